This design comes from an exercise in tuning for small area on the open sky130 flow, not from production work. Function was checked by simulation only, so behaviour that the tests miss may differ from the original. Order is by start time. A run may have started before the one above it ended, and the first run may already hold edits. Some runs may be left out. An edit can pass the tests and still lose a function that they never use. Power and IR drop assume default switching activity.

===== flow/run.sh =====
#!/bin/bash
# synth_recipe.tcl (not shown) runs the flow's synth.tcl, then flattens the netlist and writes it again
# the make line also repeats each setting of config.mk as NAME=value (left out here)
make -C /OpenROAD-flow-scripts/flow DESIGN_CONFIG=/design/flow/config.mk WORK_HOME=/design/flow/orfs CLKGATE_MAP_FILE= SYNTH_SCRIPT=/design/flow/synth_recipe.tcl finish

===== flow/constraint.sdc =====
create_clock -name core_clock -period 10.0 [get_ports {clk_i}]
set_input_delay 2.0000 -clock core_clock [delete_from_list [all_inputs] [get_ports {clk_i}]]
set_output_delay 2.0000 -clock core_clock [all_outputs]
set_load 0.01 [all_outputs]

===== flow/config.mk =====
export PLATFORM = sky130hd
export DESIGN_NAME = CPS_v3
export DESIGN_NICKNAME = CPS_v3
export VERILOG_FILES = /design/flow/design.v
export SDC_FILE = /design/flow/constraint.sdc
export NUM_CORES = 4
export LEC_CHECK = 0
export CAP_MARGIN = 20
export CORE_MARGIN = 2
export CORE_UTILIZATION = 40
export PLACE_DENSITY = 0.6
export SLEW_MARGIN = 20

===== flow/design.v =====
module CPS_v3
(	 
	input wire  			rst_i, clk_i,
	output reg  			vld_mem_o,
	input wire [383:0] 	doutb_bram12_i,
	input wire 				vld_i,
	input wire 				en_read_i,
	output reg 				rdy_o,
	output reg [6:0] 		addrb_bram12_o,
	input 					empty_i,
	output reg 				full_o,
	output reg 				wea_bram3_o,
	output reg [6:0] 		addra_bram3_o,
	output wire [383:0] 	dina_bram3_o,
	input [26:0] 			element_struct,
	input 					video_ACK_i);
	reg [3:0] 				vld_counter;
	reg [3:0] 				full_counter;
	reg		  				start_counter,read;
	reg [389:0] 			row2PE [2:0];  
	reg  						write_counter;
	wire 						WRITE;
	wire [383:0] 			processed;
	assign WRITE			= write_counter;
	always @(negedge clk_i or posedge rst_i)
	begin
		if(rst_i)
		begin
			addrb_bram12_o	<= 0;
			vld_counter		<= 0;
			rdy_o				<= 1'b1;
			read				<= 0;
		end
		else
		begin
			if( video_ACK_i )
			begin
				if( en_read_i == 1'b1 )
				begin
					if( vld_i )
					begin
						if( vld_counter != 4'd4 )
						begin
							rdy_o				<= 0;
							addrb_bram12_o	<= 0;
							vld_counter		<= 0;
							read				<= 1'b1;
						end
						else vld_counter	<= vld_counter + 1'b1;
					end
					else
					begin
						rdy_o	<= 1'b1;
						if( addrb_bram12_o != 7'd127 )
						begin
							addrb_bram12_o	<= addrb_bram12_o + 1'b1;
						end	
						else
						begin
							read	<= 0;
						end
					end
				end
				else
				begin
					addrb_bram12_o	<= 0;
					vld_counter		<= 0;
					rdy_o				<= 1'b1;
					read				<= 1'b0;
				end
			end	
		end
	end
	always @(posedge clk_i or posedge rst_i)
	begin
		if(rst_i)
		begin
			row2PE[0]		<= 0;
			row2PE[1]		<= 0;
			row2PE[2]		<= 0;
			write_counter	<= 0;
		end
		else
		begin
			if( video_ACK_i )
			begin
				if( read  &&  addrb_bram12_o != 0  &&  addrb_bram12_o != 7'd127 )
				begin
					row2PE[0][386:3]	<= doutb_bram12_i;
					row2PE[1][386:3]	<= row2PE[0][386:3];
					row2PE[2][386:3]	<= row2PE[1][386:3];
					if( write_counter == 1 )
					begin
						write_counter	<= 2'd1;
					end
					else 
					begin
						write_counter	<= write_counter+1'b1;
					end
				end
				else
				begin
					write_counter	<= 0;
					row2PE[0]		<= 0;
					row2PE[1]		<= 0;
					row2PE[2]		<= 0;
				end
			end	
		end
	end
	assign	processed[383:381]	= (element_struct=={row2PE[0][389:381],row2PE[1][389:381],row2PE[2][389:381]})? row2PE[1][386:384] : 3'b111;
	assign	processed[380:378]	= (element_struct=={row2PE[0][386:378],row2PE[1][386:378],row2PE[2][386:378]})? row2PE[1][383:381] : 3'b111;
	assign	processed[377:375]	= (element_struct=={row2PE[0][383:375],row2PE[1][383:375],row2PE[2][383:375]})? row2PE[1][380:378] : 3'b111;
	assign	processed[374:372]	= (element_struct=={row2PE[0][380:372],row2PE[1][380:372],row2PE[2][380:372]})? row2PE[1][377:375] : 3'b111;
	assign	processed[371:369]	= (element_struct=={row2PE[0][377:369],row2PE[1][377:369],row2PE[2][377:369]})? row2PE[1][374:372] : 3'b111;
	assign	processed[368:366]	= (element_struct=={row2PE[0][374:366],row2PE[1][374:366],row2PE[2][374:366]})? row2PE[1][371:369] : 3'b111;
	assign	processed[365:363]	= (element_struct=={row2PE[0][371:363],row2PE[1][371:363],row2PE[2][371:363]})? row2PE[1][368:366] : 3'b111;
	assign	processed[362:360]	= (element_struct=={row2PE[0][368:360],row2PE[1][368:360],row2PE[2][368:360]})? row2PE[1][365:363] : 3'b111;
	assign	processed[359:357]	= (element_struct=={row2PE[0][365:357],row2PE[1][365:357],row2PE[2][365:357]})? row2PE[1][362:360] : 3'b111;
	assign	processed[356:354]	= (element_struct=={row2PE[0][362:354],row2PE[1][362:354],row2PE[2][362:354]})? row2PE[1][359:357] : 3'b111;
	assign	processed[353:351]	= (element_struct=={row2PE[0][359:351],row2PE[1][359:351],row2PE[2][359:351]})? row2PE[1][356:354] : 3'b111;
	assign	processed[350:348]	= (element_struct=={row2PE[0][356:348],row2PE[1][356:348],row2PE[2][356:348]})? row2PE[1][353:351] : 3'b111;
	assign	processed[347:345]	= (element_struct=={row2PE[0][353:345],row2PE[1][353:345],row2PE[2][353:345]})? row2PE[1][350:348] : 3'b111;
	assign	processed[344:342]	= (element_struct=={row2PE[0][350:342],row2PE[1][350:342],row2PE[2][350:342]})? row2PE[1][347:345] : 3'b111;
	assign	processed[341:339]	= (element_struct=={row2PE[0][347:339],row2PE[1][347:339],row2PE[2][347:339]})? row2PE[1][344:342] : 3'b111;
	assign	processed[338:336]	= (element_struct=={row2PE[0][344:336],row2PE[1][344:336],row2PE[2][344:336]})? row2PE[1][341:339] : 3'b111;
	assign	processed[335:333]	= (element_struct=={row2PE[0][341:333],row2PE[1][341:333],row2PE[2][341:333]})? row2PE[1][338:336] : 3'b111;
	assign	processed[332:330]	= (element_struct=={row2PE[0][338:330],row2PE[1][338:330],row2PE[2][338:330]})? row2PE[1][335:333] : 3'b111;
	assign	processed[329:327]	= (element_struct=={row2PE[0][335:327],row2PE[1][335:327],row2PE[2][335:327]})? row2PE[1][332:330] : 3'b111;
	assign	processed[326:324]	= (element_struct=={row2PE[0][332:324],row2PE[1][332:324],row2PE[2][332:324]})? row2PE[1][329:327] : 3'b111;
	assign	processed[323:321]	= (element_struct=={row2PE[0][329:321],row2PE[1][329:321],row2PE[2][329:321]})? row2PE[1][326:324] : 3'b111;
	assign	processed[320:318]	= (element_struct=={row2PE[0][326:318],row2PE[1][326:318],row2PE[2][326:318]})? row2PE[1][323:321] : 3'b111;
	assign	processed[317:315]	= (element_struct=={row2PE[0][323:315],row2PE[1][323:315],row2PE[2][323:315]})? row2PE[1][320:318] : 3'b111;
	assign	processed[314:312]	= (element_struct=={row2PE[0][320:312],row2PE[1][320:312],row2PE[2][320:312]})? row2PE[1][317:315] : 3'b111;
	assign	processed[311:309]	= (element_struct=={row2PE[0][317:309],row2PE[1][317:309],row2PE[2][317:309]})? row2PE[1][314:312] : 3'b111;
	assign	processed[308:306]	= (element_struct=={row2PE[0][314:306],row2PE[1][314:306],row2PE[2][314:306]})? row2PE[1][311:309] : 3'b111;
	assign	processed[305:303]	= (element_struct=={row2PE[0][311:303],row2PE[1][311:303],row2PE[2][311:303]})? row2PE[1][308:306] : 3'b111;
	assign	processed[302:300]	= (element_struct=={row2PE[0][308:300],row2PE[1][308:300],row2PE[2][308:300]})? row2PE[1][305:303] : 3'b111;
	assign	processed[299:297]	= (element_struct=={row2PE[0][305:297],row2PE[1][305:297],row2PE[2][305:297]})? row2PE[1][302:300] : 3'b111;
	assign	processed[296:294]	= (element_struct=={row2PE[0][302:294],row2PE[1][302:294],row2PE[2][302:294]})? row2PE[1][299:297] : 3'b111;
	assign	processed[293:291]	= (element_struct=={row2PE[0][299:291],row2PE[1][299:291],row2PE[2][299:291]})? row2PE[1][296:294] : 3'b111;
	assign	processed[290:288]	= (element_struct=={row2PE[0][296:288],row2PE[1][296:288],row2PE[2][296:288]})? row2PE[1][293:291] : 3'b111;
	assign	processed[287:285]	= (element_struct=={row2PE[0][293:285],row2PE[1][293:285],row2PE[2][293:285]})? row2PE[1][290:288] : 3'b111;
	assign	processed[284:282]	= (element_struct=={row2PE[0][290:282],row2PE[1][290:282],row2PE[2][290:282]})? row2PE[1][287:285] : 3'b111;
	assign	processed[281:279]	= (element_struct=={row2PE[0][287:279],row2PE[1][287:279],row2PE[2][287:279]})? row2PE[1][284:282] : 3'b111;
	assign	processed[278:276]	= (element_struct=={row2PE[0][284:276],row2PE[1][284:276],row2PE[2][284:276]})? row2PE[1][281:279] : 3'b111;
	assign	processed[275:273]	= (element_struct=={row2PE[0][281:273],row2PE[1][281:273],row2PE[2][281:273]})? row2PE[1][278:276] : 3'b111;
	assign	processed[272:270]	= (element_struct=={row2PE[0][278:270],row2PE[1][278:270],row2PE[2][278:270]})? row2PE[1][275:273] : 3'b111;
	assign	processed[269:267]	= (element_struct=={row2PE[0][275:267],row2PE[1][275:267],row2PE[2][275:267]})? row2PE[1][272:270] : 3'b111;
	assign	processed[266:264]	= (element_struct=={row2PE[0][272:264],row2PE[1][272:264],row2PE[2][272:264]})? row2PE[1][269:267] : 3'b111;
	assign	processed[263:261]	= (element_struct=={row2PE[0][269:261],row2PE[1][269:261],row2PE[2][269:261]})? row2PE[1][266:264] : 3'b111;
	assign	processed[260:258]	= (element_struct=={row2PE[0][266:258],row2PE[1][266:258],row2PE[2][266:258]})? row2PE[1][263:261] : 3'b111;
	assign	processed[257:255]	= (element_struct=={row2PE[0][263:255],row2PE[1][263:255],row2PE[2][263:255]})? row2PE[1][260:258] : 3'b111;
	assign	processed[254:252]	= (element_struct=={row2PE[0][260:252],row2PE[1][260:252],row2PE[2][260:252]})? row2PE[1][257:255] : 3'b111;
	assign	processed[251:249]	= (element_struct=={row2PE[0][257:249],row2PE[1][257:249],row2PE[2][257:249]})? row2PE[1][254:252] : 3'b111;
	assign	processed[248:246]	= (element_struct=={row2PE[0][254:246],row2PE[1][254:246],row2PE[2][254:246]})? row2PE[1][251:249] : 3'b111;
	assign	processed[245:243]	= (element_struct=={row2PE[0][251:243],row2PE[1][251:243],row2PE[2][251:243]})? row2PE[1][248:246] : 3'b111;
	assign	processed[242:240]	= (element_struct=={row2PE[0][248:240],row2PE[1][248:240],row2PE[2][248:240]})? row2PE[1][245:243] : 3'b111;
	assign	processed[239:237]	= (element_struct=={row2PE[0][245:237],row2PE[1][245:237],row2PE[2][245:237]})? row2PE[1][242:240] : 3'b111;
	assign	processed[236:234]	= (element_struct=={row2PE[0][242:234],row2PE[1][242:234],row2PE[2][242:234]})? row2PE[1][239:237] : 3'b111;
	assign	processed[233:231]	= (element_struct=={row2PE[0][239:231],row2PE[1][239:231],row2PE[2][239:231]})? row2PE[1][236:234] : 3'b111;
	assign	processed[230:228]	= (element_struct=={row2PE[0][236:228],row2PE[1][236:228],row2PE[2][236:228]})? row2PE[1][233:231] : 3'b111;
	assign	processed[227:225]	= (element_struct=={row2PE[0][233:225],row2PE[1][233:225],row2PE[2][233:225]})? row2PE[1][230:228] : 3'b111;
	assign	processed[224:222]	= (element_struct=={row2PE[0][230:222],row2PE[1][230:222],row2PE[2][230:222]})? row2PE[1][227:225] : 3'b111;
	assign	processed[221:219]	= (element_struct=={row2PE[0][227:219],row2PE[1][227:219],row2PE[2][227:219]})? row2PE[1][224:222] : 3'b111;
	assign	processed[218:216]	= (element_struct=={row2PE[0][224:216],row2PE[1][224:216],row2PE[2][224:216]})? row2PE[1][221:219] : 3'b111;
	assign	processed[215:213]	= (element_struct=={row2PE[0][221:213],row2PE[1][221:213],row2PE[2][221:213]})? row2PE[1][218:216] : 3'b111;
	assign	processed[212:210]	= (element_struct=={row2PE[0][218:210],row2PE[1][218:210],row2PE[2][218:210]})? row2PE[1][215:213] : 3'b111;
	assign	processed[209:207]	= (element_struct=={row2PE[0][215:207],row2PE[1][215:207],row2PE[2][215:207]})? row2PE[1][212:210] : 3'b111;
	assign	processed[206:204]	= (element_struct=={row2PE[0][212:204],row2PE[1][212:204],row2PE[2][212:204]})? row2PE[1][209:207] : 3'b111;
	assign	processed[203:201]	= (element_struct=={row2PE[0][209:201],row2PE[1][209:201],row2PE[2][209:201]})? row2PE[1][206:204] : 3'b111;
	assign	processed[200:198]	= (element_struct=={row2PE[0][206:198],row2PE[1][206:198],row2PE[2][206:198]})? row2PE[1][203:201] : 3'b111;
	assign	processed[197:195]	= (element_struct=={row2PE[0][203:195],row2PE[1][203:195],row2PE[2][203:195]})? row2PE[1][200:198] : 3'b111;
	assign	processed[194:192]	= (element_struct=={row2PE[0][200:192],row2PE[1][200:192],row2PE[2][200:192]})? row2PE[1][197:195] : 3'b111;
	assign	processed[191:189]	= (element_struct=={row2PE[0][197:189],row2PE[1][197:189],row2PE[2][197:189]})? row2PE[1][194:192] : 3'b111;
	assign	processed[188:186]	= (element_struct=={row2PE[0][194:186],row2PE[1][194:186],row2PE[2][194:186]})? row2PE[1][191:189] : 3'b111;
	assign	processed[185:183]	= (element_struct=={row2PE[0][191:183],row2PE[1][191:183],row2PE[2][191:183]})? row2PE[1][188:186] : 3'b111;
	assign	processed[182:180]	= (element_struct=={row2PE[0][188:180],row2PE[1][188:180],row2PE[2][188:180]})? row2PE[1][185:183] : 3'b111;
	assign	processed[179:177]	= (element_struct=={row2PE[0][185:177],row2PE[1][185:177],row2PE[2][185:177]})? row2PE[1][182:180] : 3'b111;
	assign	processed[176:174]	= (element_struct=={row2PE[0][182:174],row2PE[1][182:174],row2PE[2][182:174]})? row2PE[1][179:177] : 3'b111;
	assign	processed[173:171]	= (element_struct=={row2PE[0][179:171],row2PE[1][179:171],row2PE[2][179:171]})? row2PE[1][176:174] : 3'b111;
	assign	processed[170:168]	= (element_struct=={row2PE[0][176:168],row2PE[1][176:168],row2PE[2][176:168]})? row2PE[1][173:171] : 3'b111;
	assign	processed[167:165]	= (element_struct=={row2PE[0][173:165],row2PE[1][173:165],row2PE[2][173:165]})? row2PE[1][170:168] : 3'b111;
	assign	processed[164:162]	= (element_struct=={row2PE[0][170:162],row2PE[1][170:162],row2PE[2][170:162]})? row2PE[1][167:165] : 3'b111;
	assign	processed[161:159]	= (element_struct=={row2PE[0][167:159],row2PE[1][167:159],row2PE[2][167:159]})? row2PE[1][164:162] : 3'b111;
	assign	processed[158:156]	= (element_struct=={row2PE[0][164:156],row2PE[1][164:156],row2PE[2][164:156]})? row2PE[1][161:159] : 3'b111;
	assign	processed[155:153]	= (element_struct=={row2PE[0][161:153],row2PE[1][161:153],row2PE[2][161:153]})? row2PE[1][158:156] : 3'b111;
	assign	processed[152:150]	= (element_struct=={row2PE[0][158:150],row2PE[1][158:150],row2PE[2][158:150]})? row2PE[1][155:153] : 3'b111;
	assign	processed[149:147]	= (element_struct=={row2PE[0][155:147],row2PE[1][155:147],row2PE[2][155:147]})? row2PE[1][152:150] : 3'b111;
	assign	processed[146:144]	= (element_struct=={row2PE[0][152:144],row2PE[1][152:144],row2PE[2][152:144]})? row2PE[1][149:147] : 3'b111;
	assign	processed[143:141]	= (element_struct=={row2PE[0][149:141],row2PE[1][149:141],row2PE[2][149:141]})? row2PE[1][146:144] : 3'b111;
	assign	processed[140:138]	= (element_struct=={row2PE[0][146:138],row2PE[1][146:138],row2PE[2][146:138]})? row2PE[1][143:141] : 3'b111;
	assign	processed[137:135]	= (element_struct=={row2PE[0][143:135],row2PE[1][143:135],row2PE[2][143:135]})? row2PE[1][140:138] : 3'b111;
	assign	processed[134:132]	= (element_struct=={row2PE[0][140:132],row2PE[1][140:132],row2PE[2][140:132]})? row2PE[1][137:135] : 3'b111;
	assign	processed[131:129]	= (element_struct=={row2PE[0][137:129],row2PE[1][137:129],row2PE[2][137:129]})? row2PE[1][134:132] : 3'b111;
	assign	processed[128:126]	= (element_struct=={row2PE[0][134:126],row2PE[1][134:126],row2PE[2][134:126]})? row2PE[1][131:129] : 3'b111;
	assign	processed[125:123]	= (element_struct=={row2PE[0][131:123],row2PE[1][131:123],row2PE[2][131:123]})? row2PE[1][128:126] : 3'b111;
	assign	processed[122:120]	= (element_struct=={row2PE[0][128:120],row2PE[1][128:120],row2PE[2][128:120]})? row2PE[1][125:123] : 3'b111;
	assign	processed[119:117]	= (element_struct=={row2PE[0][125:117],row2PE[1][125:117],row2PE[2][125:117]})? row2PE[1][122:120] : 3'b111;
	assign	processed[116:114]	= (element_struct=={row2PE[0][122:114],row2PE[1][122:114],row2PE[2][122:114]})? row2PE[1][119:117] : 3'b111;
	assign	processed[113:111]	= (element_struct=={row2PE[0][119:111],row2PE[1][119:111],row2PE[2][119:111]})? row2PE[1][116:114] : 3'b111;
	assign	processed[110:108]	= (element_struct=={row2PE[0][116:108],row2PE[1][116:108],row2PE[2][116:108]})? row2PE[1][113:111] : 3'b111;
	assign	processed[107:105]	= (element_struct=={row2PE[0][113:105],row2PE[1][113:105],row2PE[2][113:105]})? row2PE[1][110:108] : 3'b111;
	assign	processed[104:102]	= (element_struct=={row2PE[0][110:102],row2PE[1][110:102],row2PE[2][110:102]})? row2PE[1][107:105] : 3'b111;
	assign	processed[101:99]		= (element_struct=={row2PE[0][107:99], row2PE[1][107:99], row2PE[2][107:99]}) ? row2PE[1][104:102] : 3'b111;
	assign	processed[98:96]		= (element_struct=={row2PE[0][104:96], row2PE[1][104:96], row2PE[2][104:96]}) ? row2PE[1][101:99]  : 3'b111;
	assign	processed[95:93]		= (element_struct=={row2PE[0][101:93], row2PE[1][101:93], row2PE[2][101:93]}) ? row2PE[1][98:96]   : 3'b111;
	assign	processed[92:90]		= (element_struct=={row2PE[0][98:90],  row2PE[1][98:90],  row2PE[2][98:90]})  ? row2PE[1][95:93]   : 3'b111;
	assign	processed[89:87]		= (element_struct=={row2PE[0][95:87],  row2PE[1][95:87],  row2PE[2][95:87]})  ? row2PE[1][92:90]   : 3'b111;
	assign	processed[86:84]		= (element_struct=={row2PE[0][92:84],  row2PE[1][92:84],  row2PE[2][92:84]})  ? row2PE[1][89:87]   : 3'b111;
	assign	processed[83:81]		= (element_struct=={row2PE[0][89:81],  row2PE[1][89:81],  row2PE[2][89:81]})  ? row2PE[1][86:84]   : 3'b111;
	assign	processed[80:78]		= (element_struct=={row2PE[0][86:78],  row2PE[1][86:78],  row2PE[2][86:78]})  ? row2PE[1][83:81]   : 3'b111;
	assign	processed[77:75]		= (element_struct=={row2PE[0][83:75],  row2PE[1][83:75],  row2PE[2][83:75]})  ? row2PE[1][80:78]   : 3'b111;
	assign	processed[74:72]		= (element_struct=={row2PE[0][80:72],  row2PE[1][80:72],  row2PE[2][80:72]})  ? row2PE[1][77:75]   : 3'b111;
	assign	processed[71:69]		= (element_struct=={row2PE[0][77:69],  row2PE[1][77:69],  row2PE[2][77:69]})  ? row2PE[1][74:72]   : 3'b111;
	assign	processed[68:66]		= (element_struct=={row2PE[0][74:66],  row2PE[1][74:66],  row2PE[2][74:66]})  ? row2PE[1][71:69]   : 3'b111;
	assign	processed[65:63]		= (element_struct=={row2PE[0][71:63],  row2PE[1][71:63],  row2PE[2][71:63]})  ? row2PE[1][68:66]   : 3'b111;
	assign	processed[62:60]		= (element_struct=={row2PE[0][68:60],  row2PE[1][68:60],  row2PE[2][68:60]})  ? row2PE[1][65:63]   : 3'b111;
	assign	processed[59:57]		= (element_struct=={row2PE[0][65:57],  row2PE[1][65:57],  row2PE[2][65:57]})  ? row2PE[1][62:60]   : 3'b111;
	assign	processed[56:54]		= (element_struct=={row2PE[0][62:54],  row2PE[1][62:54],  row2PE[2][62:54]})  ? row2PE[1][59:57]   : 3'b111;
	assign	processed[53:51]		= (element_struct=={row2PE[0][59:51],  row2PE[1][59:51],  row2PE[2][59:51]})  ? row2PE[1][56:54]   : 3'b111;
	assign	processed[50:48]		= (element_struct=={row2PE[0][56:48],  row2PE[1][56:48],  row2PE[2][56:48]})  ? row2PE[1][53:51]   : 3'b111;
	assign	processed[47:45]		= (element_struct=={row2PE[0][53:45],  row2PE[1][53:45],  row2PE[2][53:45]})  ? row2PE[1][50:48]   : 3'b111;
	assign	processed[44:42]		= (element_struct=={row2PE[0][50:42],  row2PE[1][50:42],  row2PE[2][50:42]})  ? row2PE[1][47:45]   : 3'b111;
	assign	processed[41:39]		= (element_struct=={row2PE[0][47:39],  row2PE[1][47:39],  row2PE[2][47:39]})  ? row2PE[1][44:42]   : 3'b111;
	assign	processed[38:36]		= (element_struct=={row2PE[0][44:36],  row2PE[1][44:36],  row2PE[2][44:36]})  ? row2PE[1][41:39]   : 3'b111;
	assign	processed[35:33]		= (element_struct=={row2PE[0][41:33],  row2PE[1][41:33],  row2PE[2][41:33]})  ? row2PE[1][38:36]   : 3'b111;
	assign	processed[32:30]		= (element_struct=={row2PE[0][38:30],  row2PE[1][38:30],  row2PE[2][38:30]})  ? row2PE[1][35:33]   : 3'b111;
	assign	processed[29:27]		= (element_struct=={row2PE[0][35:27],  row2PE[1][35:27],  row2PE[2][35:27]})  ? row2PE[1][32:30]   : 3'b111;
	assign	processed[26:24]		= (element_struct=={row2PE[0][32:24],  row2PE[1][32:24],  row2PE[2][32:24]})  ? row2PE[1][29:27]   : 3'b111;
	assign	processed[23:21]		= (element_struct=={row2PE[0][29:21],  row2PE[1][29:21],  row2PE[2][29:21]})  ? row2PE[1][26:24]   : 3'b111;
	assign	processed[20:18]		= (element_struct=={row2PE[0][26:18],  row2PE[1][26:18],  row2PE[2][26:18]})  ? row2PE[1][23:21]   : 3'b111;
	assign	processed[17:15]		= (element_struct=={row2PE[0][23:15],  row2PE[1][23:15],  row2PE[2][23:15]})  ? row2PE[1][20:18]   : 3'b111;
	assign	processed[14:12]		= (element_struct=={row2PE[0][20:12],  row2PE[1][20:12],  row2PE[2][20:12]})  ? row2PE[1][17:15]   : 3'b111;
	assign	processed[11:9]		= (element_struct=={row2PE[0][17:9],   row2PE[1][17:9],   row2PE[2][17:9]})   ? row2PE[1][14:12]   : 3'b111;
	assign	processed[8:6]			= (element_struct=={row2PE[0][14:6],   row2PE[1][14:6],   row2PE[2][14:6]})   ? row2PE[1][11:9]    : 3'b111;
	assign	processed[5:3]	 		= (element_struct=={row2PE[0][11:3],   row2PE[1][11:3],   row2PE[2][11:3]})   ? row2PE[1][8:6]     : 3'b111;
	assign	processed[2:0]	 		= (element_struct=={row2PE[0][8:0],    row2PE[1][8:0],    row2PE[2][8:0]})    ? row2PE[1][5:3]     : 3'b111;
	assign 	dina_bram3_o	= processed;
	always @(negedge clk_i or posedge rst_i)
	begin
		if(rst_i)
		begin
			addra_bram3_o	<= 0;
			wea_bram3_o		<= 0;
			full_o			<= 0;
			full_counter	<= 0;
			start_counter	<= 0;
			vld_mem_o		<= 0;
		end
		else
		begin
			if( video_ACK_i )
			begin
				if( ~empty_i )
				begin
					full_o			<= 0;
					addra_bram3_o	<= 0;
					start_counter	<= 0;
					full_counter	<= 0;
				end
				else
				begin
					if( addra_bram3_o == 7'd125 ) start_counter<=1'b1;
					if( start_counter )
					begin
						if( full_counter > 4'h0 )
						begin
							full_o		<= 1'b1;
							vld_mem_o	<= 1'b1;
							wea_bram3_o	<= 1'b0;
						end
						else
						begin
							full_counter	<= full_counter + 1'b1;
						end
					end
					else
					begin
						full_o			<= 1'b0;
						full_counter	<= 0;
					end
				end
				if(WRITE) 
				begin
					if( addra_bram3_o[6] != 7'd126 )
					begin
						addra_bram3_o	<= addra_bram3_o + 1'b1;
						wea_bram3_o		<= 1'b1;
					end
					else
					begin
						wea_bram3_o		<= 1'b0;
					end
				end
				else
				begin
					wea_bram3_o			<= 1'b0;
				end	
			end		
		end
	end
endmodule

==> results.sh, run 1 <==
export IMPL_synth_area_mux_share_pct=0.02476
export IMPL_power_frac_comb_pct=16.6
export IMPL_drive_gt1_share_pct=4.497
export IMPL_hp_start="vld_mem_o$_DFFE_NP0P_"
export IMPL_rsz0062_at_grt="no"
export IMPL_finalMaxSlewViolations=0
export IMPL_synth_area_leaders="xnor2_1 (35%), dfrtp_1 (34%), a22o_1 (12%)"
export IMPL_rows=170
export IMPL_layout_nets=9333
export IMPL_worst_setup_path_end_kind="output pin"
export IMPL_cp_start_kind="flop"
export IMPL_intPower_mw=9.548
export IMPL_synthSimpleGateAreaFrac_pct=12.07
export IMPL_netlist_area_leader_share_pct=35.06
export IMPL_slowest_delay_ps=600
export IMPL_worst_pin_slew_ps=1107
export IMPL_p_sw_share_pct=28.91
export IMPL_antenna_found_initial=44
export IMPL_cts_buffers=149
export IMPL_grtUsageTotal_pct=30.09
export IMPL_clk_pin_slew_worst_paths_ps=40
export IMPL_pin_count=819
export IMPL_maxSlewHeadroom_pct=26.22
export IMPL_synth_warnings=2
export IMPL_place_ws_ps=1212
export IMPL_clkLatencyLatePin_ps=830
export IMPL_startpoint="addrb_bram12_o[4]$_DFFE_NP0P_"
export IMPL_synth_xor_area_share_pct=35.06
export IMPL_antenna_left=0
export IMPL_dpl_hpwl_um=215100
export IMPL_synth_cell_type_count=49
export IMPL_critPathRequiredTime_ps=8000
export IMPL_gp_congestion=0.8997
export IMPL_crit_family="buffers and inverters"
export IMPL_synth_commonest_cells="xnor2_1 (3439), a22o_1 (1161), dfrtp_1 (1153)"
export IMPL_synth_fa_ha_area_share_pct=0.1165
export IMPL_critPathMaxFanout=8
export IMPL_initial_utilization_pct=40.15
export IMPL_avgViaCountPerCell=6.077
export IMPL_ys_seq_area_share_pct=34.40
export IMPL_route_detailed_drc=0
export IMPL_layout_cells_non_filler=11890
export IMPL_die_x_um=467.5
export IMPL_outcome="finished clean"
export IMPL_worst_slack_ps=1099
export IMPL_vdd_ir_drop_max_uv=169.0
export IMPL_die_h_um=467.5
export IMPL_hp_class="flop to flop"
export IMPL_htreeDepth=4
export IMPL_synth_edf_count=0
export IMPL_cts_root_buf="clkbuf_16"
export IMPL_clock_path_buffers=3
export IMPL_synth_area_um2=85920
export IMPL_switchingPower_mw=3.883
export IMPL_gr_total_overflow=0
export IMPL_cts_setup_buffers=0
export IMPL_powerDensity_nw_per_um2=135.3
export IMPL_power_leakage_nw=34.44
export IMPL_grt_pass1_wl_um=497500
export IMPL_seqPwrFrac_pct=38.6
export IMPL_setup_viol_count_final=0
export IMPL_r2r_start="addrb_bram12_o[0]$_DFFE_NP0P_"
export IMPL_grt_pass1_vias=72520
export IMPL_fin_util_pct=46.40
export IMPL_drtPass1Iterations=6
export IMPL_wire_per_inst_um=28.54
export IMPL_die_area_um2=218500
export IMPL_synth_avg_cell_area_um2=9.326
export IMPL_synth_main_ff_cell="dfrtp_1"
export IMPL_crit_buf_inv=1
export IMPL_cts_sinks=1181
export IMPL_drt_initial_drc_count=8043
export IMPL_grt_max_degree=195
export IMPL_routed_wl_um=339400
export IMPL_synth_most_common_cell="xnor2_1"
export IMPL_area_growth_syn_to_layout_pct=15.54
export IMPL_hold_violations=0
export IMPL_path_class="flop to output pin"
export IMPL_worstPathCellList="clkdlybuf4s50_1"
export IMPL_via_count=72270
export IMPL_clock_power_share_pct=44.7
export IMPL_cts_hold_buf=0
export IMPL_place_inst=11600
export IMPL_synth_compound_area_share_pct=12.12
export IMPL_arrival_ps=6900
export IMPL_cts_resized=0
export IMPL_cpMaxStageDelayCell="clkdlybuf4s50_1"
export IMPL_io_buffers=818
export IMPL_synth_top_family_by_area="XOR/XNOR gates"
export IMPL_ys_ff_latch=1181
export IMPL_finalClockSkew_ps=86.99
export IMPL_synth_largest_area_cell="xnor2_1"
export IMPL_max_cap_viol_count=0
export IMPL_core_um2=214000
export IMPL_tritoncts="done"
export IMPL_async_flop_share_pct=100.0
export IMPL_synthCells=9213
==> through the flow <==
step	area, µm²	setup TNS, ps	hold slack, ps	power, mW
finish	99280	0	413.2	13.43
global route	99250	0	434.4	13.86
CTS	99200	0	417.5	13.50
detailed placement	93780	0	417.7	7.473
global placement	93760	0	420.4	7.441
floorplan	85930	-9936600	416.7	6.757
==> final cells by class <==
cell class	instances	area, µm²
fillers	19920	114700
flip-flops and latches	1181	29550
multi-input cells	6621	51030
diodes	25	62.56
well taps	2838	3551
clock inverters	63	1005
clock buffers	210	4424
repair buffers	939	9580
inverters	15	67.56
==> registers in the layout (all words and copies together), names as in the netlist <==
register	flops
addra_bram3_o	7
addrb_bram12_o	7
full_counter	4
full_o	1
rdy_o	1
read	1
row2PE	1152
start_counter	1
vld_counter	4
vld_mem_o	1
wea_bram3_o	1
write_counter	1
==> worst paths after layout <==
kind / to / slack [ps] / cells after the start
worst max-delay path: addrb_bram12_o[4] / 1100 / 1
worst min register to register: vld_mem_o$_DFFE_NP0P_ / 410 / 1
min in group asynchronous: row2PE[2][51]$_DFFE_PP0P_ / 1560 / 2
worst min-delay path: vld_mem_o$_DFFE_NP0P_ / 410 / 1
worst max register to register: row2PE[1][78]$_DFFE_PP0P_ / 2000 / 8
max in group asynchronous: rdy_o$_DFFE_NP1P_ / 2620 / 3
==> cells in the final DEF, fill, tap and decap left out, drive strengths merged, types with 16 or more instances in the layout <==
cell / n
dfrtn: 27
xnor2: 3439
a22o: 1161
nor4: 131
nand4: 766
inv: 21
nand3: 514
clkdlybuf4s50: 791
dfrtp: 1153
clkbuf: 210
o21ai: 16
buf: 148
nor2: 515
diode: 25
nand2: 25
clkinv: 24
bufinv: 23
==> cell families (layout without fill, tap and decap cells) <==
logic type / Yosys count / after routing
buffers and inverters: 1411 / 1227
and+or+nand+nor: 1974 / 1974
AOI/OAI and AO/OA: 1198 / 1198
adders and majority gates: 8 / 8
xor gates and xnor gates: 3439 / 3439
muxes: 2 / 2
other: 0 / 25
DFF: 1181 / 1181
==> metal layers <==
metal  part of all wire, %  global-route usage, %  up-vias  wire, µm
met5                 0.053                      0        -       180
met4                   6.1                  17.19       28     20580
met3                   8.8                  6.318     1015     30020
met2                    45                  46.91     4071    153400
met1                    40                  38.61    36420    135200
li1                      -                      -    30740         -
==> power by group through the flow <==
| stage | combinational, mW | sequential (mW) | clock [mW] |
|---|---|---|---|
| 3_3_place_gp | 2.18 | 5.26 | 0.00125 |
| 2_1_floorplan | 1.73 | 5.02 | 0.00125 |
| 6_report | 2.24 | 5.19 | 6.01 |
| 4_1_cts | 2.22 | 5.18 | 6.10 |
| 3_5_place_dp | 2.21 | 5.26 | 0.00125 |
| 5_1_grt | 2.39 | 5.19 | 6.29 |
==> run 2, diff against run 1 <==
==> flow/design.v (replaced) <==
module CPS_v3
(	 
	input wire  			rst_i, clk_i,
	output reg  			vld_mem_o,
	input wire [383:0] 	doutb_bram12_i,
	input wire 				vld_i,
	input wire 				en_read_i,
	output reg 				rdy_o,
	output reg [6:0] 		addrb_bram12_o,
	input 					empty_i,
	output reg 				full_o,
	output reg 				wea_bram3_o,
	output reg [6:0] 		addra_bram3_o,
	output wire [383:0] 	dina_bram3_o,
	input [26:0] 			element_struct,
	input 					video_ACK_i);
	reg						read;
	reg						full_counter, start_counter;
	reg						write_counter;
	reg						clr_q;
	reg [127:0]				W, Y, Z;
	always @(negedge clk_i or posedge rst_i)
	begin
		if(rst_i)
		begin
			addrb_bram12_o	<= 0;
			rdy_o			<= 1'b1;
			read			<= 0;
		end
		else if( video_ACK_i )
		begin
			if( en_read_i )
			begin
				if( vld_i )
				begin
					rdy_o			<= 0;
					addrb_bram12_o	<= 0;
					read			<= 1'b1;
				end
				else
				begin
					rdy_o	<= 1'b1;
					if( addrb_bram12_o != 7'd127 )
						addrb_bram12_o	<= addrb_bram12_o + 1'b1;
					else
						read	<= 0;
				end
			end
			else
			begin
				addrb_bram12_o	<= 0;
				rdy_o			<= 1'b1;
				read			<= 1'b0;
			end
		end
	end
	wire [389:0] prow = {3'b000, doutb_bram12_i, 3'b000};
	wire [127:0] m0, m1, m2;
	genvar g;
	generate
		for (g = 0; g < 128; g = g + 1)
		begin : col
			assign m0[g] = (prow[3*g+8:3*g] == element_struct[26:18]);
			assign m1[g] = (prow[3*g+8:3*g] == element_struct[17:9]);
			assign m2[g] = (prow[3*g+8:3*g] == element_struct[8:0]);
		end
	endgenerate
	wire c2   = (element_struct[8:0]  == 9'd0);
	wire c12  = (element_struct[17:0] == 18'd0);
	wire c012 = (element_struct       == 27'd0);
	wire [127:0] W_eff = clr_q ? {128{c2}}   : W;
	wire [127:0] Y_eff = clr_q ? {128{c12}}  : Y;
	wire [127:0] Z_eff = clr_q ? {128{c012}} : Z;
	wire load = read && addrb_bram12_o != 7'd0 && addrb_bram12_o != 7'd127;
	always @(posedge clk_i or posedge rst_i)
	begin
		if(rst_i)
			write_counter	<= 0;
		else if( video_ACK_i )
			write_counter	<= load;
	end
	always @(posedge clk_i)
	begin
		if( video_ACK_i )
		begin
			clr_q	<= ~load;
			if( load )
			begin
				W	<= m2;
				Y	<= m1 & W_eff;
				Z	<= m0 & Y_eff;
			end
		end
	end
	generate
		for (g = 0; g < 128; g = g + 1)
		begin : outp
			assign dina_bram3_o[3*g+2:3*g] = Z_eff[g] ? element_struct[14:12] : 3'b111;
		end
	endgenerate
	always @(negedge clk_i or posedge rst_i)
	begin
		if(rst_i)
		begin
			addra_bram3_o	<= 0;
			wea_bram3_o		<= 0;
			full_o			<= 0;
			full_counter	<= 0;
			start_counter	<= 0;
			vld_mem_o		<= 0;
		end
		else if( video_ACK_i )
		begin
			if( ~empty_i )
			begin
				full_o			<= 0;
				addra_bram3_o	<= 0;
				start_counter	<= 0;
				full_counter	<= 0;
			end
			else
			begin
				if( addra_bram3_o == 7'd125 ) start_counter <= 1'b1;
				if( start_counter )
				begin
					if( full_counter )
					begin
						full_o		<= 1'b1;
						vld_mem_o	<= 1'b1;
					end
					else
						full_counter	<= 1'b1;
				end
				else
				begin
					full_o			<= 1'b0;
					full_counter	<= 0;
				end
			end
			wea_bram3_o	<= write_counter;
			if( write_counter )
				addra_bram3_o	<= addra_bram3_o + 1'b1;
		end
	end
endmodule
==> run 2 against run 1 <==
Worst hold slack better by 18 ps. Setup slack improved by 100 ps. Clock skew fell by 36 ps. First-iteration DRC count shrank 33%. Sequential share of layout area down 12 points. Utilization grew 1.0 points. Critical endpoint is now addrb_bram12_o[2]. Wire length is 29% lower. Still clean. Sequential power fell by 62%. Area after synthesis decreased by 34%. Final area down 33%.
==> results.sh, run 2 <==
export IMPL_critPathRequiredTime_ps=8000
export IMPL_rsz0062_at_grt="no"
export IMPL_fin_util_pct=47.44
export IMPL_r2r_setup_slack_ps=2010
export IMPL_cts_buffers=59
export IMPL_gp_congestion=0.8770
export IMPL_die_area_um2=145100
export IMPL_cts_resized=0
export IMPL_worstPathCellList="clkdlybuf4s50_1"
export IMPL_outcome="finished clean"
export IMPL_drive_gt1_share_pct=3.768
export IMPL_die_h_um=380.9
export IMPL_synth_main_ff_cell="edfxtp_1"
export IMPL_power_frac_comb_pct=39.0
export IMPL_final_common_cell="xnor2_1"
export IMPL_cpMaxStageDelayCell="clkdlybuf4s50_1"
export IMPL_arrival_ps=6800
export IMPL_core_um2=141200
export IMPL_io_buffers=818
export IMPL_route_detailed_drc=0
export IMPL_final_cell_mix="xnor2_1 (3107), clkdlybuf4s50_1 (791), nand4_1 (617)"
export IMPL_gr_total_overflow=0
export IMPL_synth_area_um2=56820
export IMPL_routed_wl_um=241900
export IMPL_place_inst=8548
export IMPL_worst_slack_ps=1203
export IMPL_antenna_found_initial=59
export IMPL_synth_largest_area_cell="xnor2_1"
export IMPL_vdd_ir_drop_max_uv=131.0
export IMPL_r2r_start="addrb_bram12_o[1]$_DFFE_NP0P_"
export IMPL_synth_area_leaders="xnor2_1 (48%), edfxtp_1 (20%), nand4_1 (6.8%)"
export IMPL_cts_sinks=407
export IMPL_synth_warnings=1
export IMPL_min_to="vld_mem_o$_DFFE_NP0P_"
export IMPL_critPathMaxFanout=9
export IMPL_regToRegEndpoint="Z[56]$_DFFE_PP_"
export IMPL_ys_seq_area_share_pct=21.32
export IMPL_tritoncts="done"
export IMPL_holdPathStages=1
export IMPL_grt_max_degree=129
export IMPL_synth_cell_type_count=46
export IMPL_wire_per_inst_um=27.85
export IMPL_antenna_left=0
export IMPL_via_count=52270
export IMPL_multi_input_area_um2=41180
export IMPL_synth_edf_count=385
export IMPL_synth_most_common_cell="xnor2_1"
export IMPL_setup_viol_count_final=0
export IMPL_htreeDepth=2
export IMPL_layout_cells_non_filler=8687
export IMPL_grt_pass1_wl_um=353700
export IMPL_layout_nets=7140
export IMPL_seqPwrFrac_pct=27.8
export IMPL_avgViaCountPerCell=6.017
export IMPL_netlist_area_leader_share_pct=47.89
export IMPL_async_flop_share_pct=5.405
export IMPL_area_growth_syn_to_layout_pct=17.92
export IMPL_reg_top3="W: 128 flops, Y: 128 flops, Z: 128 flops"
export IMPL_clkLatencyLatePin_ps=690
export IMPL_seqCellArea_um2=12110
export IMPL_cts_setup_buffers=0
export IMPL_rows=138
export IMPL_grtUsageTotal_pct=31.74
export IMPL_powerDensity_nw_per_um2=105.8
export IMPL_cp_start_kind="flop"
export IMPL_p_sw_share_pct=36.33
export IMPL_drtPass1Iterations=5
export IMPL_drt_initial_drc_count=5364
export IMPL_synth_commonest_cells="xnor2_1 (3107), nand4_1 (617), buf_1 (514)"
export IMPL_die_x_um=380.9
export IMPL_hp_start="vld_mem_o$_DFFE_NP0P_"
export IMPL_initial_utilization_pct=40.23
export IMPL_cts_hold_buf=0
export IMPL_clock_path_buffers=3
export IMPL_ys_ff_latch=407
export IMPL_intPower_mw=4.513
export IMPL_path_class="flop to output pin"
export IMPL_power_leakage_nw=17.88
export IMPL_crit_family="buffers and inverters"
export IMPL_pin_count=819
export IMPL_synth_avg_cell_area_um2=8.541
export IMPL_cts_root_buf="clkbuf_16"
export IMPL_clock_power_share_pct=33.2
export IMPL_finalClockSkew_ps=50.69
export IMPL_slowest_delay_ps=600
export IMPL_clk_pin_slew_worst_paths_ps=40
export IMPL_fin_tns_setup_ps=0
export IMPL_max_cap_viol_count=0
export IMPL_worst_pin_slew_ps=1189
export IMPL_p_total_mw=7.088
export IMPL_nFillCells=13480
export IMPL_dpl_hpwl_um=150200
export IMPL_worst_setup_path_end_kind="output pin"
export IMPL_hold_violations=0
export IMPL_finalMaxSlewViolations=0
export IMPL_switchingPower_mw=2.575
export IMPL_maxSlewHeadroom_pct=20.06
export IMPL_hp_class="flop to flop"
export IMPL_place_ws_ps=1278
export IMPL_crit_buf_inv=1
export IMPL_worstRegToRegCells=6
export IMPL_grt_pass1_vias=51780
export IMPL_synthCells=6652
[run 2: cell types whose count changed in the layout (fill, tap and decap cells not counted), sizes merged, moves of 331 or more]
| cell | delta |
|---|---|
| xor2 | +331 |
| a21oi | +384 |
| edfxtp | +385 |
| xnor2 | -332 |
| nor2 | -496 |
| nand3 | -377 |
| a22o | -1156 |
| dfrtp | -1152 |
[run 2: through the flow]
stage	hold WS (ps)	cell area, µm²
6_report	431.6	67000
5_1_grt	450.7	66980
4_1_cts	440.8	66910
3_5_place_dp	436.1	64860
3_3_place_gp	415.5	64860
2_1_floorplan	426.9	56820
[run 2: layer usage]
layer / vias up / track usage [%] / share of wire [%]
met3: 578 / 6.432 / 9.7
met2: 2967 / 50.10 / 45
li1: 22650 / - / -
met4: 52 / 12.28 / 3.3
met1: 26020 / 42.39 / 42
met5: - / 0 / 0.14
[run 2: cell families after synthesis]
logic type                 after synthesis  share of synthesized area, %
AOI/OAI and AO/OA                      672                         6.120
xor gates and xnor gates              3438                         53.00
adders and majority gates                4                       0.08809
buffers and inverters                  920                         6.329
DFF                                    407                         21.32
muxes                                    4                       0.07707
and+or+nand+nor                       1207                         13.07
[run 2: cell type report]
class | instances | share of cell area (%)
well taps | 1890 | 3.530
diodes | 29 | 0.1083
flip-flops and latches | 407 | 18.08
multi-input cells | 5325 | 61.46
clock buffers | 70 | 2.392
clock inverters | 41 | 0.6798
repair buffers | 916 | 13.70
inverters | 9 | 0.05042
[run 2: worst max path at each step]
stage,from,end,cells after the start
global route,addrb_bram12_o[2]$_DFFE_NP0P_,addrb_bram12_o[2],1
CTS,rdy_o$_DFFE_NP1P_,rdy_o,1
floorplan,addrb_bram12_o[0]$_DFFE_NP0P_,W[0]$_DFFE_PP_,5
detailed placement,vld_i,addrb_bram12_o[3]$_DFFE_NP0P_,5
finish,addrb_bram12_o[2]$_DFFE_NP0P_,addrb_bram12_o[2],1
global placement,vld_i,addrb_bram12_o[3]$_DFFE_NP0P_,5
[run 2: power by group through the flow]
stage	combinational (mW)	clock, mW	sequential, mW
3_3_place_gp	2.67	0.00125	2.00
6_report	2.77	2.35	1.97
4_1_cts	2.74	2.38	1.97
5_1_grt	2.95	2.43	1.98
3_5_place_dp	2.73	0.00125	2.00
2_1_floorplan	1.97	0.00125	1.99
==> run 3, diff against run 2 <==
--- a/flow/design.v
+++ b/flow/design.v
@@ -17,7 +17,6 @@
 	reg						read;
 	reg						full_counter, start_counter;
 	reg						write_counter;
-	reg						clr_q;
 	reg [127:0]				W, Y, Z;
 	always @(negedge clk_i or posedge rst_i)
 	begin
@@ -54,24 +53,34 @@
 			end
 		end
 	end
-	wire [389:0] prow = {3'b000, doutb_bram12_i, 3'b000};
-	wire [127:0] m0, m1, m2;
+	wire [389:0] prow  = {3'b000, doutb_bram12_i, 3'b000};
+	wire [389:0] prown = ~prow;
+	wire [26:0]  e_n   = ~element_struct;
+	wire c2   = (element_struct[8:0]  == 9'd0);
+	wire c12  = (element_struct[17:0] == 18'd0);
+	wire c012 = (element_struct       == 27'd0);
+	wire load = read && addrb_bram12_o != 7'd0 && addrb_bram12_o != 7'd127;
+	wire ld    = video_ACK_i & load;
+	wire hold  = ~video_ACK_i;
+	wire clr   = video_ACK_i & ~load;
+	wire w_clr = clr & c2;
+	wire y_clr = clr & c12;
+	wire z_clr = clr & c012;
+	wire [127:0] W_d, Y_d, Z_d;
 	genvar g;
 	generate
 		for (g = 0; g < 128; g = g + 1)
 		begin : col
-			assign m0[g] = (prow[3*g+8:3*g] == element_struct[26:18]);
-			assign m1[g] = (prow[3*g+8:3*g] == element_struct[17:9]);
-			assign m2[g] = (prow[3*g+8:3*g] == element_struct[8:0]);
+			CPS_v3_col u_col (
+				.p(prow[3*g+8:3*g]), .pn(prown[3*g+8:3*g]),
+				.e(element_struct), .en(e_n),
+				.ld(ld), .hold(hold),
+				.w(W[g]), .w_clr(w_clr),
+				.y(Y[g]), .y_clr(y_clr),
+				.z(Z[g]), .z_clr(z_clr),
+				.w_d(W_d[g]), .y_d(Y_d[g]), .z_d(Z_d[g]));
 		end
 	endgenerate
-	wire c2   = (element_struct[8:0]  == 9'd0);
-	wire c12  = (element_struct[17:0] == 18'd0);
-	wire c012 = (element_struct       == 27'd0);
-	wire [127:0] W_eff = clr_q ? {128{c2}}   : W;
-	wire [127:0] Y_eff = clr_q ? {128{c12}}  : Y;
-	wire [127:0] Z_eff = clr_q ? {128{c012}} : Z;
-	wire load = read && addrb_bram12_o != 7'd0 && addrb_bram12_o != 7'd127;
 	always @(posedge clk_i or posedge rst_i)
 	begin
 		if(rst_i)
@@ -81,21 +90,14 @@
 	end
 	always @(posedge clk_i)
 	begin
-		if( video_ACK_i )
-		begin
-			clr_q	<= ~load;
-			if( load )
-			begin
-				W	<= m2;
-				Y	<= m1 & W_eff;
-				Z	<= m0 & Y_eff;
-			end
-		end
+		W	<= W_d;
+		Y	<= Y_d;
+		Z	<= Z_d;
 	end
 	generate
 		for (g = 0; g < 128; g = g + 1)
 		begin : outp
-			assign dina_bram3_o[3*g+2:3*g] = Z_eff[g] ? element_struct[14:12] : 3'b111;
+			assign dina_bram3_o[3*g+2:3*g] = Z[g] ? element_struct[14:12] : 3'b111;
 		end
 	endgenerate
 	always @(negedge clk_i or posedge rst_i)
@@ -143,3 +145,22 @@
 		end
 	end
 endmodule
+module CPS_v3_col
+(
+	input  [8:0]  p, pn,
+	input  [26:0] e, en,
+	input        ld, hold,
+	input        w, w_clr,
+	input        y, y_clr,
+	input        z, z_clr,
+	output       w_d, y_d, z_d);
+	wire [26:0] pp  = {p, p, p};
+	wire [26:0] ppn = {pn, pn, pn};
+	wire [26:0] lit = (e | ppn) & (en | pp);
+	wire m0 = &lit[26:18];
+	wire m1 = &lit[17:9];
+	wire m2 = &lit[8:0];
+	assign w_d = (ld & m2)     | (hold & w) | w_clr;
+	assign y_d = (ld & m1 & w) | (hold & y) | y_clr;
+	assign z_d = (ld & m0 & y) | (hold & z) | z_clr;
+endmodule
==> flow/flow/run.sh (new file) <==
#!/bin/bash
# Standard ORFS layout, with the port buffers that global placement inserts on
# every input and output made of the smallest buffer cell (buf_1) instead of
# the cell buffer_ports picks by default.
set -euo pipefail
export BUFFER_PORTS_ARGS="-buffer_cell sky130_fd_sc_hd__buf_1"
bash standard.sh finish > standard_flow.log 2>&1
==> flow/standard.sh (new file) <==
#!/bin/bash
# synth_recipe.tcl (not shown) runs the flow's synth.tcl, then flattens the netlist and writes it again
# the make line also repeats each setting of config.mk as NAME=value (left out here)
make -C /OpenROAD-flow-scripts/flow DESIGN_CONFIG=/design/flow/config.mk WORK_HOME=/design/flow/orfs CLKGATE_MAP_FILE= SYNTH_SCRIPT=/design/flow/synth_recipe.tcl "${@:-finish}"
--- a/flow/config.mk
+++ b/flow/config.mk
@@ -7,6 +7,8 @@
 export LEC_CHECK = 0
 export CAP_MARGIN = 20
 export CORE_MARGIN = 2
-export CORE_UTILIZATION = 40
-export PLACE_DENSITY = 0.6
+export CORE_UTILIZATION = 20
+export PLACE_DENSITY = 0.3
 export SLEW_MARGIN = 20
+export SYNTH_HIERARCHICAL = 1
+export SYNTH_MINIMUM_KEEP_SIZE = 0
removed: flow/run.sh
==> run 3 against run 2 <==
Count of clock-buffer cells in the layout is 43 higher. Critical path type is now flop to flop. Still clean. Utilization down 23 points. Setup slack better by 260 ps. Die area is 69% higher. Clock power up about 20%. Highest routed layer unchanged. Sequential power fell by 17%.
==> results.sh, run 3 <==
export IMPL_core_um2=240300
export IMPL_netlist_area_leader_share_pct=38.17
export IMPL_wire_per_inst_um=40.58
export IMPL_outcome="finished clean"
export IMPL_synth_warnings=7
export IMPL_clock_power_share_pct=39.0
export IMPL_synth_commonest_cells="o22ai_1 (2944), nor2_1 (776), nand2_1 (528)"
export IMPL_critPathRequiredTime_ps=10650
export IMPL_power_frac_comb_pct=38.2
export IMPL_critPathMaxFanout=48
export IMPL_synth_area_mux_share_pct=0.1115
export IMPL_synthSimpleGateAreaFrac_pct=19.87
export IMPL_synth_area_leaders="o22ai_1 (38%), dfxtp_1 (16%), nor4_1 (6.7%)"
export IMPL_setup_viol_count_final=0
export IMPL_cp_start_kind="flop"
export IMPL_via_count=84390
export IMPL_synth_fa_ha_area_share_pct=0.1037
export IMPL_rows=180
export IMPL_routed_wl_um=470200
export IMPL_power_leakage_nw=17.69
export IMPL_antenna_left=0
export IMPL_async_flop_share_pct=5.419
export IMPL_synthCells=7244
export IMPL_max_cap_viol_count=0
export IMPL_cts_resized=0
export IMPL_worst_setup_path_end_kind="flop"
export IMPL_pin_count=819
export IMPL_finalMaxSlewViolations=0
export IMPL_avgViaCountPerCell=7.284
export IMPL_grt_pass1_wl_um=650000
export IMPL_fin_tns_setup_ps=0
export IMPL_gp_congestion=0.8706
export IMPL_initial_utilization_pct=20.08
export IMPL_cts_sinks=406
export IMPL_gr_total_overflow=0
export IMPL_grt_pass1_vias=81570
export IMPL_dpl_hpwl_um=261300
export IMPL_io_buffers=818
export IMPL_rsz0062_at_grt="no"
export IMPL_finalClockSkew_ps=83.58
export IMPL_clock_path_buffers=3
export IMPL_tritoncts="done"
export IMPL_place_ws_ps=1493
export IMPL_cts_buffers=72
export IMPL_hp_class="flop to flop"
export IMPL_area_growth_syn_to_layout_pct=23.74
export IMPL_place_area_um2=57120
export IMPL_p_total_mw=7.190
export IMPL_cts_setup_buffers=0
export IMPL_whs_ps=436.3
export IMPL_switchingPower_mw=3.304
export IMPL_path_class="flop to flop"
export IMPL_die_area_um2=245200
export IMPL_clkLatencyLatePin_ps=750
export IMPL_synth_most_common_cell="o22ai_1"
export IMPL_drtPass1Iterations=9
export IMPL_cts_hold_buf=0
export IMPL_synth_cell_type_count=44
export IMPL_reg_top3="W: 128 flops, Y: 128 flops, Z: 128 flops"
export IMPL_clk_pin_slew_worst_paths_ps=60
export IMPL_hold_violations=0
export IMPL_p_sw_share_pct=45.96
export IMPL_worst_slack_ps=1463
export IMPL_ys_seq_area_share_pct=17.07
export IMPL_synth_xor_area_share_pct=0
export IMPL_maxSlewHeadroom_pct=11.53
export IMPL_drive_gt1_share_pct=7.498
export IMPL_powerDensity_nw_per_um2=120.4
export IMPL_arrival_ps=9190
export IMPL_worst_pin_slew_ps=1327
export IMPL_intPower_mw=3.885
export IMPL_place_inst=11420
export IMPL_vdd_ir_drop_max_uv=118.5
export IMPL_synth_edf_count=0
export IMPL_synth_main_ff_cell="dfxtp_1"
export IMPL_grt_max_degree=131
export IMPL_die_x_um=495.2
export IMPL_route_detailed_drc=0
export IMPL_synth_largest_area_cell="o22ai_1"
export IMPL_layout_cells_non_filler=11590
export IMPL_htreeDepth=3
export IMPL_die_h_um=495.2
export IMPL_layout_nets=8728
export IMPL_grtUsageTotal_pct=35.97
export IMPL_seqPwrFrac_pct=22.7
export IMPL_drt_initial_drc_count=14260
export IMPL_cts_root_buf="clkbuf_16"
export IMPL_synth_area_um2=48250
export IMPL_final_cell_mix="o22ai_1 (2944), buf_1 (791), nor2_1 (775)"
export IMPL_fin_util_pct=24.85
export IMPL_design_area_um2=59710
export IMPL_synth_avg_cell_area_um2=6.661
export IMPL_synth_top_family_by_area="compound AO/OA/AOI/OAI gates"
export IMPL_ys_ff_latch=406
export IMPL_antenna_found_initial=78
export IMPL_synth_compound_area_share_pct=59.18
export IMPL_final_common_cell="o22ai_1"
run 3: worst paths after layout:
kind,from,end,slack (ps),cells after the start
min in group asynchronous,rst_i,write_counter$_DFFE_PP0P_,1430,2
max in group asynchronous,rst_i,addra_bram3_o[5]$_DFFE_NP0P_,3040,2
setup / recovery,addrb_bram12_o[0]$_DFFE_NP0P_,Z[98]$_DFF_P_,1460,10
hold reg to reg,vld_mem_o$_DFFE_NP0P_,vld_mem_o$_DFFE_NP0P_,440,1
hold / removal,vld_mem_o$_DFFE_NP0P_,vld_mem_o$_DFFE_NP0P_,440,1
setup reg to reg,addrb_bram12_o[0]$_DFFE_NP0P_,Z[98]$_DFF_P_,1460,10
run 3: modules after synthesis (local to each module, per instance):
module	flops+latches	area, µm²	copies in the design	cells inside
CPS_v3	406	12060	1	1356
CPS_v3_col	0	282.8	128	46
run 3: cell type report:
type | count | area [µm²]
diodes | 39 | 97.59
repair buffers | 1001 | 4768
inverters | 419 | 1732
clock buffers | 113 | 2270
well taps | 3185 | 3985
clock inverters | 17 | 170.2
flip-flops and latches | 406 | 8239
multi-input cells | 6406 | 38450
fillers | 27140 | 180600
run 3: critical path, cell delays in order (launching register included):
cell and delay (ps):
dfrtn_1 450, inv_1 80, ha_1 210, nand3b_1 150
nor2b_2 260, and2_4 690, buf_4 700, o211ai_1 180
nor4_1 360, nand3_1 130, o31ai_2 180
run 3: power groups by stage:
stage | Combinational [mW] | Sequential, mW | Clock (mW)
after floorplan | 1.18 | 1.67 | 0.00125
after global placement | 2.57 | 1.67 | 0.00125
after detailed placement | 2.57 | 1.67 | 0.00125
after CTS | 2.58 | 1.63 | 2.87
after global routing | 2.78 | 1.64 | 2.89
final | 2.75 | 1.64 | 2.81
run 3: logic make-up after synthesis:
logic type      Yosys count
flops                   406
compound gates         4256
fa+ha+maj                 4
mux                       5
buf+inv                 466
other cells               2
simple gates           2105
run 3: layer usage:
layer / wire [µm] / share of wire (%) / up-vias / track usage, %
met5: 386 / 0.082 / - / 0.05871
met4: 27860 / 5.9 / 60 / 20.30
met3: 58590 / 12 / 2125 / 11.52
met2: 196800 / 42 / 8047 / 52.73
met1: 186600 / 40 / 40930 / 46.12
li1: - / - / 33230 / -
==> run 4, diff against run 3 <==
--- a/flow/design.v
+++ b/flow/design.v
@@ -60,7 +60,7 @@
 	wire c12  = (element_struct[17:0] == 18'd0);
 	wire c012 = (element_struct       == 27'd0);
 	wire load = read && addrb_bram12_o != 7'd0 && addrb_bram12_o != 7'd127;
-	wire ld    = video_ACK_i & load;
+	wire ld_n  = ~(video_ACK_i & load);
 	wire hold  = ~video_ACK_i;
 	wire clr   = video_ACK_i & ~load;
 	wire w_clr = clr & c2;
@@ -74,7 +74,7 @@
 			CPS_v3_col u_col (
 				.p(prow[3*g+8:3*g]), .pn(prown[3*g+8:3*g]),
 				.e(element_struct), .en(e_n),
-				.ld(ld), .hold(hold),
+				.ld_n(ld_n), .hold(hold),
 				.w(W[g]), .w_clr(w_clr),
 				.y(Y[g]), .y_clr(y_clr),
 				.z(Z[g]), .z_clr(z_clr),
@@ -149,7 +149,7 @@
 (
 	input  [8:0]  p, pn,
 	input  [26:0] e, en,
-	input        ld, hold,
+	input        ld_n, hold,
 	input        w, w_clr,
 	input        y, y_clr,
 	input        z, z_clr,
@@ -160,6 +160,7 @@
 	wire m0 = &lit[26:18];
 	wire m1 = &lit[17:9];
 	wire m2 = &lit[8:0];
+	wire ld = ~ld_n;
 	assign w_d = (ld & m2)     | (hold & w) | w_clr;
 	assign y_d = (ld & m1 & w) | (hold & y) | y_clr;
 	assign z_d = (ld & m0 & y) | (hold & z) | z_clr;
==> flow/flow/run.sh (replaced) <==
#!/bin/bash
# Standard ORFS layout, except:
#  - the column matcher CPS_v3_col is read as a hand-mapped gate-level module
#    (flow/col_gates.v, same function as the RTL module) instead of being
#    mapped by ABC; all registers stay in the top module and go through the
#    standard synthesis unchanged;
#  - the port buffers that global placement puts on every input and output
#    use the smallest buffer cell (buf_1).
set -euo pipefail
python3 flow/swap_col.py design.v flow/col_gates.v design_mapped.v > swap_col.log 2>&1
export BUFFER_PORTS_ARGS="-buffer_cell sky130_fd_sc_hd__buf_1"
bash standard.sh VERILOG_FILES="$PWD/design_mapped.v" finish > standard_flow.log 2>&1
==> flow/flow/col_gates.v (new file) <==
// Gate-level CPS_v3_col for sky130hd: one o22ai per compared bit (its output
// is high on a mismatch), NOR4/NOR2 trees, and a NAND/AOI stage that merges
// the load, hold and clear terms. Same function as CPS_v3_col in the RTL.
module CPS_v3_col
(
	input  [8:0]  p, pn,
	input  [26:0] e, en,
	input        ld_n, hold,
	input        w, w_clr,
	input        y, y_clr,
	input        z, z_clr,
	output       w_d, y_d, z_d);

	wire [26:0] pp  = {p, p, p};
	wire [26:0] ppn = {pn, pn, pn};
	wire [26:0] x;
	genvar k;
	generate
		for (k = 0; k < 27; k = k + 1)
		begin : lit
			sky130_fd_sc_hd__o22ai_1 u_x (.A1(e[k]), .A2(ppn[k]), .B1(en[k]), .B2(pp[k]), .Y(x[k]));
		end
	endgenerate

	wire [2:0] a, b, c, g, h;
	wire [2:0] hq = {z, y, w};
	wire [2:0] hc = {z_clr, y_clr, w_clr};
	wire [2:0] o;
	generate
		for (k = 0; k < 3; k = k + 1)
		begin : row
			sky130_fd_sc_hd__nor4_1 u_a (.A(x[9*k+0]), .B(x[9*k+1]), .C(x[9*k+2]), .D(x[9*k+3]), .Y(a[k]));
			sky130_fd_sc_hd__nor4_1 u_b (.A(x[9*k+4]), .B(x[9*k+5]), .C(x[9*k+6]), .D(x[9*k+7]), .Y(b[k]));
			sky130_fd_sc_hd__nor2_1 u_c (.A(x[9*k+8]), .B(ld_n), .Y(c[k]));
			sky130_fd_sc_hd__a21oi_1 u_h (.A1(hold), .A2(hq[k]), .B1(hc[k]), .Y(h[k]));
			sky130_fd_sc_hd__nand2_1 u_o (.A(g[k]), .B(h[k]), .Y(o[k]));
		end
	endgenerate
	sky130_fd_sc_hd__nand3_1 u_g0 (.A(a[0]), .B(b[0]), .C(c[0]), .Y(g[0]));
	sky130_fd_sc_hd__nand4_1 u_g1 (.A(a[1]), .B(b[1]), .C(c[1]), .D(w), .Y(g[1]));
	sky130_fd_sc_hd__nand4_1 u_g2 (.A(a[2]), .B(b[2]), .C(c[2]), .D(y), .Y(g[2]));
	assign w_d = o[0];
	assign y_d = o[1];
	assign z_d = o[2];
endmodule
==> flow/flow/swap_col.py (new file) <==
# Writes design_mapped.v: design.v with the RTL module CPS_v3_col replaced by
# the gate-level CPS_v3_col in flow/col_gates.v.
import re, sys
src = open(sys.argv[1]).read()
gates = open(sys.argv[2]).read()
m = re.search(r'^module CPS_v3_col\b.*?^endmodule\b', src, re.S | re.M)
if not m:
    sys.exit('CPS_v3_col not found in ' + sys.argv[1])
open(sys.argv[3], 'w').write(src[:m.start()] + src[m.end():] + '\n' + gates)
--- a/flow/config.mk
+++ b/flow/config.mk
@@ -6,9 +6,12 @@
 export NUM_CORES = 4
 export LEC_CHECK = 0
 export CAP_MARGIN = 20
+export CELL_PAD_IN_SITES_DETAIL_PLACEMENT = 1
+export CELL_PAD_IN_SITES_GLOBAL_PLACEMENT = 1
 export CORE_MARGIN = 2
-export CORE_UTILIZATION = 20
-export PLACE_DENSITY = 0.3
+export CORE_UTILIZATION = 30
+export CTS_BUF_LIST = sky130_fd_sc_hd__clkbuf_4 sky130_fd_sc_hd__clkbuf_8
+export PLACE_DENSITY = 0.5
 export SLEW_MARGIN = 20
 export SYNTH_HIERARCHICAL = 1
 export SYNTH_MINIMUM_KEEP_SIZE = 0
==> run 4 against run 3 <==
Clock skew is 61 ps higher. Sequential share of layout area grew 1.1 points. Count of clock-buffer cells in the layout up 39. Via count shrank 1.4%. Non-clock buffer count shrank 26. Critical path type is now flop to output pin. Critical endpoint is now addrb_bram12_o[3]. Largest power group is now combinational logic. Highest routed layer unchanged.
==> results.sh, run 4 <==
export IMPL_worst_setup_path_end_kind="output pin"
export IMPL_clock_path_buffers=3
export IMPL_hold_violations=0
export IMPL_avgViaCountPerCell=8.047
export IMPL_core_um2=150300
export IMPL_clkLatencyLatePin_ps=890
export IMPL_cts_root_buf="clkbuf_8"
export IMPL_tritoncts="done"
export IMPL_r2r_setup_slack_ps=2020
export IMPL_finalClockSkew_ps=145.0
export IMPL_slowest_delay_ps=570
export IMPL_layout_nets=8598
export IMPL_cts_resized=0
export IMPL_cts_buffers=96
export IMPL_final_common_cell="o22ai_1"
export IMPL_power_leakage_nw=18.21
export IMPL_grt_max_degree=163
export IMPL_grt_pass1_wl_um=578100
export IMPL_gp_congestion=0.9091
export IMPL_cpMaxStageDelayCell="dfrtn_1"
export IMPL_hp_class="flop to flop"
export IMPL_place_area_um2=52800
export IMPL_path_class="flop to output pin"
export IMPL_netlist_area_leader_share_pct=47.49
export IMPL_clk_pin_slew_worst_paths_ps=40
export IMPL_reg_top3="W: 128 flops, Y: 128 flops, Z: 128 flops"
export IMPL_async_flop_share_pct=5.419
export IMPL_critPathMaxFanout=9
export IMPL_synth_avg_cell_area_um2=6.398
export IMPL_final_cell_mix="o22ai_1 (3456), buf_1 (791), nand2_1 (784)"
export IMPL_gr_total_overflow=0
export IMPL_synth_main_ff_cell="dfxtp_1"
export IMPL_antenna_left=0
export IMPL_routed_wl_um=402800
export IMPL_fin_tns_setup_ps=0
export IMPL_max_cap_viol_count=0
export IMPL_die_h_um=393.6
export IMPL_synth_edf_count=0
export IMPL_die_x_um=393.6
export IMPL_synth_most_common_cell="o22ai_1"
export IMPL_grtUsageTotal_pct=48.54
export IMPL_area_growth_syn_to_layout_pct=21.20
export IMPL_drtPass1Iterations=7
export IMPL_cts_setup_buffers=0
export IMPL_grt_pass1_vias=81950
export IMPL_setup_viol_count_final=0
export IMPL_dpl_hpwl_um=222600
export IMPL_crit_family="flip-flops"
export IMPL_rsz0062_at_grt="no"
export IMPL_vdd_ir_drop_max_uv=93.61
export IMPL_drt_initial_drc_count=15910
export IMPL_worstPathCellList="buf_1"
export IMPL_cts_hold_buf=0
export IMPL_rows=142
export IMPL_wire_per_inst_um=38.94
export IMPL_nFillCells=19900
export IMPL_powerDensity_nw_per_um2=121.6
export IMPL_synth_area_um2=45530
export IMPL_io_buffers=818
export IMPL_ys_seq_area_share_pct=18.10
export IMPL_synth_cell_type_count=41
export IMPL_cts_sinks=406
export IMPL_cp_start_kind="flop"
export IMPL_synth_area_leaders="o22ai_1 (47%), dfxtp_1 (17%), nor4_1 (11%)"
export IMPL_drive_gt1_share_pct=4.917
export IMPL_synth_warnings=7
export IMPL_route_detailed_drc=0
export IMPL_pin_count=819
export IMPL_synth_commonest_cells="o22ai_1 (3456), nand2_1 (785), nor4_1 (771)"
export IMPL_worst_pin_slew_ps=1291
export IMPL_maxSlewHeadroom_pct=13.95
export IMPL_antenna_found_initial=109
export IMPL_synth_largest_area_cell="o22ai_1"
export IMPL_die_area_um2=154900
export IMPL_worst_slack_ps=1456
export IMPL_arrival_ps=6540
export IMPL_synthCells=7116
export IMPL_finalMaxSlewViolations=0
export IMPL_initial_utilization_pct=30.29
export IMPL_design_area_um2=55180
export IMPL_place_ws_ps=1559
export IMPL_htreeDepth=3
export IMPL_ys_ff_latch=406
export IMPL_critPathRequiredTime_ps=8000
export IMPL_crit_buf_inv=1
export IMPL_outcome="finished clean"
export IMPL_via_count=83230
run 4: metrics by stage:
| step | util, % | std cells | total power [mW] | hold WS (ps) |
|---|---|---|---|---|
| 2_1_floorplan | - | 7150 | 2.916 | 435.4 |
| 3_3_place_gp | 35.12 | 10090 | 4.096 | 425.2 |
| 3_5_place_dp | 35.13 | 10100 | 4.122 | 421.7 |
| 4_1_cts | 36.59 | 10270 | 6.530 | 421.6 |
| 5_1_grt | 36.69 | 10330 | 6.815 | 428.8 |
| 6_report | 36.71 | 10340 | 6.710 | 418.6 |
run 4: layer usage:
metal	vias up	global-route usage, %	part of all wire (%)
met3	2246	18.24	15
met1	39720	60.36	37
met4	86	30.92	6.8
met2	8144	69.92	41
li1	33030	-	-
met5	-	0	0.13
run 4: logic make-up (layout without fill, tap and decap cells):
family	after synthesis	in the layout	share of synthesized area, %
buffers and inverters	466	1573	3.861
adder cells (fa/ha/maj)	4	4	0.1099
multiplexers	5	5	0.1182
AND/OR/NAND/NOR	2361	2361	25.62
AO/OA/AOI/OAI	3872	3872	52.17
flip-flops	406	406	18.10
other	2	106	0.01650
run 4: layout make-up:
class | count | area, µm² | area share, %
Tap cell | 2016 | 2522 | 4.571
Timing Repair Buffer | 975 | 4579 | 8.299
Sequential cell | 406 | 8239 | 14.93
Multi-Input combinational cell | 6278 | 35720 | 64.74
Clock buffer | 152 | 1954 | 3.542
Clock inverter | 27 | 254.0 | 0.4603
Antenna cell | 70 | 175.2 | 0.3174
Inverter | 419 | 1732 | 3.138
run 4: where the power goes:
part	total [mW]	switching, mW	internal [mW]
clock	2.42	1.08	1.34
sequential	1.63	0.00829	1.63
combinational	2.65	1.97	0.678
run 4: final timing paths:
check	start	to	depth (start not counted)
worst max register to register	addrb_bram12_o[1]$_DFFE_NP0P_	Z[10]$_DFF_P_	9
max in group asynchronous	rst_i	start_counter$_DFFE_NP0P_	2
min in group asynchronous	rst_i	write_counter$_DFFE_PP0P_	2
worst min-delay path	vld_mem_o$_DFFE_NP0P_	vld_mem_o$_DFFE_NP0P_	1
worst max-delay path	addrb_bram12_o[3]$_DFFE_NP0P_	addrb_bram12_o[3]	1
worst min register to register	vld_mem_o$_DFFE_NP0P_	vld_mem_o$_DFFE_NP0P_	1
run 4: modules after synthesis (local to each module, per instance):
module | flops+latches | cells inside
CPS_v3 | 406 | 1356
CPS_v3_col | 0 | 45
==> run 5, diff against run 4 <==
--- a/flow/design.v
+++ b/flow/design.v
@@ -71,7 +71,7 @@
 	generate
 		for (g = 0; g < 128; g = g + 1)
 		begin : col
-			CPS_v3_col u_col (
+			CPS_v3_col #(.EDGE(g == 0 ? 1 : g == 127 ? 2 : 0)) u_col (
 				.p(prow[3*g+8:3*g]), .pn(prown[3*g+8:3*g]),
 				.e(element_struct), .en(e_n),
 				.ld_n(ld_n), .hold(hold),
@@ -146,6 +146,9 @@
 	end
 endmodule
 module CPS_v3_col
+#(
+	parameter EDGE = 0
+)
 (
 	input  [8:0]  p, pn,
 	input  [26:0] e, en,
@@ -154,9 +157,10 @@
 	input        y, y_clr,
 	input        z, z_clr,
 	output       w_d, y_d, z_d);
+	localparam [26:0] OUT = EDGE == 1 ? {3{9'b000_000_111}} : EDGE == 2 ? {3{9'b111_000_000}} : 27'd0;
 	wire [26:0] pp  = {p, p, p};
 	wire [26:0] ppn = {pn, pn, pn};
-	wire [26:0] lit = (e | ppn) & (en | pp);
+	wire [26:0] lit = ((e | ppn) & (en | pp) & ~OUT) | (~e & OUT);
 	wire m0 = &lit[26:18];
 	wire m1 = &lit[17:9];
 	wire m2 = &lit[8:0];
--- a/flow/flow/col_gates.v
+++ b/flow/flow/col_gates.v
@@ -1,7 +1,11 @@
 // Gate-level CPS_v3_col for sky130hd: one o22ai per compared bit (its output
 // is high on a mismatch), NOR4/NOR2 trees, and a NAND/AOI stage that merges
-// the load, hold and clear terms. Same function as CPS_v3_col in the RTL.
+// the load, hold and clear terms. Same function as CPS_v3_col in the RTL,
+// including its EDGE parameter.
 module CPS_v3_col
+#(
+	parameter EDGE = 0
+)
 (
 	input  [8:0]  p, pn,
 	input  [26:0] e, en,
@@ -18,7 +22,15 @@
 	generate
 		for (k = 0; k < 27; k = k + 1)
 		begin : lit
-			sky130_fd_sc_hd__o22ai_1 u_x (.A1(e[k]), .A2(ppn[k]), .B1(en[k]), .B2(pp[k]), .Y(x[k]));
+			// a window pixel outside the row is 0: its bits mismatch where e is 1
+			if ((EDGE == 1 && k % 9 < 3) || (EDGE == 2 && k % 9 >= 6))
+			begin : out
+				assign x[k] = e[k];
+			end
+			else
+			begin : in
+				sky130_fd_sc_hd__o22ai_1 u_x (.A1(e[k]), .A2(ppn[k]), .B1(en[k]), .B2(pp[k]), .Y(x[k]));
+			end
 		end
 	endgenerate
 
--- a/flow/config.mk
+++ b/flow/config.mk
@@ -10,7 +10,9 @@
 export CELL_PAD_IN_SITES_GLOBAL_PLACEMENT = 1
 export CORE_MARGIN = 2
 export CORE_UTILIZATION = 30
-export CTS_BUF_LIST = sky130_fd_sc_hd__clkbuf_4 sky130_fd_sc_hd__clkbuf_8
+export CTS_BUF_LIST = sky130_fd_sc_hd__clkbuf_8
+export CTS_CLUSTER_DIAMETER = 80
+export CTS_CLUSTER_SIZE = 14
 export PLACE_DENSITY = 0.5
 export SLEW_MARGIN = 20
 export SYNTH_HIERARCHICAL = 1
==> run 5 against run 4 <==
Synthesized cell count decreased by 0.28%. Global-route usage increased by 1.5 points. Sequential share of layout area increased by 0.29 points. Flip-flop and latch count unchanged. Setup slack got worse by 26 ps. Non-clock buffer count decreased by 5. Count of clock-buffer cells in the layout decreased by 89. Clock power decreased by 22%. Via count increased by 0.57%. Critical path depth unchanged. Combinational power about the same. Critical path type unchanged. Largest cell class unchanged.
==> results.sh, run 5 <==
export IMPL_cts_root_buf="clkbuf_8"
export IMPL_cts_setup_buffers=0
export IMPL_cts_sinks=406
export IMPL_synth_warnings=7
export IMPL_initial_utilization_pct=30.25
export IMPL_cts_resized=0
export IMPL_synth_area_um2=45410
export IMPL_pin_count=819
export IMPL_nFillCells=19830
export IMPL_rsz0062_at_grt="no"
export IMPL_clk_pin_slew_worst_paths_ps=70
export IMPL_rows=142
export IMPL_hold_violations=0
export IMPL_die_x_um=393.1
export IMPL_setup_viol_count_final=0
export IMPL_io_buffers=818
export IMPL_layout_nets=8503
export IMPL_grt_max_degree=162
export IMPL_htreeDepth=2
export IMPL_finalClockSkew_ps=210.0
export IMPL_synth_avg_cell_area_um2=6.399
export IMPL_dpl_hpwl_um=225800
export IMPL_vdd_ir_drop_max_uv=122.4
export IMPL_finalMaxSlewViolations=0
export IMPL_cpMaxStageDelayCell="dfrtn_1"
export IMPL_wire_per_inst_um=40.25
export IMPL_slowest_delay_ps=600
export IMPL_fin_util_pct=36.05
export IMPL_clkLatencyLatePin_ps=960
export IMPL_drive_gt1_share_pct=4.046
export IMPL_cp_start_kind="flop"
export IMPL_worst_pin_slew_ps=1307
export IMPL_final_common_cell="o22ai_1"
export IMPL_drt_initial_drc_count=16190
export IMPL_grtUsageTotal_pct=50.02
export IMPL_p_total_mw=6.191
export IMPL_outcome="finished clean"
export IMPL_worst_setup_path_end_kind="output pin"
export IMPL_crit_buf_inv=1
export IMPL_grt_pass1_wl_um=582600
export IMPL_reg_top3="W: 128 flops, Y: 128 flops, Z: 128 flops"
export IMPL_area_growth_syn_to_layout_pct=19.18
export IMPL_cts_buffers=60
export IMPL_power_leakage_nw=17.62
export IMPL_via_count=83710
export IMPL_grt_pass1_vias=81310
export IMPL_arrival_ps=6570
export IMPL_gp_congestion=0.9425
export IMPL_powerDensity_nw_per_um2=114.4
export IMPL_cts_hold_buf=0
export IMPL_hp_class="flop to flop"
export IMPL_critPathRequiredTime_ps=8000
export IMPL_die_area_um2=154500
export IMPL_gr_total_overflow=0
export IMPL_avgViaCountPerCell=8.179
export IMPL_final_cell_mix="o22ai_1 (3438), buf_1 (791), nand2_1 (784)"
export IMPL_core_um2=150100
export IMPL_antenna_found_initial=121
export IMPL_antenna_left=0
export IMPL_die_h_um=393.1
export IMPL_route_detailed_drc=0
export IMPL_whs_ps=423.4
export IMPL_routed_wl_um=411900
export IMPL_drtPass1Iterations=7
export IMPL_crit_family="flip-flops"
export IMPL_clock_path_buffers=3
export IMPL_path_class="flop to output pin"
export IMPL_synthCells=7096
export IMPL_maxSlewHeadroom_pct=12.86
export IMPL_worstPathCellList="buf_1"
export IMPL_r2r_setup_slack_ps=2080
export IMPL_max_cap_viol_count=0
export IMPL_critPathMaxFanout=9
export IMPL_tritoncts="done"
-- run 5: power breakdown --
group          switching, mW  internal, mW  total (mW)
Sequential           0.00820          1.62        1.63
Clock                   1.06         0.829        1.89
Combinational           2.00         0.674        2.67
Total                   3.06          3.13        6.19
-- run 5: through the flow --
stage	setup slack [ps]	std cells	TNS, ps	area, µm²
after floorplan	-291.4	7096	-37300	45440
after global placement	1311	10040	0	52440
after detailed placement	1262	10040	0	52440
after CTS	1408	10150	0	53870
after global routing	1384	10210	0	54070
final	1430	10230	0	54120
-- run 5: per-layer routing --
metal / share of wire [%] / track usage (%) / vias to the layer above
li1: - / - / 32810
met1: 36 / 61.41 / 39800
met2: 41 / 71.37 / 8430
met3: 15 / 18.87 / 2573
met4: 7.8 / 35.07 / 88
met5: 0.15 / 0.6380 / -
-- run 5: path summary, 6_finish.rpt --
path	start	end	cells after the start
max	addrb_bram12_o[3]$_DFFE_NP0P_	addrb_bram12_o[3]	1
min	vld_mem_o$_DFFE_NP0P_	vld_mem_o$_DFFE_NP0P_	1
max reg2reg	addrb_bram12_o[1]$_DFFE_NP0P_	Z[60]$_DFF_P_	9
min reg2reg	vld_mem_o$_DFFE_NP0P_	vld_mem_o$_DFFE_NP0P_	1
max in group asynchronous	rst_i	addra_bram3_o[5]$_DFFE_NP0P_	2
min in group asynchronous	rst_i	write_counter$_DFFE_PP0P_	2
-- run 5: final cells by class --
type / count / area (µm²) / area share, %
Antenna cell: 86 / 215.2 / 0.3977
Clock buffer: 63 / 867.1 / 1.602
Clock inverter: 50 / 566.8 / 1.047
Inverter: 419 / 1734 / 3.204
Multi-Input combinational cell: 6224 / 35470 / 65.53
Sequential cell: 406 / 8239 / 15.22
Tap cell: 2016 / 2522 / 4.661
Timing Repair Buffer: 970 / 4508 / 8.330
==> run 6, diff against run 5 <==
==> flow/config.mk (replaced) <==
export PLATFORM = sky130hd
export DESIGN_NAME = CPS_v3
export DESIGN_NICKNAME = CPS_v3
export VERILOG_FILES = /design/flow/design.v
export SDC_FILE = /design/flow/constraint.sdc
export NUM_CORES = 4
export LEC_CHECK = 0
export CAP_MARGIN = 10
export CELL_PAD_IN_SITES_DETAIL_PLACEMENT = 1
export CELL_PAD_IN_SITES_GLOBAL_PLACEMENT = 1
export CORE_MARGIN = 2
export CORE_UTILIZATION = 35
export CTS_BUF_LIST = sky130_fd_sc_hd__clkbuf_8
export CTS_CLUSTER_DIAMETER = 70
export CTS_CLUSTER_SIZE = 12
export PLACE_DENSITY = 0.55
export SLEW_MARGIN = 10
export SYNTH_HIERARCHICAL = 1
export SYNTH_MINIMUM_KEEP_SIZE = 0
==> run 6 against run 5 <==
Sequential share of layout area hardly changed. Critical path type unchanged. Setup slack better by 70 ps. Clock skew down 51 ps. Largest cell class unchanged. Critical path depth did not move. Combinational power barely moved.
==> results.sh, run 6 <==
export IMPL_powerDensity_nw_per_um2=118.1
export IMPL_arrival_ps=6500
export IMPL_synth_avg_cell_area_um2=6.399
export IMPL_worst_setup_path_end_kind="output pin"
export IMPL_final_common_cell="o22ai_1"
export IMPL_clk_pin_slew_worst_paths_ps=60
export IMPL_route_detailed_drc=0
export IMPL_clock_path_buffers=3
export IMPL_die_h_um=364.2
export IMPL_io_buffers=818
export IMPL_cts_sinks=406
export IMPL_grt_max_degree=153
export IMPL_via_count=84960
export IMPL_cts_buffers=73
export IMPL_slowest_delay_ps=580
export IMPL_synthCells=7096
export IMPL_layout_nets=8513
export IMPL_core_um2=129200
export IMPL_cts_resized=0
export IMPL_clkLatencyLatePin_ps=870
export IMPL_hold_violations=0
export IMPL_vdd_ir_drop_max_uv=100.3
export IMPL_path_class="flop to output pin"
export IMPL_tritoncts="done"
export IMPL_area_growth_syn_to_layout_pct=18.94
export IMPL_drtPass1Iterations=14
export IMPL_crit_family="flip-flops"
export IMPL_antenna_found_initial=125
export IMPL_grt_pass1_wl_um=561300
export IMPL_cp_start_kind="flop"
export IMPL_finalClockSkew_ps=159.4
export IMPL_worst_pin_slew_ps=1323
export IMPL_hp_class="flop to flop"
export IMPL_whs_ps=434.3
export IMPL_worst_slack_ps=1500
export IMPL_cpMaxStageDelayCell="dfrtn_1"
export IMPL_grtUsageTotal_pct=55.60
export IMPL_cts_setup_buffers=0
export IMPL_fin_tns_setup_ps=0
export IMPL_setup_viol_count_final=0
export IMPL_finalMaxSlewViolations=0
export IMPL_cts_hold_buf=0
export IMPL_critPathMaxFanout=9
export IMPL_place_ws_ps=1523
export IMPL_place_inst=9759
export IMPL_routed_wl_um=392400
export IMPL_final_cell_mix="o22ai_1 (3438), buf_1 (791), nand2_1 (784)"
export IMPL_synth_warnings=7
export IMPL_outcome="finished clean"
export IMPL_grt_pass1_vias=81790
export IMPL_htreeDepth=3
export IMPL_die_x_um=364.2
export IMPL_drt_initial_drc_count=19950
export IMPL_maxSlewHeadroom_pct=11.81
export IMPL_initial_utilization_pct=35.16
export IMPL_wire_per_inst_um=39.35
export IMPL_cts_root_buf="clkbuf_8"
export IMPL_worstPathCellList="buf_1"
export IMPL_die_area_um2=132600
export IMPL_max_cap_viol_count=0
export IMPL_crit_buf_inv=1
export IMPL_pin_count=819
export IMPL_avgViaCountPerCell=8.520
export IMPL_power_leakage_nw=17.71
export IMPL_drive_gt1_share_pct=4.233
export IMPL_rsz0062_at_grt="no"
export IMPL_rows=132
export IMPL_gp_congestion=0.9465
export IMPL_reg_top3="W: 128 flops, Y: 128 flops, Z: 128 flops"
export IMPL_fin_util_pct=41.82
export IMPL_critPathRequiredTime_ps=8000
export IMPL_gr_total_overflow=0
export IMPL_layout_cells_non_filler=9972
export IMPL_antenna_left=0
export IMPL_synth_area_um2=45410
export IMPL_dpl_hpwl_um=210300
==> run 6: per-stage QoR <==
stage | power, mW | instance area, µm²
floorplan | 2.909 | 45440
global placement | 4.045 | 52090
detailed placement | 4.081 | 52090
CTS | 6.129 | 53800
global route | 6.433 | 53970
finish | 6.380 | 54010
==> run 6: layout make-up <==
type | instances | area (µm²)
Clock inverter | 52 | 589.3
Timing Repair Buffer | 967 | 4466
Multi-Input combinational cell | 6224 | 35470
Tap cell | 1742 | 2180
Antenna cell | 80 | 200.2
Clock buffer | 82 | 1129
Sequential cell | 406 | 8239
Inverter | 419 | 1732
Fill cell | 17480 | 75150
==> run 6: worst paths after layout <==
check | startpoint | to | slack (ps) | depth (start not counted)
max in group asynchronous | rst_i | addrb_bram12_o[5]$_DFFE_NP0P_ | 3100 | 2
hold / removal | vld_mem_o$_DFFE_NP0P_ | vld_mem_o$_DFFE_NP0P_ | 430 | 1
hold reg to reg | vld_mem_o$_DFFE_NP0P_ | vld_mem_o$_DFFE_NP0P_ | 430 | 1
setup / recovery | addrb_bram12_o[3]$_DFFE_NP0P_ | addrb_bram12_o[3] | 1500 | 1
setup reg to reg | addrb_bram12_o[1]$_DFFE_NP0P_ | Z[72]$_DFF_P_ | 1870 | 8
min in group asynchronous | rst_i | write_counter$_DFFE_PP0P_ | 1330 | 2
==> run 6: metal layers <==
layer,up-vias,GRT usage (%),wire length [µm]
li1,32800,-,-
met1,39440,66.66,135200
met3,3139,26.54,69770
met4,98,42.12,33990
met2,9487,75.77,152800
met5,-,0.6173,646
==> run 6: power breakdown <==
group	switching (mW)	internal [mW]	total (mW)
clock	1.06	1.03	2.09
combinational	1.98	0.673	2.65
sequential	0.00824	1.62	1.63
==> run 7, diff against run 6 <==
--- a/flow/flow/run.sh
+++ b/flow/flow/run.sh
@@ -5,8 +5,9 @@
 #    mapped by ABC; all registers stay in the top module and go through the
 #    standard synthesis unchanged;
 #  - the port buffers that global placement puts on every input and output
-#    use the smallest buffer cell (buf_1).
+#    use the smallest buffer cell (buf_1);
 set -euo pipefail
 python3 flow/swap_col.py design.v flow/col_gates.v design_mapped.v > swap_col.log 2>&1
 export BUFFER_PORTS_ARGS="-buffer_cell sky130_fd_sc_hd__buf_1"
+export CTS_ARGS="-sink_clustering_enable -repair_clock_nets -buf_list sky130_fd_sc_hd__clkbuf_8 -sink_clustering_size 14 -sink_clustering_max_diameter 80 -dont_use_dummy_load"
 bash standard.sh VERILOG_FILES="$PWD/design_mapped.v" finish > standard_flow.log 2>&1
==> flow/config.mk (replaced) <==
export PLATFORM = sky130hd
export DESIGN_NAME = CPS_v3
export DESIGN_NICKNAME = CPS_v3
export VERILOG_FILES = /design/flow/design.v
export SDC_FILE = /design/flow/constraint.sdc
export NUM_CORES = 4
export LEC_CHECK = 0
export CAP_MARGIN = 20
export CELL_PAD_IN_SITES_DETAIL_PLACEMENT = 1
export CELL_PAD_IN_SITES_GLOBAL_PLACEMENT = 1
export CORE_MARGIN = 2
export CORE_UTILIZATION = 30
export CTS_BUF_LIST = sky130_fd_sc_hd__clkbuf_8
export CTS_CLUSTER_DIAMETER = 80
export CTS_CLUSTER_SIZE = 14
export PLACE_DENSITY = 0.5
export SLEW_MARGIN = 20
export SYNTH_HIERARCHICAL = 1
export SYNTH_MINIMUM_KEEP_SIZE = 0
==> run 7 against run 6 <==
Clock power shrank 33%. Via count is 1.6% lower. Final area shrank 0.94%. Non-clock buffer count rose by 3. Worst hold slack worse by 15 ps. Combinational power barely moved. Total power is 10% lower. Critical path depth stayed put. Sequential share of layout area up 0.15 points. Area after synthesis is the same. Clock skew increased by 47 ps. Count of clock-buffer cells in the layout is 22 lower. Critical path type unchanged. Largest cell class unchanged.
==> results.sh, run 7 <==
export IMPL_synth_avg_cell_area_um2=6.399
export IMPL_cts_hold_buf=0
export IMPL_routed_wl_um=412000
export IMPL_drive_gt1_share_pct=3.478
export IMPL_core_um2=150100
export IMPL_drtPass1Iterations=7
export IMPL_crit_buf_inv=1
export IMPL_worstPathCellList="buf_1"
export IMPL_final_common_cell="o22ai_1"
export IMPL_finalClockSkew_ps=206.8
export IMPL_grt_pass1_vias=81130
export IMPL_grtUsageTotal_pct=50.04
export IMPL_path_class="flop to output pin"
export IMPL_place_inst=10040
export IMPL_outcome="finished clean"
export IMPL_via_count=83610
export IMPL_grt_max_degree=162
export IMPL_die_x_um=393.1
export IMPL_setup_viol_count_final=0
export IMPL_final_cell_mix="o22ai_1 (3438), buf_1 (791), nand2_1 (784)"
export IMPL_die_area_um2=154500
export IMPL_crit_family="flip-flops"
export IMPL_drt_initial_drc_count=16300
export IMPL_dpl_hpwl_um=225800
export IMPL_crit_path_end="addrb_bram12_o[3]"
export IMPL_layout_cells_non_filler=10180
export IMPL_initial_utilization_pct=30.25
export IMPL_powerDensity_nw_per_um2=106.8
export IMPL_io_buffers=818
export IMPL_cts_resized=0
export IMPL_reg_top3="W: 128 flops, Y: 128 flops, Z: 128 flops"
export IMPL_hold_violations=0
export IMPL_path_depth=1
export IMPL_cp_start_kind="flop"
export IMPL_r2r_start="addrb_bram12_o[1]$_DFFE_NP0P_"
export IMPL_max_cap_viol_count=0
export IMPL_place_ws_ps=1262
export IMPL_critPathRequiredTime_ps=8000
export IMPL_regToRegEndpoint="Z[60]$_DFF_P_"
export IMPL_fin_tns_setup_ps=0
export IMPL_layout_nets=8503
export IMPL_rsz0062_at_grt="no"
export IMPL_maxSlewHeadroom_pct=13.33
export IMPL_vdd_ir_drop_max_uv=119.4
export IMPL_p_total_mw=5.712
export IMPL_r2r_setup_slack_ps=2020
export IMPL_worstRegToRegCells=9
export IMPL_finalMaxSlewViolations=0
export IMPL_clk_pin_slew_worst_paths_ps=60
export IMPL_tritoncts="done"
export IMPL_cts_buffers=60
export IMPL_worst_pin_slew_ps=1300
export IMPL_clkLatencyLatePin_ps=940
export IMPL_pin_count=819
export IMPL_cts_sinks=406
export IMPL_grt_pass1_wl_um=582600
export IMPL_antenna_left=0
export IMPL_clock_path_buffers=3
export IMPL_cts_root_buf="clkbuf_8"
export IMPL_cts_setup_buffers=0
export IMPL_slowest_delay_ps=600
export IMPL_avgViaCountPerCell=8.216
export IMPL_htreeDepth=2
export IMPL_die_h_um=393.1
export IMPL_worst_slack_ps=1443
export IMPL_gr_total_overflow=0
export IMPL_area_growth_syn_to_layout_pct=17.82
export IMPL_power_leakage_nw=17.30
export IMPL_synth_warnings=7
export IMPL_holdPathStages=1
export IMPL_gp_congestion=0.9425
export IMPL_worst_setup_path_end_kind="output pin"
export IMPL_synthCells=7096
export IMPL_route_detailed_drc=0
export IMPL_cpMaxStageDelayCell="dfrtn_1"
export IMPL_arrival_ps=6560
export IMPL_synth_area_um2=45410
export IMPL_rows=142
export IMPL_hp_class="flop to flop"
export IMPL_critPathMaxFanout=9
export IMPL_antenna_found_initial=122
export IMPL_wire_per_inst_um=40.48
export IMPL_startpoint="addrb_bram12_o[3]$_DFFE_NP0P_"
-- run 7: worst min-delay path by stage --
stage                                     endpoint                     start
after CTS                    vld_mem_o$_DFFE_NP0P_     vld_mem_o$_DFFE_NP0P_
after floorplan           full_counter$_DFFE_NP0P_  full_counter$_DFFE_NP0P_
after detailed placement     vld_mem_o$_DFFE_NP0P_     vld_mem_o$_DFFE_NP0P_
final                        vld_mem_o$_DFFE_NP0P_     vld_mem_o$_DFFE_NP0P_
after global placement       vld_mem_o$_DFFE_NP0P_     vld_mem_o$_DFFE_NP0P_
after global routing                 Y[29]$_DFF_P_             W[29]$_DFF_P_
-- run 7: final cells by class --
type / instances / area (µm²)
fillers: 19860 / 96630
multi-input cells: 6224 / 35470
flip-flops and latches: 406 / 8239
repair buffers: 970 / 4508
well taps: 2016 / 2522
inverters: 419 / 1734
clock buffers: 60 / 825.8
diodes: 80 / 200.2
clock inverters: 1 / 3.754
-- run 7: power breakdown --
group          internal (mW)  switching (mW)  total, mW
registers               1.62         0.00822       1.63
clock network          0.526           0.879       1.41
logic                  0.674            2.00       2.67
-- run 7: routing by layer --
layer / vias up / share of wire (%) / GRT usage (%)
li1: 32770 / - / -
met1: 39720 / 37 / 61.61
met2: 8427 / 41 / 71.66
met3: 2608 / 15 / 18.92
met4: 84 / 7.6 / 34.15
met5: - / 0.13 / 0
-- run 7: through the flow --
step           hold WS (ps)  util (%)  cell area (µm²)
2_1_floorplan         435.4         -            45440
3_3_place_gp          414.4     34.93            52440
3_5_place_dp          421.8     34.93            52440
4_1_cts               422.7     35.48            53270
5_1_grt               452.8     35.61            53460
6_report              419.5     35.63            53500
==> run 8, diff against run 7 <==
==> flow/config.mk (replaced) <==
export PLATFORM = sky130hd
export DESIGN_NAME = CPS_v3
export DESIGN_NICKNAME = CPS_v3
export VERILOG_FILES = /design/flow/design.v
export SDC_FILE = /design/flow/constraint.sdc
export NUM_CORES = 4
export LEC_CHECK = 0
export CAP_MARGIN = 10
export CELL_PAD_IN_SITES_DETAIL_PLACEMENT = 1
export CELL_PAD_IN_SITES_GLOBAL_PLACEMENT = 1
export CORE_MARGIN = 2
export CORE_UTILIZATION = 35
export CTS_BUF_LIST = sky130_fd_sc_hd__clkbuf_8
export CTS_CLUSTER_DIAMETER = 80
export CTS_CLUSTER_SIZE = 14
export PLACE_DENSITY = 0.55
export SLEW_MARGIN = 10
export SYNTH_HIERARCHICAL = 1
export SYNTH_MINIMUM_KEEP_SIZE = 0
==> run 8 against run 7 <==
Flip-flop and latch count did not move. Clock skew up 3.7 ps. Critical path depth did not move. Setup slack improved by 33 ps. Largest cell class unchanged.
==> results.sh, run 8 <==
export IMPL_finalMaxSlewViolations=0
export IMPL_clk_pin_slew_worst_paths_ps=120
export IMPL_reg_top3="W: 128 flops, Y: 128 flops, Z: 128 flops"
export IMPL_tritoncts="done"
export IMPL_worst_pin_slew_ps=1346
export IMPL_p_sw_share_pct=50.62
export IMPL_clock_power_share_pct=23.3
export IMPL_cts_buffers=52
export IMPL_cts_resized=0
export IMPL_cts_root_buf="clkbuf_8"
export IMPL_powerDensity_nw_per_um2=105.2
export IMPL_switchingPower_mw=2.824
export IMPL_worst_slack_ps=1475
export IMPL_gp_congestion=0.9465
export IMPL_r2r_setup_slack_ps=1890
export IMPL_multi_input_area_um2=35470
export IMPL_place_ws_ps=1523
export IMPL_rows=132
export IMPL_clock_path_buffers=3
export IMPL_critPathMaxFanout=9
export IMPL_core_um2=129200
export IMPL_clkLatencyLatePin_ps=920
export IMPL_seqPwrFrac_pct=29.3
export IMPL_synth_avg_cell_area_um2=6.399
export IMPL_fin_util_pct=41.05
export IMPL_area_growth_syn_to_layout_pct=16.74
export IMPL_layout_cells_non_filler=9892
export IMPL_path_class="flop to output pin"
export IMPL_drive_gt1_share_pct=3.346
export IMPL_wire_per_inst_um=39.45
export IMPL_die_h_um=364.2
export IMPL_hold_violations=0
export IMPL_place_inst=9759
export IMPL_pin_count=819
export IMPL_worst_setup_path_end_kind="output pin"
export IMPL_outcome="finished clean"
export IMPL_routed_wl_um=390200
export IMPL_power_leakage_nw=17.22
export IMPL_layout_nets=8492
export IMPL_whs_ps=386.5
export IMPL_cts_hold_buf=0
export IMPL_intPower_mw=2.755
export IMPL_critPathRequiredTime_ps=8000
export IMPL_power_frac_comb_pct=47.5
export IMPL_dpl_hpwl_um=210300
export IMPL_crit_family="flip-flops"
export IMPL_hp_class="flop to flop"
export IMPL_setup_viol_count_final=0
export IMPL_p_total_mw=5.579
export IMPL_design_area_um2=53010
export IMPL_final_cell_mix="o22ai_1 (3438), buf_1 (791), nand2_1 (784)"
export IMPL_finalClockSkew_ps=210.5
export IMPL_vdd_ir_drop_max_uv=105.7
export IMPL_max_cap_viol_count=0
export IMPL_place_area_um2=52090
export IMPL_cts_sinks=406
export IMPL_slowest_delay_ps=600
export IMPL_nFillCells=17520
export IMPL_via_count=84730
export IMPL_die_area_um2=132600
export IMPL_fin_tns_setup_ps=0
export IMPL_grtUsageTotal_pct=55.23
export IMPL_cts_setup_buffers=0
export IMPL_drtPass1Iterations=17
export IMPL_grt_max_degree=153
export IMPL_final_common_cell="o22ai_1"
export IMPL_cpMaxStageDelayCell="dfrtn_1"
export IMPL_arrival_ps=6520
export IMPL_avgViaCountPerCell=8.566
export IMPL_grt_pass1_wl_um=560000
export IMPL_grt_pass1_vias=81550
export IMPL_synth_area_um2=45410
export IMPL_cp_start_kind="flop"
export IMPL_route_detailed_drc=0
export IMPL_antenna_left=0
export IMPL_worstPathCellList="buf_1"
export IMPL_seqCellArea_um2=8239
export IMPL_rsz0062_at_grt="no"
export IMPL_antenna_found_initial=126
export IMPL_synth_warnings=7
export IMPL_maxSlewHeadroom_pct=10.28
export IMPL_htreeDepth=2
export IMPL_synthCells=7096
export IMPL_io_buffers=818
export IMPL_gr_total_overflow=0
export IMPL_crit_buf_inv=1
export IMPL_initial_utilization_pct=35.16
export IMPL_die_x_um=364.2
export IMPL_drt_initial_drc_count=20350
run 8: area by class of cell:
cell class / count / area share [%]
inverter: 419 / 3.267
timing repair buffer: 967 / 8.424
multi-input combinational: 6224 / 66.92
antenna: 81 / 0.3824
clock buffer: 52 / 1.350
clock inverter: 1 / 0.007081
sequential: 406 / 15.54
tap: 1742 / 4.111
run 8: power by group through the flow:
stage / logic [mW] / registers [mW] / clock network [mW]
final: 2.65 / 1.63 / 1.30
after detailed placement: 2.41 / 1.67 / 0.00125
after floorplan: 1.24 / 1.67 / 0.00125
after CTS: 2.42 / 1.63 / 1.28
after global placement: 2.37 / 1.67 / 0.00125
after global routing: 2.65 / 1.63 / 1.34
run 8: worst paths after layout:
check | from | endpoint | depth (start not counted)
max reg2reg | addrb_bram12_o[1]$_DFFE_NP0P_ | Z[25]$_DFF_P_ | 8
max | addrb_bram12_o[3]$_DFFE_NP0P_ | addrb_bram12_o[3] | 1
min | Y[82]$_DFF_P_ | Z[82]$_DFF_P_ | 2
min in group asynchronous | rst_i | write_counter$_DFFE_PP0P_ | 2
max in group asynchronous | rst_i | addrb_bram12_o[4]$_DFFE_NP0P_ | 2
min reg2reg | Y[82]$_DFF_P_ | Z[82]$_DFF_P_ | 2
run 8: layer usage:
layer	vias to the layer above	share of wire (%)	global-route usage (%)
met4	92	8.9	41.23
met1	39260	34	66.24
li1	32700	-	-
met2	9538	39	76.08
met5	-	0.15	1.126
met3	3139	18	25.57
==> run 9, diff against run 8 <==
--- a/flow/flow/run.sh
+++ b/flow/flow/run.sh
@@ -9,5 +9,5 @@
 set -euo pipefail
 python3 flow/swap_col.py design.v flow/col_gates.v design_mapped.v > swap_col.log 2>&1
 export BUFFER_PORTS_ARGS="-buffer_cell sky130_fd_sc_hd__buf_1"
-export CTS_ARGS="-sink_clustering_enable -repair_clock_nets -buf_list sky130_fd_sc_hd__clkbuf_8 -sink_clustering_size 14 -sink_clustering_max_diameter 80 -dont_use_dummy_load"
+export CTS_ARGS="-sink_clustering_enable -repair_clock_nets -buf_list sky130_fd_sc_hd__clkbuf_8 -sink_clustering_size 16 -sink_clustering_max_diameter 90 -dont_use_dummy_load"
 bash standard.sh VERILOG_FILES="$PWD/design_mapped.v" finish > standard_flow.log 2>&1
==> flow/config.mk (replaced) <==
export PLATFORM = sky130hd
export DESIGN_NAME = CPS_v3
export DESIGN_NICKNAME = CPS_v3
export VERILOG_FILES = /design/flow/design.v
export SDC_FILE = /design/flow/constraint.sdc
export NUM_CORES = 4
export LEC_CHECK = 0
export CAP_MARGIN = 20
export CELL_PAD_IN_SITES_DETAIL_PLACEMENT = 1
export CELL_PAD_IN_SITES_GLOBAL_PLACEMENT = 1
export CORE_MARGIN = 2
export CORE_UTILIZATION = 30
export CTS_BUF_LIST = sky130_fd_sc_hd__clkbuf_8
export CTS_CLUSTER_DIAMETER = 90
export CTS_CLUSTER_SIZE = 16
export PLACE_DENSITY = 0.5
export SLEW_MARGIN = 20
export SYNTH_HIERARCHICAL = 1
export SYNTH_MINIMUM_KEEP_SIZE = 0
==> run 9 against run 8 <==
Final cell count is 2.8% higher. Final area is 0.62% higher. First-iteration DRC count is 20% lower. Setup slack worse by 5.9 ps. Sequential power hardly changed. Worst hold slack better by 33 ps. Synthesized cell count stayed put. Non-clock buffer count is 3 higher. Total power is 0.27% lower. Clock power is 3% lower. Critical path type unchanged. Critical endpoint unchanged. Largest cell class unchanged. Highest routed layer unchanged.
==> results.sh, run 9 <==
export IMPL_outcome="finished clean"
export IMPL_grt_pass1_vias=81050
export IMPL_min_to="vld_mem_o$_DFFE_NP0P_"
export IMPL_rsz0062_at_grt="no"
export IMPL_rows=142
export IMPL_worst_setup_path_end_kind="output pin"
export IMPL_power_leakage_nw=17.21
export IMPL_grt_util_met2_pct=71.63
export IMPL_finalMaxSlewViolations=0
export IMPL_regToRegEndpoint="Z[67]$_DFF_P_"
export IMPL_worstPathCellList="buf_1"
export IMPL_r2r_setup_slack_ps=1990
export IMPL_power_frac_comb_pct=48.0
export IMPL_grt_max_degree=162
export IMPL_htreeDepth=2
export IMPL_reg_top3="W: 128 flops, Y: 128 flops, Z: 128 flops"
export IMPL_pin_count=819
export IMPL_grt_pass1_wl_um=581400
export IMPL_intPower_mw=2.723
export IMPL_grtUsageTotal_pct=49.94
export IMPL_drt_initial_drc_count=16340
export IMPL_clk_pin_slew_worst_paths_ps=70
export IMPL_gp_congestion=0.9425
export IMPL_clkLatencyLatePin_ps=850
export IMPL_p_sw_share_pct=51.06
export IMPL_cts_root_buf="clkbuf_8"
export IMPL_holdPathStages=1
export IMPL_die_area_um2=154500
export IMPL_clock_power_share_pct=22.7
export IMPL_path_class="flop to output pin"
export IMPL_max_cap_viol_count=0
export IMPL_crit_family="flip-flops"
export IMPL_fin_tns_setup_ps=0
export IMPL_critPathMaxFanout=9
export IMPL_die_x_um=393.1
export IMPL_powerDensity_nw_per_um2=104.3
export IMPL_worst_pin_slew_ps=1288
export IMPL_clock_path_buffers=3
export IMPL_initial_utilization_pct=30.25
export IMPL_layout_nets=8491
export IMPL_cp_start_kind="flop"
export IMPL_avgViaCountPerCell=8.230
export IMPL_setup_viol_count_final=0
export IMPL_global_route_usage_met3_pct=18.66
export IMPL_whs_ps=419.1
export IMPL_synth_warnings=7
export IMPL_final_common_cell="o22ai_1"
export IMPL_hold_violations=0
export IMPL_synth_avg_cell_area_um2=6.399
export IMPL_vdd_ir_drop_max_uv=106.5
export IMPL_met1_usage_pct=61.38
export IMPL_place_inst=10040
export IMPL_arrival_ps=6530
export IMPL_crit_buf_inv=1
export IMPL_critPathRequiredTime_ps=8000
export IMPL_cts_buffers=48
export IMPL_die_h_um=393.1
export IMPL_cts_sinks=406
export IMPL_maxSlewHeadroom_pct=14.14
export IMPL_via_count=83680
export IMPL_hp_class="flop to flop"
export IMPL_drtPass1Iterations=10
export IMPL_switchingPower_mw=2.841
export IMPL_antenna_left=0
export IMPL_cts_setup_buffers=0
export IMPL_gr_total_overflow=0
export IMPL_area_growth_syn_to_layout_pct=17.47
export IMPL_p_total_mw=5.565
export IMPL_slowest_delay_ps=600
export IMPL_place_ws_ps=1262
export IMPL_wire_per_inst_um=40.40
export IMPL_worst_slack_ps=1470
export IMPL_worstRegToRegCells=9
export IMPL_hp_start="vld_mem_o$_DFFE_NP0P_"
export IMPL_cts_hold_buf=0
export IMPL_tritoncts="done"
export IMPL_r2r_start="addrb_bram12_o[1]$_DFFE_NP0P_"
export IMPL_core_um2=150100
export IMPL_io_buffers=818
export IMPL_finalClockSkew_ps=138.8
export IMPL_synthCells=7096
export IMPL_synth_area_um2=45410
export IMPL_layout_cells_non_filler=10170
export IMPL_seqCellArea_um2=8239
export IMPL_route_detailed_drc=0
export IMPL_multi_input_area_um2=35470
export IMPL_nFillCells=19830
export IMPL_final_cell_mix="o22ai_1 (3438), buf_1 (791), nand2_1 (784)"
export IMPL_drive_gt1_share_pct=3.334
export IMPL_cpMaxStageDelayCell="dfrtn_1"
export IMPL_cts_resized=0
export IMPL_seqPwrFrac_pct=29.3
export IMPL_busiest_layer="met2"
export IMPL_routed_wl_um=410700
export IMPL_antenna_found_initial=120
export IMPL_dpl_hpwl_um=225800
-- run 9: area by class of cell --
class                           instances  area share, %
Clock buffer                           48          1.239
Multi-Input combinational cell       6224          66.49
Clock inverter                          1       0.007037
Sequential cell                       406          15.45
Inverter                              419          3.251
Tap cell                             2016          4.729
Timing Repair Buffer                  970          8.451
Antenna cell                           83         0.3894
-- run 9: power by group through the flow --
stage               Clock, mW  Sequential [mW]  Combinational, mW
floorplan             0.00125             1.67               1.24
global placement      0.00125             1.67               2.44
detailed placement    0.00125             1.67               2.47
CTS                      1.27             1.63               2.47
global route             1.31             1.63               2.69
finish                   1.26             1.63               2.67
-- run 9: through the flow --
stage | area (µm²) | util [%]
floorplan | 45440 | -
global placement | 52440 | 34.93
detailed placement | 52440 | 34.93
CTS | 53100 | 35.37
global route | 53290 | 35.50
finish | 53340 | 35.53
-- run 9: worst max path at each step --
stage                                  start  cells after the start                      endpoint
2_1_floorplan  addrb_bram12_o[1]$_DFFE_NP0P_                      7                  Z[0]$_DFF_P_
3_3_place_gp                     video_ACK_i                      3  addra_bram3_o[2]$_DFFE_NP0P_
3_5_place_dp                     video_ACK_i                      3  addra_bram3_o[5]$_DFFE_NP0P_
4_1_cts        addrb_bram12_o[3]$_DFFE_NP0P_                      1             addrb_bram12_o[3]
5_1_grt        addrb_bram12_o[3]$_DFFE_NP0P_                      1             addrb_bram12_o[3]
6_report       addrb_bram12_o[3]$_DFFE_NP0P_                      1             addrb_bram12_o[3]
-- run 9: per-layer routing --
metal  vias up  share of wire (%)
met5         -               0.17
met4        90                7.5
met3      2563                 15
met2      8394                 41
met1     39890                 37
li1      32740                  -
==> run 10, diff against run 9 <==
--- a/flow/flow/run.sh
+++ b/flow/flow/run.sh
@@ -9,5 +9,5 @@
 set -euo pipefail
 python3 flow/swap_col.py design.v flow/col_gates.v design_mapped.v > swap_col.log 2>&1
 export BUFFER_PORTS_ARGS="-buffer_cell sky130_fd_sc_hd__buf_1"
-export CTS_ARGS="-sink_clustering_enable -repair_clock_nets -buf_list sky130_fd_sc_hd__clkbuf_8 -sink_clustering_size 16 -sink_clustering_max_diameter 90 -dont_use_dummy_load"
+export CTS_ARGS="-sink_clustering_enable -repair_clock_nets -buf_list sky130_fd_sc_hd__clkbuf_8 -sink_clustering_size 14 -sink_clustering_max_diameter 80 -dont_use_dummy_load"
 bash standard.sh VERILOG_FILES="$PWD/design_mapped.v" finish > standard_flow.log 2>&1
==> flow/config.mk (replaced) <==
export PLATFORM = sky130hd
export DESIGN_NAME = CPS_v3
export DESIGN_NICKNAME = CPS_v3
export VERILOG_FILES = /design/flow/design.v
export SDC_FILE = /design/flow/constraint.sdc
export NUM_CORES = 4
export LEC_CHECK = 0
export CAP_MARGIN = 10
export CELL_PAD_IN_SITES_DETAIL_PLACEMENT = 1
export CELL_PAD_IN_SITES_GLOBAL_PLACEMENT = 1
export CORE_MARGIN = 2
export CORE_UTILIZATION = 40
export CTS_BUF_LIST = sky130_fd_sc_hd__clkbuf_8
export CTS_CLUSTER_DIAMETER = 80
export CTS_CLUSTER_SIZE = 14
export PLACE_DENSITY = 0.6
export SLEW_MARGIN = 10
export SYNTH_HIERARCHICAL = 1
export SYNTH_MINIMUM_KEEP_SIZE = 0
==> run 10 against run 9 <==
Worst hold slack gained 8.9 ps. Non-clock buffer count shrank 25. Sequential share of layout area grew 0.24 points. Setup slack gained 31 ps. Sequential power is essentially flat. Synthesized cell count is the same. Global-route usage grew 10 points. Via count grew 2.5%. Final cell count shrank 5.1%. Critical endpoint is now addrb_bram12_o[5]. Largest cell class unchanged.
==> results.sh, run 10 <==
export IMPL_hp_start="vld_mem_o$_DFFE_NP0P_"
export IMPL_drtPass1Iterations=17
export IMPL_grt_pass1_vias=82530
export IMPL_routed_wl_um=374200
export IMPL_cpMaxStageDelayCell="dfrtn_1"
export IMPL_synth_area_um2=45410
export IMPL_clk_pin_slew_worst_paths_ps=70
export IMPL_finalClockSkew_ps=135.2
export IMPL_die_h_um=340.9
export IMPL_cts_resized=0
export IMPL_path_class="flop to output pin"
export IMPL_cts_buffers=49
export IMPL_crit_buf_inv=1
export IMPL_synth_warnings=7
export IMPL_layout_cells_non_filler=9646
export IMPL_hold_violations=0
export IMPL_antenna_left=0
export IMPL_slowest_delay_ps=570
export IMPL_place_ws_ps=1247
export IMPL_critPathMaxFanout=8
export IMPL_gp_congestion=0.9705
export IMPL_die_x_um=340.9
export IMPL_clkLatencyLatePin_ps=850
export IMPL_grt_pass1_wl_um=541000
export IMPL_hp_class="flop to flop"
export IMPL_pin_count=819
export IMPL_cts_root_buf="clkbuf_8"
export IMPL_place_inst=9495
export IMPL_via_count=85770
export IMPL_worst_slack_ps=1501
export IMPL_worst_setup_path_end_kind="output pin"
export IMPL_worstPathCellList="buf_1"
export IMPL_synth_avg_cell_area_um2=6.399
export IMPL_grtUsageTotal_pct=60.08
export IMPL_cts_hold_buf=0
export IMPL_synthCells=7096
export IMPL_initial_utilization_pct=40.36
export IMPL_die_area_um2=116200
export IMPL_vdd_ir_drop_max_uv=100.9
export IMPL_worst_pin_slew_ps=1418
export IMPL_nFillCells=15600
export IMPL_whs_ps=428.0
export IMPL_wire_per_inst_um=38.79
export IMPL_crit_family="flip-flops"
export IMPL_dpl_hpwl_um=198300
export IMPL_cts_setup_buffers=0
export IMPL_maxSlewHeadroom_pct=5.468
export IMPL_cts_sinks=406
export IMPL_setup_viol_count_final=0
export IMPL_drt_initial_drc_count=22060
export IMPL_final_cell_mix="o22ai_1 (3438), buf_1 (791), nand2_1 (784)"
export IMPL_cp_start_kind="flop"
export IMPL_power_leakage_nw=17.09
export IMPL_htreeDepth=2
export IMPL_rows=123
export IMPL_tritoncts="done"
export IMPL_outcome="finished clean"
export IMPL_clock_path_buffers=3
export IMPL_gr_total_overflow=0
export IMPL_route_detailed_drc=0
export IMPL_antenna_found_initial=125
export IMPL_startpoint="addrb_bram12_o[5]$_DFFE_NP0P_"
export IMPL_critPathRequiredTime_ps=8000
export IMPL_grt_max_degree=161
export IMPL_finalMaxSlewViolations=0
export IMPL_reg_top3="W: 128 flops, Y: 128 flops, Z: 128 flops"
export IMPL_r2r_start="addrb_bram12_o[1]$_DFFE_NP0P_"
export IMPL_core_um2=112500
export IMPL_final_common_cell="o22ai_1"
export IMPL_powerDensity_nw_per_um2=104.9
export IMPL_layout_nets=8467
export IMPL_max_cap_viol_count=0
export IMPL_drive_gt1_share_pct=3.058
export IMPL_arrival_ps=6500
export IMPL_avgViaCountPerCell=8.892
export IMPL_io_buffers=818
export IMPL_rsz0062_at_grt="no"
export IMPL_area_growth_syn_to_layout_pct=15.71
==> run 10: stage by stage <==
stage / TNS [ps] / power, mW / instance area (µm²) / utilization, %
after floorplan: -37300 / 2.909 / 45440 / -
after global placement: 0 / 3.986 / 51610 / 45.88
after detailed placement: 0 / 4.032 / 51610 / 45.88
after CTS: 0 / 5.220 / 52290 / 46.48
after global routing: 0 / 5.510 / 52450 / 46.62
final: 0 / 5.512 / 52540 / 46.70
==> run 10: final cells by class <==
cell class	count	area, µm²	area share [%]
antenna	102	255.2	0.4858
timing repair buffer	945	4288	8.161
tap	1500	1877	3.572
clock buffer	49	674.4	1.284
multi-input combinational	6224	35470	67.51
inverter	419	1732	3.296
sequential	406	8239	15.68
clock inverter	1	3.754	0.007144
==> run 10: final timing paths <==
kind	end	slack [ps]	depth (start not counted)
max reg2reg	Z[25]$_DFF_P_	1820	8
min in group asynchronous	write_counter$_DFFE_PP0P_	1320	2
min	vld_mem_o$_DFFE_NP0P_	430	1
max	addrb_bram12_o[5]	1500	1
min reg2reg	vld_mem_o$_DFFE_NP0P_	430	1
max in group asynchronous	addrb_bram12_o[6]$_DFFE_NP0P_	3120	2
==> run 10: layer usage <==
| metal | GRT usage, % | vias up | routed length (µm) |
|---|---|---|---|
| li1 | - | 32660 | - |
| met5 | 1.185 | - | 559 |
| met3 | 31.96 | 3856 | 70660 |
| met1 | 69.74 | 38800 | 121500 |
| met2 | 80.83 | 10380 | 143400 |
| met4 | 48.78 | 74 | 38090 |
==> run 10: report_power, final <==
group | switching (mW) | internal [mW]
clock | 0.825 | 0.433
sequential | 0.00785 | 1.62
combinational | 1.95 | 0.668
